Context: an optimization exercise on an open-source flow, tuned for small area and a short achievable clock period. The choices shown serve that exercise and are no tape-out recipe.
At most, simulation tests tie the RTL to the original design; equivalence was not proved.
Order is by start time. A run may have started before the one above it ended, and the first run may already hold edits.
The series may have gaps, and a smaller design here may also do less where the tests do not look.
Only the layout flow was run in runs 3 and 4; the RTL was not checked for function there.
No activity file was given, so power comes from the tool's default toggle rates.

==> design/flow/design.v <==
module solix16_alu_top (
    input             clk,
    input      [15:0] a,
    input      [15:0] b,
    input      [2:0]  alu_op,
    output reg [15:0] result,
    output reg        zero,
    output reg        negative,
    output reg        carry,
    output reg        overflow
);
reg [15:0] a_q;
reg [15:0] b_q;
reg [2:0]  op_q;
wire [15:0] alu_result;
wire        alu_zero;
wire        alu_negative;
wire        alu_carry;
wire        alu_overflow;
alu u_alu (
    .a        (a_q),
    .b        (b_q),
    .alu_op   (op_q),
    .result   (alu_result),
    .zero     (alu_zero),
    .negative (alu_negative),
    .carry    (alu_carry),
    .overflow (alu_overflow)
);
always @(posedge clk) begin
    a_q      <= a;
    b_q      <= b;
    op_q     <= alu_op;
    result   <= alu_result;
    zero     <= alu_zero;
    negative <= alu_negative;
    carry    <= alu_carry;
    overflow <= alu_overflow;
end
endmodule

module alu(
    input [15:0] a,         
    input [15:0] b,         
    input [2:0] alu_op,     
    output reg [15:0] result,   
    output reg zero,        
    output reg negative,    
    output reg carry,       
    output reg overflow     
);
wire [16:0] add_result;   
wire [16:0] sub_result;   
wire [15:0] b_invert;     
assign add_result = {1'b0, a} + {1'b0, b};
assign b_invert = ~b;
assign sub_result = {1'b0, a} + {1'b0, b_invert} + 17'b1;
always @(*) begin
    carry = 0;
    overflow = 0;
    case(alu_op)
        3'b000: begin  
            result = add_result[15:0];
            carry = add_result[16];   
            overflow = (a[15] & b[15] & ~result[15]) | (~a[15] & ~b[15] & result[15]);
        end
        3'b001: begin  
            result = sub_result[15:0];
            carry = sub_result[16];
            overflow = (a[15] & ~b[15] & ~result[15]) | (~a[15] & b[15] & result[15]);
        end
        3'b010: begin  
            result = a & b;
        end
        3'b011: begin  
            result = a | b;
        end
        3'b100: begin  
            result = a ^ b;
        end
        3'b101: begin  
            result = ~a;   
        end
        3'b110: begin  
            result = a << 1;
            carry = a[15];   
        end
        3'b111: begin  
            result = a >> 1;
            carry = a[0];    
        end
        default: begin
            result = 16'h0000;
        end
    endcase
    zero = (result == 16'h0000);
    negative = result[15];
end
endmodule
==> design/flow/run.sh <==
#!/bin/bash
# synth_recipe.tcl (not shown) runs the flow's synth.tcl, then flattens the netlist and writes it again
# the make line also repeats each setting of config.mk as NAME=value (left out here)
make -C /OpenROAD-flow-scripts/flow DESIGN_CONFIG=/design/flow/config.mk WORK_HOME=/design/flow/orfs CLKGATE_MAP_FILE= SYNTH_SCRIPT=/design/flow/synth_recipe.tcl finish
==> design/flow/config.mk <==
export PLATFORM = sky130hd
export DESIGN_NAME = solix16_alu_top
export DESIGN_NICKNAME = solix16_alu_top
export VERILOG_FILES = /design/flow/design.v
export SDC_FILE = /design/flow/constraint.sdc
export NUM_CORES = 4
export LEC_CHECK = 0
export CAP_MARGIN = 20
export CORE_MARGIN = 2
export CORE_UTILIZATION = 40
export SLEW_MARGIN = 20
==> design/flow/constraint.sdc <==
create_clock -name core_clock -period 3.5 [get_ports {clk}]
set_input_delay 0.7000 -clock core_clock [delete_from_list [all_inputs] [get_ports {clk}]]
set_output_delay 0.7000 -clock core_clock [all_outputs]
set_load 0.01 [all_outputs]
==> load_flow_metrics.sql, run 1 <==
INSERT INTO impl_metrics (metric_group, metric, value, unit) VALUES
('run', 'max_cap_violations', '0', ''),
('route', 'antenna_violating_nets_post_route', '0', ''),
('outcome', 'outcome', 'finished clean', ''),
('finish', 'final_cell_area', '5199', 'um^2'),
('floorplanning', 'dieHeight', '108.2', 'um'),
('yosys', 'synth.mux.area_fraction', '4.724', '%'),
('setup_path', 'critical_path.n_buffers_inverters', '1', ''),
('yosys', 'share_of_the_synthesized_area_in_the_top_cell_type', '24.88', '%'),
('setup_path', 'critical_path_arrival', '3.60', 'ns'),
('pwr', 'ir_worst_vdd', '0.0001717', 'V'),
('setup_path', 'critical-path-top-delay-family', 'compound AO/OA/AOI/OAI gates', ''),
('floorplanning', 'design.portCount', '56', ''),
('setup_path', 'critPathMaxFanout', '10', ''),
('finish', 'layout-area-overhead-vs-synth', '19.67', '%'),
('setup_path', 'timing.setup.critical_path_class', 'reg2reg', ''),
('setup_path', 'critical_path.startpoint_type', 'register', ''),
('floorplanning', 'dieWidth', '108.2', 'um'),
('placement', 'detailed_place_hpwl', '9976', 'um'),
('yosys', 'synth_enable_flop_cells', '0', ''),
('sta', 'fin_worst_hold_slack', '0.7380', 'ns'),
('sta', 'setup_viol', '0', ''),
('floorplanning', 'floorplan.initialDensity', '40.61', '%'),
('clocking', 'cts_inserted_buffers', '5', ''),
('sta', 'min_period', '3.351', 'ns'),
('floorplanning', 'row_count', '38', ''),
('sta', 'worst_clock_skew', '0.005284', 'ns'),
('clocking', 'tritoncts', 'built', ''),
('yosys', 'synth_cell_type_count', '70', ''),
('clocking', 'cts.reportedPaths.clkPinSlew', '0.10', 'ns'),
('global_route', 'groute.usage.overall', '22.88', '%'),
('yosys', 'synth.top_cells.by_area', 'sky130_fd_sc_hd__dfxtp_1 25%, sky130_fd_sc_hd__ha_1 15%, sky130_fd_sc_hd__inv_1 4.7%', ''),
('yosys', 'post_synthesis_compound_gate_area_fraction', '28.34', '%'),
('yosys', 'synth_ff_type', 'sky130_fd_sc_hd__dfxtp_1', ''),
('pwr', 'total_leakage_power', '2.218', 'nW'),
('yosys', 'synth-seq-area-share', '24.88', '%'),
('route', 'postRouteWirelength', '13060', 'um'),
('placement', 'place_congestion', '0.9408', ''),
('placement', 'detailed_place.area', '5087', 'um^2'),
('clocking', 'clockRootBuffer', 'sky130_fd_sc_hd__clkbuf_8', ''),
('yosys', 'yosys.area.top_type', 'sky130_fd_sc_hd__dfxtp_1', ''),
('placement', 'place.port_buffers', '55', ''),
('clocking', 'cts.path.max_buffers', '2', ''),
('yosys', 'synth-warning-count', '2', ''),
('route', 'drt-pass1-iter-count', '6', ''),
('yosys', 'synth_top_family_by_area', 'compound AO/OA/AOI/OAI gates', ''),
('sta', 'max_freq', '298.4', 'MHz'),
('yosys', 'postSynthRegisterBits', '54', ''),
('global_route', 'first_global_vias', '3868', ''),
('pwr', 'p_per_area', '341.7', 'nW/um^2'),
('sta', 'count_of_final_max_slew_check_failures', '0', ''),
('setup_path', 'number_of_cells_on_the_critical_path', '10', ''),
('floorplanning', 'dieArea', '11710', 'um^2'),
('clocking', 'ctsHtreeMaxLevel', '2', ''),
('route', 'routed_wire_length_per_instance', '18.04', 'um'),
('setup_path', 'worst-r2r-setup-slack', '0.15', 'ns'),
('yosys', 'synthesis.nets', '623', ''),
('setup_path', 'cp-endpoint', 'zero', ''),
('setup_path', 'reg2reg_to', 'zero', ''),
('yosys', 'post_synth.cell_area_avg', '8.166', 'um^2'),
('global_route', 'grt_pass1_wl', '20580', 'um'),
('finish', 'drive_above_1_share', '9.247', '%'),
('hold_path', 'min-delay-path-class', 'reg2reg', ''),
('sta', 'slew_headroom', '62.26', '%'),
('route', 'remaining_drc_errors', '0', ''),
('floorplanning', 'coreArea', '10700', 'um^2'),
('yosys', 'syn-instance-count', '532', ''),
('yosys', 'synthXorXnorAreaFrac', '0.8065', '%'),
('setup_path', 'worstPathCellList', 'inv_1 > ha_1 > and2_4 > a221o_1 > o2111a_2 > o41ai_4 > nor2_2 > o31a_1 > or4b_1 > nor4_2', ''),
('global_route', 'grt_max_degree', '40', ''),
('route', 'via_count', '4201', ''),
('setup_path', 'cp-end-kind', 'register', '');
[per-layer routing]
metal  routed length, um  GRT usage (%)
met1                6039          32.43
met2                5557          34.86
met3                1189          4.882
met4                 276          6.685
met5                   0              0
[kinds of logic (layout without fill, tap and decap cells)]
logic type	Yosys count	count (layout)
fa+ha+maj	55	55
simple gates	144	144
buf+inv	85	137
mux	14	14
xor+xnor	4	4
compound gates	176	176
flops	54	54
[worst min path at each step]
| stage | startpoint | to | slack, ns | depth (start not counted) |
|---|---|---|---|---|
| after floorplan | b_q[0] | result[0] | 0.62 | 3 |
| after CTS | op_q[1] | carry | 0.71 | 2 |
| after global placement | op_q[1] | carry | 0.68 | 2 |
| final | op_q[1] | carry | 0.74 | 2 |
| after detailed placement | op_q[1] | carry | 0.69 | 2 |
| after global routing | op_q[1] | carry | 0.77 | 2 |
[metrics by stage]
step	TNS [ns]	setup slack, ns	std cells	utilization [%]	power (mW)
floorplan	0	0.3283	532	-	1.141
global placement	0	0.2834	716	47.56	1.400
detailed placement	0	0.2156	716	47.56	1.406
CTS	0	0.1781	724	48.43	1.772
global route	-0.006412	-0.006412	724	48.60	1.881
finish	0	0.1492	724	48.60	1.776
[tightest hold or removal path, delay by kind of cell (launching register included)]
family,cells,cell delay (ns)
compound gates,2,0.29
flops,1,0.39
[placed cells by master (no fill, tap or decap), types with 4 or more instances in the layout]
master and count:
sky130_fd_sc_hd__a21oi_1 34, sky130_fd_sc_hd__nor2b_1 12, sky130_fd_sc_hd__a21o_1 8, sky130_fd_sc_hd__or3_1 4
sky130_fd_sc_hd__dfxtp_1 54, sky130_fd_sc_hd__clkdlybuf4s50_1 55, sky130_fd_sc_hd__a211oi_1 13, sky130_fd_sc_hd__nor4_1 4
sky130_fd_sc_hd__mux4_2 5, sky130_fd_sc_hd__a31oi_1 6, sky130_fd_sc_hd__o221ai_1 7, sky130_fd_sc_hd__buf_4 20
sky130_fd_sc_hd__nor2_1 34, sky130_fd_sc_hd__ha_1 53, sky130_fd_sc_hd__inv_1 54, sky130_fd_sc_hd__nand2_1 29
sky130_fd_sc_hd__clkbuf_8 5, sky130_fd_sc_hd__a221o_1 6, sky130_fd_sc_hd__a22oi_1 7, sky130_fd_sc_hd__a22o_1 5
sky130_fd_sc_hd__nor3_1 13, sky130_fd_sc_hd__and2_1 5, sky130_fd_sc_hd__o211ai_1 6, sky130_fd_sc_hd__o22ai_1 7
sky130_fd_sc_hd__o21ai_0 35, sky130_fd_sc_hd__or2_2 6, sky130_fd_sc_hd__mux2i_1 7, sky130_fd_sc_hd__nand2b_1 10
sky130_fd_sc_hd__nand3_1 9
[sequential cells by signal (all words and copies together) (netlist names)]
name	flops
a_q	16
b_q	16
carry	1
op_q	3
overflow	1
result	16
zero	1
[cell usage after synthesis, types with 6 or more instances]
library cell,instances
sky130_fd_sc_hd__o221ai_1,7
sky130_fd_sc_hd__clkbuf_1,23
sky130_fd_sc_hd__a211oi_1,14
sky130_fd_sc_hd__nand2_1,29
sky130_fd_sc_hd__nor2_1,34
sky130_fd_sc_hd__nand2b_1,10
sky130_fd_sc_hd__dfxtp_1,54
sky130_fd_sc_hd__o21ai_0,35
sky130_fd_sc_hd__o22ai_1,7
sky130_fd_sc_hd__nor3_1,13
sky130_fd_sc_hd__mux2i_1,7
sky130_fd_sc_hd__a31oi_1,6
sky130_fd_sc_hd__ha_1,53
sky130_fd_sc_hd__a22oi_1,7
sky130_fd_sc_hd__a21oi_1,34
sky130_fd_sc_hd__o211ai_1,6
sky130_fd_sc_hd__a221o_1,6
sky130_fd_sc_hd__nor2b_1,12
sky130_fd_sc_hd__nand3_1,9
sky130_fd_sc_hd__inv_1,54
sky130_fd_sc_hd__a21o_1,8
sky130_fd_sc_hd__or2_2,6
[layout make-up]
class / count / area (um^2)
multi-input cells: 393 / 2945
clock inverters: 3 / 25.02
flip-flops and latches: 54 / 1081
clock buffers: 5 / 68.82
repair buffers: 75 / 700.7
well taps: 140 / 175.2
inverters: 54 / 202.7
fillers: 1047 / 5499
[where the power goes]
group	total (mW)	internal [mW]	switching [mW]
clock network	0.365	0.145	0.220
registers	0.708	0.675	0.0333
logic	0.703	0.325	0.378
[timing repair]
item / in CTS / in global routing
endpoints found under the setup margin: 0 / 1
buffers inserted: 0 / 0
hold buffers: 0 / 0
resized for setup: 0 / 3
==> run 2: changes to the inputs <==
==> design/flow/design.v (replaced) <==
module solix16_alu_top (
    input             clk,
    input      [15:0] a,
    input      [15:0] b,
    input      [2:0]  alu_op,
    output reg [15:0] result,
    output reg        zero,
    output reg        negative,
    output reg        carry,
    output reg        overflow
);
reg [15:0] a_q;
reg [15:0] b_q;
reg [2:0]  op_q;
wire [15:0] alu_result;
wire        alu_zero;
wire        alu_negative;
wire        alu_carry;
wire        alu_overflow;
alu u_alu (
    .a        (a_q),
    .b        (b_q),
    .alu_op   (op_q),
    .result   (alu_result),
    .zero     (alu_zero),
    .negative (alu_negative),
    .carry    (alu_carry),
    .overflow (alu_overflow)
);
always @(posedge clk) begin
    a_q      <= a;
    b_q      <= b;
    op_q     <= alu_op;
    result   <= alu_result;
    zero     <= alu_zero;
    negative <= alu_negative;
    carry    <= alu_carry;
    overflow <= alu_overflow;
end
endmodule

module alu(
    input [15:0] a,         
    input [15:0] b,         
    input [2:0] alu_op,     
    output reg [15:0] result,   
    output reg zero,        
    output reg negative,    
    output reg carry,       
    output reg overflow     
);
wire        cin = alu_op[0];
wire [15:0] bb  = b ^ {16{cin}};
wire [15:0] g0  = a & bb;
wire [15:0] p0  = a ^ bb;
wire [15:0] g1, p1, g2, p2, g3, p3, g4;
wire        gin0 = g0[0] | (p0[0] & cin);
genvar i;
generate
    for (i = 0; i < 16; i = i + 1) begin : l1
        if (i == 0) begin
            assign g1[i] = gin0;
            assign p1[i] = 1'b0;
        end else if (i == 1) begin
            assign g1[i] = g0[i] | (p0[i] & gin0);
            assign p1[i] = 1'b0;
        end else begin
            assign g1[i] = g0[i] | (p0[i] & g0[i-1]);
            assign p1[i] = p0[i] & p0[i-1];
        end
    end
    for (i = 0; i < 16; i = i + 1) begin : l2
        if (i < 2) begin
            assign g2[i] = g1[i];
            assign p2[i] = 1'b0;
        end else begin
            assign g2[i] = g1[i] | (p1[i] & g1[i-2]);
            assign p2[i] = p1[i] & p1[i-2];
        end
    end
    for (i = 0; i < 16; i = i + 1) begin : l3
        if (i < 4) begin
            assign g3[i] = g2[i];
            assign p3[i] = 1'b0;
        end else begin
            assign g3[i] = g2[i] | (p2[i] & g2[i-4]);
            assign p3[i] = p2[i] & p2[i-4];
        end
    end
    for (i = 0; i < 16; i = i + 1) begin : l4
        if (i < 8) begin
            assign g4[i] = g3[i];
        end else begin
            assign g4[i] = g3[i] | (p3[i] & g3[i-8]);
        end
    end
endgenerate
wire [16:0] c   = {g4, cin};
wire [15:0] sum = p0 ^ c[15:0];
wire [15:0] kbelow = {a[14:0] | bb[14:0], cin};
wire        zero_arith = ~|(p0 ^ kbelow);
wire        arith = ~alu_op[2] & ~alu_op[1];
always @(*) begin
    carry = 1'b0;
    overflow = 1'b0;
    case (alu_op)
        3'b000, 3'b001: begin
            result = sum;
            carry = c[16];
            overflow = (a[15] ~^ bb[15]) & (bb[15] ^ c[15]);
        end
        3'b010: result = a & b;
        3'b011: result = a | b;
        3'b100: result = a ^ b;
        3'b101: result = ~a;
        3'b110: begin
            result = {a[14:0], 1'b0};
            carry = a[15];
        end
        default: begin
            result = {1'b0, a[15:1]};
            carry = a[0];
        end
    endcase
    zero = arith ? zero_arith : (result == 16'h0000);
    negative = result[15];
end
endmodule
==> run 2 against run 1 <==
Compared with the run above:
- critical path type unchanged
- register-to-register slack better by 0.03 ns
- setup slack gained 0.032 ns
- wire length is 16% lower
==> load_flow_metrics.sql, run 2 <==
INSERT INTO impl_metrics (metric_group, metric, value, unit) VALUES
('pwr', 'ir_worst_vdd', '0.0001666', 'V'),
('setup_path', 'rr_worst_depth', '12', ''),
('global_route', 'grt_max_degree', '22', ''),
('sta', 'timing_worst_slew_pin_value', '0.6871', 'ns'),
('yosys', 'yosys.area.top_type', 'sky130_fd_sc_hd__dfxtp_1', ''),
('yosys', 'postSynthRegisterBits', '54', ''),
('placement', 'detailedPlace.worstSlack', '-0.01480', 'ns'),
('sta', 'final_critical_path_setup_slack', '0.1816', 'ns'),
('yosys', 'synthXorXnorAreaFrac', '9.679', '%'),
('setup_path', 'critical_path.startpoint_type', 'register', ''),
('sta', 'min_period', '3.318', 'ns'),
('yosys', 'post_synth.cell_area_avg', '8.693', 'um^2'),
('yosys', 'synth_cell_type_count', '57', ''),
('setup_path', 'timing.setup.critical_path_class', 'reg2reg', ''),
('setup_path', 'cpMaxStageDelayCell', 'sky130_fd_sc_hd__or4_1', ''),
('sta', 'final_hold_viol_count', '0', ''),
('yosys', 'synth_top_family_by_area', 'adder cells', ''),
('setup_path', 'worst-r2r-setup-slack', '0.18', 'ns'),
('placement', 'place_congestion', '0.9217', ''),
('clocking', 'cts_inserted_buffers', '5', ''),
('setup_path', 'cp-end-kind', 'register', ''),
('placement', 'instance_count_after_placement_with_tap_cells_included', '647', ''),
('floorplanning', 'coreArea', '9729', 'um^2'),
('finish', 'drive_above_1_share', '10.67', '%'),
('yosys', 'synth_ff_type', 'sky130_fd_sc_hd__dfxtp_1', ''),
('finish', 'nets', '624', ''),
('route', 'drt-pass1-iter-count', '4', ''),
('setup_path', 'critical-path-top-cell-by-count', 'sky130_fd_sc_hd__or4_1', ''),
('yosys', 'synth.top_cells.by_area', 'sky130_fd_sc_hd__dfxtp_1 27%, sky130_fd_sc_hd__ha_1 20%, sky130_fd_sc_hd__xor2_1 7.3%', ''),
('sta', 'slew_headroom', '54.10', '%'),
('finish', 'reg.largest.list', 'a_q (16), b_q (16), result (16)', ''),
('finish', 'fillers', '945', ''),
('route', 'routed_wire_length_per_instance', '16.78', 'um'),
('hold_path', 'min-delay-path-class', 'reg2reg', ''),
('sta', 'count_of_final_max_slew_check_failures', '0', ''),
('sta', 'grt_setup_unrepaired', 'false', ''),
('clocking', 'clockRootBuffer', 'sky130_fd_sc_hd__clkbuf_8', ''),
('sta', 'max_freq', '301.4', 'MHz'),
('setup_path', 'worst-endpoint-required', '3.71', 'ns'),
('placement', 'detailed_place_hpwl', '8594', 'um'),
('clocking', 'cts.path.max_buffers', '2', ''),
('route', 'post_drt_via_cell_ratio', '5.214', ''),
('yosys', 'synthAdderAreaFrac', '20.30', '%'),
('yosys', 'synth_commonest_cells', '63 x sky130_fd_sc_hd__ha_1, 54 x sky130_fd_sc_hd__dfxtp_1, 53 x sky130_fd_sc_hd__inv_1', ''),
('route', 'postRouteWirelength', '11040', 'um'),
('finish', 'final_cell_area', '4985', 'um^2'),
('floorplanning', 'dieWidth', '103.8', 'um'),
('hold_path', 'hold_path_depth', '2', ''),
('finish', 'layout.core_utilization', '51.23', '%'),
('setup_path', 'critPathMaxStageDelay', '0.52', 'ns'),
('floorplanning', 'design.portCount', '56', ''),
('pwr', 'p_per_area', '365.9', 'nW/um^2'),
('yosys', 'synth_simple_gate_area_share', '10.53', '%'),
('run', 'max_cap_violations', '0', ''),
('setup_path', 'reg2reg_to', 'zero', ''),
('yosys', 'syn-instance-count', '458', ''),
('yosys', 'synth_enable_flop_cells', '0', ''),
('placement', 'detailed_place.area', '4810', 'um^2'),
('floorplanning', 'floorplan.initialDensity', '40.92', '%'),
('placement', 'place.port_buffers', '55', ''),
('finish', 'layout.cells.non_filler', '658', ''),
('sta', 'finalSetupTns', '0', 'ns'),
('global_route', 'first_global_vias', '3506', ''),
('setup_path', 'worstPathCellList', 'buf_4 > xor2_1 > inv_1 > ha_4 > inv_2 > nand3_1 > o21ai_0 > a221oi_2 > or3b_1 > or4_1 > or4_1 > o41ai_2', ''),
('sta', 'setup_viol', '0', ''),
('floorplanning', 'dieArea', '10770', 'um^2'),
('clocking', 'clock_sinks', '54', ''),
('setup_path', 'critical_path.reg2reg.startpoint', 'op_q[0]', ''),
('route', 'drt-initial-drc-count', '186', ''),
('clocking', 'clk_latency', '0.31', 'ns'),
('yosys', 'synthMostInstantiatedCell', 'sky130_fd_sc_hd__ha_1', ''),
('pwr', 'fin_total_pwr', '1.824', 'mW'),
('pwr', 'total_leakage_power', '2.356', 'nW'),
('yosys', 'share_of_the_synthesized_area_in_the_top_cell_type', '27.15', '%'),
('clocking', 'cts.reportedPaths.clkPinSlew', '0.09', 'ns'),
('floorplanning', 'dieHeight', '103.8', 'um'),
('hold_path', 'worst_hold_launch', 'a_q[10]', ''),
('sta', 'worst_clock_skew', '0.008476', 'ns'),
('route', 'antenna_violating_nets_post_route', '0', ''),
('setup_path', 'critPathMaxFanout', '4', ''),
('outcome', 'outcome', 'finished clean', ''),
('yosys', 'post_synthesis_compound_gate_area_fraction', '19.17', '%'),
('global_route', 'groute.usage.overall', '20.84', '%'),
('route', 'via_count', '3431', ''),
('yosys', 'syn-cell-area', '3981', 'um^2'),
('floorplanning', 'row_count', '36', ''),
('global_route', 'grt.overflow.total', '0', ''),
('global_route', 'grt_pass1_wl', '17900', 'um'),
('clocking', 'ctsHtreeMaxLevel', '2', ''),
('yosys', 'synth-warning-count', '2', ''),
('yosys', 'synthesis.nets', '558', ''),
('yosys', 'synth-seq-area-share', '27.15', '%'),
('yosys', 'share_of_synthesized_flip_flops_with_an_asynchronous_set_or_reset', '0', '%'),
('global_route', 'initial_antenna_violation_count', '0', ''),
('yosys', 'synth.mux.area_fraction', '5.091', '%'),
('finish', 'layout-area-overhead-vs-synth', '25.20', '%'),
('sta', 'fin_worst_hold_slack', '0.5864', 'ns'),
('clocking', 'tritoncts', 'built', ''),
('hold_path', 'worstHoldEndpoint', 'result[9]', ''),
('finish', 'layout_commonest_cell', 'sky130_fd_sc_hd__ha_1', ''),
('finish', 'final_cell_mix', '60 x sky130_fd_sc_hd__ha_1, 55 x sky130_fd_sc_hd__clkdlybuf4s50_1, 53 x sky130_fd_sc_hd__dfxtp_1, 51 x sky130_fd_sc_hd__inv_1, 36 x sky130_fd_sc_hd__a21oi_1', ''),
('setup_path', 'critical_path_arrival', '3.53', 'ns'),
('sta', 'finalCritPeriodShare', '94.81', '%'),
('finish', 'antennaDiodeCount', '0', ''),
('route', 'remaining_drc_errors', '0', '');
-- run 2: changes by cell type in the layout (fill, tap and decap cells not counted), moves of 5 or more --
cell | before | now
sky130_fd_sc_hd__nand2_1 | 29 | 21
sky130_fd_sc_hd__xor2_1 | 1 | 30
sky130_fd_sc_hd__o221ai_1 | 7 | 1
sky130_fd_sc_hd__nand2b_1 | 10 | 1
sky130_fd_sc_hd__nor2_1 | 34 | 27
sky130_fd_sc_hd__nor2b_1 | 12 | 5
sky130_fd_sc_hd__xnor2_1 | 3 | 11
sky130_fd_sc_hd__ha_1 | 53 | 60
sky130_fd_sc_hd__o21ai_0 | 35 | 20
sky130_fd_sc_hd__a221o_1 | 6 | 1
sky130_fd_sc_hd__nor3_1 | 13 | 3
sky130_fd_sc_hd__or2_2 | 6 | 0
sky130_fd_sc_hd__a211oi_1 | 13 | 0
sky130_fd_sc_hd__mux2i_1 | 7 | 12
-- run 2: area by class of cell --
| cell class | instances | area [um^2] | share of cell area [%] |
|---|---|---|---|
| repair buffers | 80 | 763.2 | 15.31 |
| clock buffers | 7 | 76.32 | 1.531 |
| well taps | 133 | 166.4 | 3.338 |
| multi-input cells | 328 | 2658 | 53.31 |
| inverters | 55 | 206.4 | 4.142 |
| flip-flops and latches | 54 | 1085 | 21.76 |
| clock inverters | 1 | 30.03 | 0.6024 |
-- run 2: power breakdown --
part / internal (mW) / leakage, nW / total, mW / switching (mW)
Sequential: 0.668 / 0.455 / 0.708 / 0.0405
Clock: 0.214 / 0.0524 / 0.418 / 0.203
Combinational: 0.340 / 1.85 / 0.698 / 0.358
Total: 1.22 / 2.36 / 1.82 / 0.601
-- run 2: repair_timing --
item | in CTS | in global routing
hold buffers | 0 | 0
setup endpoints to repair | 1 | 1
gates cloned | 0 | 0
setup buffers | 3 | 0
resized for setup | 0 | 6
pin swaps | 0 | 0
-- run 2: critical path, delay by kind of cell (launching register included) --
kind                       cells  cell delay, ns
buffers and inverters          3            0.30
DFF                            1            0.40
xor gates and xnor gates       1            0.21
AOI/OAI and AO/OA              3            0.59
and+or+nand+nor                4            1.42
adders and majority gates      1            0.30
-- run 2: kinds of logic after synthesis --
| group | Yosys count |
|---|---|
| simple gates | 86 |
| fa+ha+maj | 64 |
| buf+inv | 76 |
| xor+xnor | 44 |
| mux | 17 |
| flops | 54 |
| compound gates | 117 |
-- run 2: layer usage --
metal	global-route usage, %	part of all wire (%)	vias to the layer above
met1	28.49	46	1595
met3	3.210	6.6	8
met2	34.82	47	124
li1	-	-	1704
met4	4.537	0.90	0
met5	0	0	-
-- run 2: worst max path at each step --
stage | startpoint | end | slack [ns] | cells past startpoint
floorplan | op_q[0] | zero | -0.006 | 16
global placement | op_q[0] | zero | -0.04 | 13
detailed placement | op_q[0] | zero | -0.01 | 13
CTS | op_q[0] | zero | 0.14 | 13
global route | op_q[0] | zero | 0.005 | 13
finish | op_q[0] | zero | 0.18 | 12
==> run 3: changes to the inputs <==
==> design/flow/design.v (replaced) <==
module solix16_alu_top (
    input             clk,
    input      [15:0] a,
    input      [15:0] b,
    input      [2:0]  alu_op,
    output reg [15:0] result,
    output reg        zero,
    output reg        negative,
    output reg        carry,
    output reg        overflow
);
reg [15:0] a_q;
reg [15:0] b_q;
reg [2:0]  op_q;
wire [15:0] alu_result;
wire        alu_zero;
wire        alu_negative;
wire        alu_carry;
wire        alu_overflow;
alu u_alu (
    .a        (a_q),
    .b        (b_q),
    .alu_op   (op_q),
    .result   (alu_result),
    .zero     (alu_zero),
    .negative (alu_negative),
    .carry    (alu_carry),
    .overflow (alu_overflow)
);
always @(posedge clk) begin
    a_q      <= a;
    b_q      <= b;
    op_q     <= alu_op;
    result   <= alu_result;
    zero     <= alu_zero;
    negative <= alu_negative;
    carry    <= alu_carry;
    overflow <= alu_overflow;
end
endmodule

module alu(
    input [15:0] a,         
    input [15:0] b,         
    input [2:0] alu_op,     
    output [15:0] result,   
    output zero,            
    output negative,        
    output carry,           
    output overflow         
);
wire [2:0] op = alu_op;
wire sub;       
wire arith;     
wire sl, sr;    
wire [3:0] T;   
wire [15:0] res;
wire carry_o, overflow_o, zero_o, zero_arith, zero_logic;
alu_dec udec (.op(op), .sub(sub), .arith(arith), .sl(sl), .sr(sr), .t(T));
wire bb0;
wire pn0;
wire gn0;
wire t0;
wire bb1;
wire pn1;
wire gn1;
wire t1;
wire k0;
wire bb2;
wire pn2;
wire gn2;
wire t2;
wire k1;
wire bb3;
wire pn3;
wire gn3;
wire t3;
wire k2;
wire bb4;
wire pn4;
wire gn4;
wire t4;
wire k3;
wire bb5;
wire pn5;
wire gn5;
wire t5;
wire k4;
wire bb6;
wire pn6;
wire gn6;
wire t6;
wire k5;
wire bb7;
wire pn7;
wire gn7;
wire t7;
wire k6;
wire bb8;
wire pn8;
wire gn8;
wire t8;
wire k7;
wire bb9;
wire pn9;
wire gn9;
wire t9;
wire k8;
wire bb10;
wire pn10;
wire gn10;
wire t10;
wire k9;
wire bb11;
wire pn11;
wire gn11;
wire t11;
wire k10;
wire bb12;
wire pn12;
wire gn12;
wire t12;
wire k11;
wire bb13;
wire pn13;
wire gn13;
wire t13;
wire k12;
wire bb14;
wire pn14;
wire gn14;
wire t14;
wire k13;
wire bb15;
wire pn15;
wire gn15;
wire t15;
wire k14;
wire g1_1;
wire g1_2;
wire p1_2;
wire g1_3;
wire p1_3;
wire g1_4;
wire p1_4;
wire g1_5;
wire p1_5;
wire g1_6;
wire p1_6;
wire g1_7;
wire p1_7;
wire g1_8;
wire p1_8;
wire g1_9;
wire p1_9;
wire g1_10;
wire p1_10;
wire g1_11;
wire p1_11;
wire g1_12;
wire p1_12;
wire g1_13;
wire p1_13;
wire g1_14;
wire p1_14;
wire g1_15;
wire p1_15;
wire g2_2n;
wire gn0_p;
wire g2_3n;
wire g2_4n;
wire p2_4n;
wire g2_5n;
wire p2_5n;
wire g2_6n;
wire p2_6n;
wire g2_7n;
wire p2_7n;
wire g2_8n;
wire p2_8n;
wire g2_9n;
wire p2_9n;
wire g2_10n;
wire p2_10n;
wire g2_11n;
wire p2_11n;
wire g2_12n;
wire p2_12n;
wire g2_13n;
wire p2_13n;
wire g2_14n;
wire p2_14n;
wire g2_15n;
wire p2_15n;
wire g3_4;
wire g3_5;
wire g1_1_n;
wire g3_6;
wire g3_7;
wire g3_8;
wire p3_8;
wire g3_9;
wire p3_9;
wire g3_10;
wire p3_10;
wire g3_11;
wire p3_11;
wire g3_12;
wire p3_12;
wire g3_13;
wire p3_13;
wire g3_14;
wire p3_14;
wire g3_15;
wire p3_15;
wire g4_8n;
wire g4_9n;
wire g4_10n;
wire g2_2n_p;
wire g4_11n;
wire g2_3n_p;
wire g4_12n;
wire g4_13n;
wire g4_14n;
wire g4_15n;
wire x0;
wire x1;
wire x2;
wire x3;
wire x4;
wire x5;
wire x6;
wire x7;
wire x8;
wire x9;
wire x10;
wire x11;
wire x12;
wire x13;
wire x14;
wire x15;
    alu_xor2 u1 (.a(b[0]), .b(sub), .y(bb0));
    alu_xnor2 u2 (.a(a[0]), .b(bb0), .y(pn0));
    alu_g0n u3 (.a0(a[0]), .b0(b[0]), .sub(sub), .arith(arith), .y(gn0));
    alu_xnor2 u4 (.a(pn0), .b(sub), .y(t0));
    alu_xor2 u5 (.a(b[1]), .b(sub), .y(bb1));
    alu_xnor2 u6 (.a(a[1]), .b(bb1), .y(pn1));
    alu_nand3 u7 (.a(a[1]), .b(bb1), .c(arith), .y(gn1));
    alu_or2 u8 (.a(a[0]), .b(bb0), .y(k0));
    alu_xnor2 u9 (.a(pn1), .b(k0), .y(t1));
    alu_xor2 u10 (.a(b[2]), .b(sub), .y(bb2));
    alu_xnor2 u11 (.a(a[2]), .b(bb2), .y(pn2));
    alu_nand3 u12 (.a(a[2]), .b(bb2), .c(arith), .y(gn2));
    alu_or2 u13 (.a(a[1]), .b(bb1), .y(k1));
    alu_xnor2 u14 (.a(pn2), .b(k1), .y(t2));
    alu_xor2 u15 (.a(b[3]), .b(sub), .y(bb3));
    alu_xnor2 u16 (.a(a[3]), .b(bb3), .y(pn3));
    alu_nand3 u17 (.a(a[3]), .b(bb3), .c(arith), .y(gn3));
    alu_or2 u18 (.a(a[2]), .b(bb2), .y(k2));
    alu_xnor2 u19 (.a(pn3), .b(k2), .y(t3));
    alu_xor2 u20 (.a(b[4]), .b(sub), .y(bb4));
    alu_xnor2 u21 (.a(a[4]), .b(bb4), .y(pn4));
    alu_nand3 u22 (.a(a[4]), .b(bb4), .c(arith), .y(gn4));
    alu_or2 u23 (.a(a[3]), .b(bb3), .y(k3));
    alu_xnor2 u24 (.a(pn4), .b(k3), .y(t4));
    alu_xor2 u25 (.a(b[5]), .b(sub), .y(bb5));
    alu_xnor2 u26 (.a(a[5]), .b(bb5), .y(pn5));
    alu_nand3 u27 (.a(a[5]), .b(bb5), .c(arith), .y(gn5));
    alu_or2 u28 (.a(a[4]), .b(bb4), .y(k4));
    alu_xnor2 u29 (.a(pn5), .b(k4), .y(t5));
    alu_xor2 u30 (.a(b[6]), .b(sub), .y(bb6));
    alu_xnor2 u31 (.a(a[6]), .b(bb6), .y(pn6));
    alu_nand3 u32 (.a(a[6]), .b(bb6), .c(arith), .y(gn6));
    alu_or2 u33 (.a(a[5]), .b(bb5), .y(k5));
    alu_xnor2 u34 (.a(pn6), .b(k5), .y(t6));
    alu_xor2 u35 (.a(b[7]), .b(sub), .y(bb7));
    alu_xnor2 u36 (.a(a[7]), .b(bb7), .y(pn7));
    alu_nand3 u37 (.a(a[7]), .b(bb7), .c(arith), .y(gn7));
    alu_or2 u38 (.a(a[6]), .b(bb6), .y(k6));
    alu_xnor2 u39 (.a(pn7), .b(k6), .y(t7));
    alu_xor2 u40 (.a(b[8]), .b(sub), .y(bb8));
    alu_xnor2 u41 (.a(a[8]), .b(bb8), .y(pn8));
    alu_nand3 u42 (.a(a[8]), .b(bb8), .c(arith), .y(gn8));
    alu_or2 u43 (.a(a[7]), .b(bb7), .y(k7));
    alu_xnor2 u44 (.a(pn8), .b(k7), .y(t8));
    alu_xor2 u45 (.a(b[9]), .b(sub), .y(bb9));
    alu_xnor2 u46 (.a(a[9]), .b(bb9), .y(pn9));
    alu_nand3 u47 (.a(a[9]), .b(bb9), .c(arith), .y(gn9));
    alu_or2 u48 (.a(a[8]), .b(bb8), .y(k8));
    alu_xnor2 u49 (.a(pn9), .b(k8), .y(t9));
    alu_xor2 u50 (.a(b[10]), .b(sub), .y(bb10));
    alu_xnor2 u51 (.a(a[10]), .b(bb10), .y(pn10));
    alu_nand3 u52 (.a(a[10]), .b(bb10), .c(arith), .y(gn10));
    alu_or2 u53 (.a(a[9]), .b(bb9), .y(k9));
    alu_xnor2 u54 (.a(pn10), .b(k9), .y(t10));
    alu_xor2 u55 (.a(b[11]), .b(sub), .y(bb11));
    alu_xnor2 u56 (.a(a[11]), .b(bb11), .y(pn11));
    alu_nand3 u57 (.a(a[11]), .b(bb11), .c(arith), .y(gn11));
    alu_or2 u58 (.a(a[10]), .b(bb10), .y(k10));
    alu_xnor2 u59 (.a(pn11), .b(k10), .y(t11));
    alu_xor2 u60 (.a(b[12]), .b(sub), .y(bb12));
    alu_xnor2 u61 (.a(a[12]), .b(bb12), .y(pn12));
    alu_nand3 u62 (.a(a[12]), .b(bb12), .c(arith), .y(gn12));
    alu_or2 u63 (.a(a[11]), .b(bb11), .y(k11));
    alu_xnor2 u64 (.a(pn12), .b(k11), .y(t12));
    alu_xor2 u65 (.a(b[13]), .b(sub), .y(bb13));
    alu_xnor2 u66 (.a(a[13]), .b(bb13), .y(pn13));
    alu_nand3 u67 (.a(a[13]), .b(bb13), .c(arith), .y(gn13));
    alu_or2 u68 (.a(a[12]), .b(bb12), .y(k12));
    alu_xnor2 u69 (.a(pn13), .b(k12), .y(t13));
    alu_xor2 u70 (.a(b[14]), .b(sub), .y(bb14));
    alu_xnor2 u71 (.a(a[14]), .b(bb14), .y(pn14));
    alu_nand3 u72 (.a(a[14]), .b(bb14), .c(arith), .y(gn14));
    alu_or2 u73 (.a(a[13]), .b(bb13), .y(k13));
    alu_xnor2 u74 (.a(pn14), .b(k13), .y(t14));
    alu_xor2 u75 (.a(b[15]), .b(sub), .y(bb15));
    alu_xnor2 u76 (.a(a[15]), .b(bb15), .y(pn15));
    alu_nand3 u77 (.a(a[15]), .b(bb15), .c(arith), .y(gn15));
    alu_or2 u78 (.a(a[14]), .b(bb14), .y(k14));
    alu_xnor2 u79 (.a(pn15), .b(k14), .y(t15));
    alu_oai21 u80 (.a1(pn1), .a2(gn0), .b1(gn1), .y(g1_1));
    alu_oai21 u81 (.a1(pn2), .a2(gn1), .b1(gn2), .y(g1_2));
    alu_nor2 u82 (.a(pn2), .b(pn1), .y(p1_2));
    alu_oai21 u83 (.a1(pn3), .a2(gn2), .b1(gn3), .y(g1_3));
    alu_nor2 u84 (.a(pn3), .b(pn2), .y(p1_3));
    alu_oai21 u85 (.a1(pn4), .a2(gn3), .b1(gn4), .y(g1_4));
    alu_nor2 u86 (.a(pn4), .b(pn3), .y(p1_4));
    alu_oai21 u87 (.a1(pn5), .a2(gn4), .b1(gn5), .y(g1_5));
    alu_nor2 u88 (.a(pn5), .b(pn4), .y(p1_5));
    alu_oai21 u89 (.a1(pn6), .a2(gn5), .b1(gn6), .y(g1_6));
    alu_nor2 u90 (.a(pn6), .b(pn5), .y(p1_6));
    alu_oai21 u91 (.a1(pn7), .a2(gn6), .b1(gn7), .y(g1_7));
    alu_nor2 u92 (.a(pn7), .b(pn6), .y(p1_7));
    alu_oai21 u93 (.a1(pn8), .a2(gn7), .b1(gn8), .y(g1_8));
    alu_nor2 u94 (.a(pn8), .b(pn7), .y(p1_8));
    alu_oai21 u95 (.a1(pn9), .a2(gn8), .b1(gn9), .y(g1_9));
    alu_nor2 u96 (.a(pn9), .b(pn8), .y(p1_9));
    alu_oai21 u97 (.a1(pn10), .a2(gn9), .b1(gn10), .y(g1_10));
    alu_nor2 u98 (.a(pn10), .b(pn9), .y(p1_10));
    alu_oai21 u99 (.a1(pn11), .a2(gn10), .b1(gn11), .y(g1_11));
    alu_nor2 u100 (.a(pn11), .b(pn10), .y(p1_11));
    alu_oai21 u101 (.a1(pn12), .a2(gn11), .b1(gn12), .y(g1_12));
    alu_nor2 u102 (.a(pn12), .b(pn11), .y(p1_12));
    alu_oai21 u103 (.a1(pn13), .a2(gn12), .b1(gn13), .y(g1_13));
    alu_nor2 u104 (.a(pn13), .b(pn12), .y(p1_13));
    alu_oai21 u105 (.a1(pn14), .a2(gn13), .b1(gn14), .y(g1_14));
    alu_nor2 u106 (.a(pn14), .b(pn13), .y(p1_14));
    alu_oai21 u107 (.a1(pn15), .a2(gn14), .b1(gn15), .y(g1_15));
    alu_nor2 u108 (.a(pn15), .b(pn14), .y(p1_15));
    alu_inv u109 (.a(gn0), .y(gn0_p));
    alu_aoi21 u110 (.a1(p1_2), .a2(gn0_p), .b1(g1_2), .y(g2_2n));
    alu_aoi21 u111 (.a1(p1_3), .a2(g1_1), .b1(g1_3), .y(g2_3n));
    alu_aoi21 u112 (.a1(p1_4), .a2(g1_2), .b1(g1_4), .y(g2_4n));
    alu_nand2 u113 (.a(p1_4), .b(p1_2), .y(p2_4n));
    alu_aoi21 u114 (.a1(p1_5), .a2(g1_3), .b1(g1_5), .y(g2_5n));
    alu_nand2 u115 (.a(p1_5), .b(p1_3), .y(p2_5n));
    alu_aoi21 u116 (.a1(p1_6), .a2(g1_4), .b1(g1_6), .y(g2_6n));
    alu_nand2 u117 (.a(p1_6), .b(p1_4), .y(p2_6n));
    alu_aoi21 u118 (.a1(p1_7), .a2(g1_5), .b1(g1_7), .y(g2_7n));
    alu_nand2 u119 (.a(p1_7), .b(p1_5), .y(p2_7n));
    alu_aoi21 u120 (.a1(p1_8), .a2(g1_6), .b1(g1_8), .y(g2_8n));
    alu_nand2 u121 (.a(p1_8), .b(p1_6), .y(p2_8n));
    alu_aoi21 u122 (.a1(p1_9), .a2(g1_7), .b1(g1_9), .y(g2_9n));
    alu_nand2 u123 (.a(p1_9), .b(p1_7), .y(p2_9n));
    alu_aoi21 u124 (.a1(p1_10), .a2(g1_8), .b1(g1_10), .y(g2_10n));
    alu_nand2 u125 (.a(p1_10), .b(p1_8), .y(p2_10n));
    alu_aoi21 u126 (.a1(p1_11), .a2(g1_9), .b1(g1_11), .y(g2_11n));
    alu_nand2 u127 (.a(p1_11), .b(p1_9), .y(p2_11n));
    alu_aoi21 u128 (.a1(p1_12), .a2(g1_10), .b1(g1_12), .y(g2_12n));
    alu_nand2 u129 (.a(p1_12), .b(p1_10), .y(p2_12n));
    alu_aoi21 u130 (.a1(p1_13), .a2(g1_11), .b1(g1_13), .y(g2_13n));
    alu_nand2 u131 (.a(p1_13), .b(p1_11), .y(p2_13n));
    alu_aoi21 u132 (.a1(p1_14), .a2(g1_12), .b1(g1_14), .y(g2_14n));
    alu_nand2 u133 (.a(p1_14), .b(p1_12), .y(p2_14n));
    alu_aoi21 u134 (.a1(p1_15), .a2(g1_13), .b1(g1_15), .y(g2_15n));
    alu_nand2 u135 (.a(p1_15), .b(p1_13), .y(p2_15n));
    alu_oai21 u136 (.a1(p2_4n), .a2(gn0), .b1(g2_4n), .y(g3_4));
    alu_inv u137 (.a(g1_1), .y(g1_1_n));
    alu_oai21 u138 (.a1(p2_5n), .a2(g1_1_n), .b1(g2_5n), .y(g3_5));
    alu_oai21 u139 (.a1(p2_6n), .a2(g2_2n), .b1(g2_6n), .y(g3_6));
    alu_oai21 u140 (.a1(p2_7n), .a2(g2_3n), .b1(g2_7n), .y(g3_7));
    alu_oai21 u141 (.a1(p2_8n), .a2(g2_4n), .b1(g2_8n), .y(g3_8));
    alu_nor2 u142 (.a(p2_8n), .b(p2_4n), .y(p3_8));
    alu_oai21 u143 (.a1(p2_9n), .a2(g2_5n), .b1(g2_9n), .y(g3_9));
    alu_nor2 u144 (.a(p2_9n), .b(p2_5n), .y(p3_9));
    alu_oai21 u145 (.a1(p2_10n), .a2(g2_6n), .b1(g2_10n), .y(g3_10));
    alu_nor2 u146 (.a(p2_10n), .b(p2_6n), .y(p3_10));
    alu_oai21 u147 (.a1(p2_11n), .a2(g2_7n), .b1(g2_11n), .y(g3_11));
    alu_nor2 u148 (.a(p2_11n), .b(p2_7n), .y(p3_11));
    alu_oai21 u149 (.a1(p2_12n), .a2(g2_8n), .b1(g2_12n), .y(g3_12));
    alu_nor2 u150 (.a(p2_12n), .b(p2_8n), .y(p3_12));
    alu_oai21 u151 (.a1(p2_13n), .a2(g2_9n), .b1(g2_13n), .y(g3_13));
    alu_nor2 u152 (.a(p2_13n), .b(p2_9n), .y(p3_13));
    alu_oai21 u153 (.a1(p2_14n), .a2(g2_10n), .b1(g2_14n), .y(g3_14));
    alu_nor2 u154 (.a(p2_14n), .b(p2_10n), .y(p3_14));
    alu_oai21 u155 (.a1(p2_15n), .a2(g2_11n), .b1(g2_15n), .y(g3_15));
    alu_nor2 u156 (.a(p2_15n), .b(p2_11n), .y(p3_15));
    alu_aoi21 u157 (.a1(p3_8), .a2(gn0_p), .b1(g3_8), .y(g4_8n));
    alu_aoi21 u158 (.a1(p3_9), .a2(g1_1), .b1(g3_9), .y(g4_9n));
    alu_inv u159 (.a(g2_2n), .y(g2_2n_p));
    alu_aoi21 u160 (.a1(p3_10), .a2(g2_2n_p), .b1(g3_10), .y(g4_10n));
    alu_inv u161 (.a(g2_3n), .y(g2_3n_p));
    alu_aoi21 u162 (.a1(p3_11), .a2(g2_3n_p), .b1(g3_11), .y(g4_11n));
    alu_aoi21 u163 (.a1(p3_12), .a2(g3_4), .b1(g3_12), .y(g4_12n));
    alu_aoi21 u164 (.a1(p3_13), .a2(g3_5), .b1(g3_13), .y(g4_13n));
    alu_aoi21 u165 (.a1(p3_14), .a2(g3_6), .b1(g3_14), .y(g4_14n));
    alu_aoi21 u166 (.a1(p3_15), .a2(g3_7), .b1(g3_15), .y(g4_15n));
    alu_lbit_lo u167 (.t(T), .a(a[0]), .b(b[0]), .sr(sr), .ap(a[1]), .y(x0));
    alu_xor2 u168 (.a(x0), .b(sub), .y(res[0]));
    alu_lbit u169 (.t(T), .a(a[1]), .b(b[1]), .sl(sl), .am(a[0]), .sr(sr), .ap(a[2]), .y(x1));
    alu_xor2 u170 (.a(x1), .b(gn0_p), .y(res[1]));
    alu_lbit u171 (.t(T), .a(a[2]), .b(b[2]), .sl(sl), .am(a[1]), .sr(sr), .ap(a[3]), .y(x2));
    alu_xor2 u172 (.a(x2), .b(g1_1), .y(res[2]));
    alu_lbit u173 (.t(T), .a(a[3]), .b(b[3]), .sl(sl), .am(a[2]), .sr(sr), .ap(a[4]), .y(x3));
    alu_xor2 u174 (.a(x3), .b(g2_2n_p), .y(res[3]));
    alu_lbit u175 (.t(T), .a(a[4]), .b(b[4]), .sl(sl), .am(a[3]), .sr(sr), .ap(a[5]), .y(x4));
    alu_xor2 u176 (.a(x4), .b(g2_3n_p), .y(res[4]));
    alu_lbit u177 (.t(T), .a(a[5]), .b(b[5]), .sl(sl), .am(a[4]), .sr(sr), .ap(a[6]), .y(x5));
    alu_xor2 u178 (.a(x5), .b(g3_4), .y(res[5]));
    alu_lbit u179 (.t(T), .a(a[6]), .b(b[6]), .sl(sl), .am(a[5]), .sr(sr), .ap(a[7]), .y(x6));
    alu_xor2 u180 (.a(x6), .b(g3_5), .y(res[6]));
    alu_lbit u181 (.t(T), .a(a[7]), .b(b[7]), .sl(sl), .am(a[6]), .sr(sr), .ap(a[8]), .y(x7));
    alu_xor2 u182 (.a(x7), .b(g3_6), .y(res[7]));
    alu_lbit u183 (.t(T), .a(a[8]), .b(b[8]), .sl(sl), .am(a[7]), .sr(sr), .ap(a[9]), .y(x8));
    alu_xor2 u184 (.a(x8), .b(g3_7), .y(res[8]));
    alu_lbit u185 (.t(T), .a(a[9]), .b(b[9]), .sl(sl), .am(a[8]), .sr(sr), .ap(a[10]), .y(x9));
    alu_xnor2 u186 (.a(x9), .b(g4_8n), .y(res[9]));
    alu_lbit u187 (.t(T), .a(a[10]), .b(b[10]), .sl(sl), .am(a[9]), .sr(sr), .ap(a[11]), .y(x10));
    alu_xnor2 u188 (.a(x10), .b(g4_9n), .y(res[10]));
    alu_lbit u189 (.t(T), .a(a[11]), .b(b[11]), .sl(sl), .am(a[10]), .sr(sr), .ap(a[12]), .y(x11));
    alu_xnor2 u190 (.a(x11), .b(g4_10n), .y(res[11]));
    alu_lbit u191 (.t(T), .a(a[12]), .b(b[12]), .sl(sl), .am(a[11]), .sr(sr), .ap(a[13]), .y(x12));
    alu_xnor2 u192 (.a(x12), .b(g4_11n), .y(res[12]));
    alu_lbit u193 (.t(T), .a(a[13]), .b(b[13]), .sl(sl), .am(a[12]), .sr(sr), .ap(a[14]), .y(x13));
    alu_xnor2 u194 (.a(x13), .b(g4_12n), .y(res[13]));
    alu_lbit u195 (.t(T), .a(a[14]), .b(b[14]), .sl(sl), .am(a[13]), .sr(sr), .ap(a[15]), .y(x14));
    alu_xnor2 u196 (.a(x14), .b(g4_13n), .y(res[14]));
    alu_lbit_hi u197 (.t(T), .a(a[15]), .b(b[15]), .sl(sl), .am(a[14]), .y(x15));
    alu_xnor2 u198 (.a(x15), .b(g4_14n), .y(res[15]));
    alu_cflag u199 (.sl(sl), .sr(sr), .a15(a[15]), .a0(a[0]), .cs(g4_15n), .y(carry_o));
    alu_vflag u200 (.arith(arith), .a15(a[15]), .bb15(bb15), .cs(g4_14n), .y(overflow_o));
    alu_zero16 u201 (.t({t15, t14, t13, t12, t11, t10, t9, t8, t7, t6, t5, t4, t3, t2, t1, t0}), .y(zero_arith));
    alu_zero16 u202 (.t({x15, x14, x13, x12, x11, x10, x9, x8, x7, x6, x5, x4, x3, x2, x1, x0}), .y(zero_logic));
    alu_mux2 u203 (.s(arith), .d0(zero_logic), .d1(zero_arith), .y(zero_o));
assign result = res;
assign negative = res[15];
assign carry = carry_o;
assign overflow = overflow_o;
assign zero = zero_o;
endmodule
module alu_buf(input a, output y); assign y = a; endmodule
module alu_inv(input a, output y); assign y = ~a; endmodule
module alu_xor2(input a, b, output y); assign y = a ^ b; endmodule
module alu_xnor2(input a, b, output y); assign y = ~(a ^ b); endmodule
module alu_nand2(input a, b, output y); assign y = ~(a & b); endmodule
module alu_nor2(input a, b, output y); assign y = ~(a | b); endmodule
module alu_or2(input a, b, output y); assign y = a | b; endmodule
module alu_aoi21(input a1, a2, b1, output y); assign y = ~((a1 & a2) | b1); endmodule
module alu_oai21(input a1, a2, b1, output y); assign y = ~((a1 | a2) & b1); endmodule
module alu_mux2(input s, d0, d1, output y); assign y = s ? d1 : d0; endmodule
module alu_g0n(input a0, b0, sub, arith, output y);
    assign y = ~(arith & (sub ? (a0 | ~b0) : (a0 & b0)));
endmodule
module alu_nand3(input a, b, c, output y); assign y = ~(a & b & c); endmodule
module alu_dec(input [2:0] op, output sub, arith, sl, sr, output reg [3:0] t);
    assign arith = (op[2:1] == 2'b00);
    assign sub = (op == 3'b001);
    assign sl = (op == 3'b110);
    assign sr = (op == 3'b111);
    always @(*) case (op)               
        3'b000: t = 4'b0110;
        3'b001: t = 4'b1001;
        3'b010: t = 4'b1000;
        3'b011: t = 4'b1110;
        3'b100: t = 4'b0110;
        3'b101: t = 4'b0011;
        default: t = 4'b0000;
    endcase
endmodule
module alu_mux4(input [3:0] t, input a, b, output y); assign y = t[{a, b}]; endmodule
module alu_lbit(input [3:0] t, input a, b, sl, am, sr, ap, output y);
    wire f;
    alu_mux4 um (.t(t), .a(a), .b(b), .y(f));
    assign y = f | (sl & am) | (sr & ap);
endmodule
module alu_lbit_lo(input [3:0] t, input a, b, sr, ap, output y);
    wire f;
    alu_mux4 um (.t(t), .a(a), .b(b), .y(f));
    assign y = f | (sr & ap);
endmodule
module alu_lbit_hi(input [3:0] t, input a, b, sl, am, output y);
    wire f;
    alu_mux4 um (.t(t), .a(a), .b(b), .y(f));
    assign y = f | (sl & am);
endmodule
module alu_cflag(input sl, sr, a15, a0, cs, output y);
    wire c16 = ~cs;
    assign y = c16 | (sl & a15) | (sr & a0);
endmodule
module alu_vflag(input arith, a15, bb15, cs, output y);
    wire c15 = ~cs;
    assign y = arith & (c15 ? (~a15 & ~bb15) : (a15 & bb15));
endmodule
module alu_zero16(input [15:0] t, output y); assign y = ~|t; endmodule
--- a/design/flow/config.mk
+++ b/design/flow/config.mk
@@ -9,3 +9,4 @@
 export CORE_MARGIN = 2
 export CORE_UTILIZATION = 40
 export SLEW_MARGIN = 20
+export SYNTH_HIERARCHICAL = 1
==> run 3 against run 2 <==
Compared with the run above:
- total power is 15% lower
- synthesized cell count decreased by 35%
- sequential power increased by 3.2%
- global-route usage fell by 3.0 points
- die area down 23%
- first-iteration DRC count shrank 48%
- sequential share of layout area is 7.1 points higher
- register-to-register slack improved by 0.40 ns
- flip-flop and latch count up 1
- maximum frequency grew 14%
- critical path depth down 1
- clock power fell by 24%
- critical endpoint is now overflow
==> load_flow_metrics.sql, run 3 <==
INSERT INTO impl_metrics (metric_group, metric, value, unit) VALUES
('outcome', 'outcome', 'finished clean', ''),
('hold_path', 'min-delay-path-class', 'reg2reg', ''),
('route', 'remaining_drc_errors', '0', ''),
('yosys', 'synth-warning-count', '8', ''),
('finish', 'antennaDiodeCount', '0', ''),
('setup_path', 'cpMaxStageDelayCell', 'sky130_fd_sc_hd__and2b_1', ''),
('yosys', 'synth-seq-area-share', '36.39', '%'),
('yosys', 'share_of_synthesized_flip_flops_with_an_asynchronous_set_or_reset', '0', '%'),
('route', 'drt-initial-drc-count', '96', ''),
('pwr', 'total_leakage_power', '1.409', 'nW'),
('setup_path', 'critical_path.n_buffers_inverters', '1', ''),
('yosys', 'post_synth.cell_area_avg', '10.12', 'um^2'),
('route', 'drt-pass1-iter-count', '4', ''),
('sta', 'min_period', '2.920', 'ns'),
('global_route', 'grt_pass1_wl', '11770', 'um'),
('clocking', 'cts.hold.buffers_added', '0', ''),
('setup_path', 'critical-path-top-delay-family', 'simple AND/OR/NAND/NOR gates', ''),
('sta', 'worst_clock_skew', '0.006925', 'ns'),
('sta', 'final_critical_path_setup_slack', '0.5796', 'ns'),
('yosys', 'synth.top_cells.by_area', 'sky130_fd_sc_hd__dfxtp_1 36%, sky130_fd_sc_hd__mux4_2 12%, sky130_fd_sc_hd__xnor2_1 12%', ''),
('finish', 'nets', '402', ''),
('floorplanning', 'row_count', '31', ''),
('pwr', 'p_per_area', '409.0', 'nW/um^2'),
('route', 'post_drt_via_cell_ratio', '5.181', ''),
('finish', 'drive_above_1_share', '14.25', '%'),
('pwr', 'ir_worst_vdd', '0.0001424', 'V'),
('route', 'antenna_violating_nets_post_route', '0', ''),
('yosys', 'synth_commonest_cells', '55 x sky130_fd_sc_hd__dfxtp_1, 40 x sky130_fd_sc_hd__xnor2_1, 27 x sky130_fd_sc_hd__o21ai_1', ''),
('clocking', 'cts.path.max_buffers', '2', ''),
('finish', 'reg.largest.list', 'a_q (16), b_q (16), result (16)', ''),
('sta', 'count_of_final_max_slew_check_failures', '0', ''),
('yosys', 'postSynthRegisterBits', '55', ''),
('sta', 'final_hold_viol_count', '0', ''),
('floorplanning', 'dieWidth', '90.97', 'um'),
('sta', 'timing_worst_slew_pin_value', '0.6875', 'ns'),
('finish', 'final_cell_area', '3812', 'um^2'),
('yosys', 'synth_simple_gate_area_share', '14.39', '%'),
('setup_path', 'worstPathCellList', 'nor2b_4 > and2b_1 > buf_4 > xor2_1 > xnor2_1 > nor2_1 > nand2_1 > o21ai_1 > a21oi_2 > or3_1 > a21boi_1', ''),
('global_route', 'grt_max_degree', '19', ''),
('yosys', 'synthesis.nets', '335', ''),
('setup_path', 'timing.setup.critical_path_class', 'reg2reg', ''),
('clocking', 'clk_latency', '0.31', 'ns'),
('sta', 'fin_worst_hold_slack', '0.5963', 'ns'),
('yosys', 'share_of_the_synthesized_area_in_the_top_cell_type', '36.39', '%'),
('finish', 'layout-area-overhead-vs-synth', '26.01', '%'),
('clocking', 'post_cts_resized', '0', ''),
('global_route', 'initial_antenna_violation_count', '0', ''),
('sta', 'setup_viol', '0', ''),
('route', 'postRouteWirelength', '7084', 'um'),
('setup_path', 'critical_path_arrival', '3.17', 'ns'),
('clocking', 'postCtsSetupBuffers', '0', ''),
('finish', 'layout.core_utilization', '52.28', '%'),
('yosys', 'synth_enable_flop_cells', '0', ''),
('clocking', 'cts_inserted_buffers', '5', ''),
('yosys', 'synth_ff_type', 'sky130_fd_sc_hd__dfxtp_1', ''),
('placement', 'place_congestion', '0.8972', ''),
('global_route', 'grt.overflow.total', '0', ''),
('clocking', 'tritoncts', 'built', ''),
('placement', 'detailed_place.area', '3740', 'um^2'),
('yosys', 'synth_cell_type_count', '26', ''),
('sta', 'slew_headroom', '54.16', '%'),
('clocking', 'cts.reportedPaths.clkPinSlew', '0.09', 'ns'),
('clocking', 'clock_sinks', '55', ''),
('yosys', 'synth_top_family_by_area', 'XOR/XNOR gates', ''),
('yosys', 'yosys.area.top_type', 'sky130_fd_sc_hd__dfxtp_1', ''),
('setup_path', 'cp-end-kind', 'register', ''),
('route', 'routed_wire_length_per_instance', '15.27', 'um'),
('global_route', 'first_global_vias', '2303', ''),
('run', 'max_cap_violations', '0', ''),
('yosys', 'syn-instance-count', '299', ''),
('sta', 'grt_setup_unrepaired', 'false', ''),
('placement', 'place.port_buffers', '55', ''),
('finish', 'final_cell_mix', '55 x sky130_fd_sc_hd__dfxtp_1, 55 x sky130_fd_sc_hd__clkdlybuf4s50_1, 40 x sky130_fd_sc_hd__xnor2_1, 27 x sky130_fd_sc_hd__o21ai_1, 26 x sky130_fd_sc_hd__nor2_1', ''),
('floorplanning', 'dieArea', '8276', 'um^2'),
('sta', 'max_freq', '342.4', 'MHz'),
('clocking', 'clockRootBuffer', 'sky130_fd_sc_hd__clkbuf_8', ''),
('yosys', 'synth.mux.area_fraction', '12.78', '%'),
('setup_path', 'critPathMaxFanout', '13', ''),
('clocking', 'ctsHtreeMaxLevel', '2', ''),
('global_route', 'groute.usage.overall', '17.80', '%'),
('sta', 'finalCritPeriodShare', '83.44', '%'),
('setup_path', 'critPathMaxStageDelay', '0.57', 'ns'),
('placement', 'detailed_place_hpwl', '5684', 'um'),
('setup_path', 'worst-endpoint-required', '3.75', 'ns'),
('sta', 'finalSetupTns', '0', 'ns'),
('setup_path', 'critical_path.startpoint_type', 'register', ''),
('yosys', 'synthXorXnorAreaFrac', '18.82', '%'),
('placement', 'detailedPlace.worstSlack', '0.5886', 'ns'),
('yosys', 'syn-cell-area', '3025', 'um^2'),
('route', 'via_count', '2404', ''),
('yosys', 'synthAdderAreaFrac', '0', '%'),
('floorplanning', 'floorplan.initialDensity', '41.49', '%'),
('yosys', 'synthMostInstantiatedCell', 'sky130_fd_sc_hd__dfxtp_1', ''),
('floorplanning', 'coreArea', '7292', 'um^2'),
('floorplanning', 'dieHeight', '90.97', 'um'),
('yosys', 'post_synthesis_compound_gate_area_fraction', '16.71', '%'),
('floorplanning', 'design.portCount', '56', '');
==> run 3: final cells by class <==
class | instances | area, um^2
clock buffer | 6 | 72.57
multi-input combinational | 238 | 1897
inverter | 4 | 15.01
sequential | 55 | 1101
tap | 99 | 123.9
timing repair buffer | 62 | 603.1
fill | 722 | 3480
==> run 3: report_power, final <==
part	switching, mW	total, mW	internal [mW]
sequential	0.0394	0.731	0.692
combinational	0.245	0.511	0.266
clock	0.183	0.317	0.134
==> run 3: metrics by stage <==
step	instances	power [mW]
after floorplan	299	1.056
after global placement	458	1.255
after detailed placement	458	1.257
after CTS	464	1.575
after global routing	464	1.662
final	464	1.559
==> run 3: logic make-up (layout without fill, tap and decap cells) <==
| kind of cell | after synthesis | after routing |
|---|---|---|
| AND/OR/NAND/NOR | 87 | 87 |
| flip-flops | 55 | 55 |
| buffers and inverters | 6 | 72 |
| multiplexers | 18 | 18 |
| XOR/XNOR | 65 | 65 |
| AO/OA/AOI/OAI | 68 | 68 |
==> run 3: final timing paths <==
kind	end	depth (start not counted)	slack, ns	startpoint
min	overflow	2	0.60	a_q[15]
max reg2reg	overflow	11	0.58	op_q[0]
max	overflow	11	0.58	op_q[0]
min reg2reg	overflow	2	0.60	a_q[15]
==> run 3: routing by layer <==
layer / vias to the layer above / GRT usage, % / part of all wire [%]
met3: 9 / 3.071 / 3.9
met2: 58 / 27.47 / 46
li1: 1215 / - / -
met5: - / 0 / 0
met4: 0 / 4.798 / 1.3
met1: 1122 / 25.70 / 49
==> run 3: modules after synthesis, one instance, submodules excluded, a selection <==
module	cells inside	area, um^2	times used	flops+latches
alu_nand3	1	5.005	15	0
alu	1	7.507	1	0
alu_lbit	1	10.01	14	0
alu_cflag	2	11.26	1	0
alu_g0n	2	15.01	1	0
alu_xor2	1	8.758	25	0
alu_inv	1	3.754	4	0
alu_oai21	1	5.005	27	0
alu_aoi21	1	8.758	22	0
alu_dec	12	73.82	1	0
alu_mux4	1	22.52	16	0
alu_lbit_hi	1	7.507	1	0
solix16_alu_top	55	1101	1	55
==> run 3: worst reg2reg max path, stage by stage (launching register included) <==
cell and delay, ns:
sky130_fd_sc_hd__dfxtp_1 0.38, sky130_fd_sc_hd__nor2b_4 0.19, sky130_fd_sc_hd__and2b_1 0.57, sky130_fd_sc_hd__buf_4 0.27, sky130_fd_sc_hd__xor2_1 0.25, sky130_fd_sc_hd__xnor2_1 0.19, sky130_fd_sc_hd__nor2_1 0.23, sky130_fd_sc_hd__nand2_1 0.11
sky130_fd_sc_hd__o21ai_1 0.16, sky130_fd_sc_hd__a21oi_2 0.07, sky130_fd_sc_hd__or3_1 0.32, sky130_fd_sc_hd__a21boi_1 0.14
==> run 4: changes to the inputs <==
--- a/design/flow/config.mk
+++ b/design/flow/config.mk
@@ -8,5 +8,6 @@
 export CAP_MARGIN = 20
 export CORE_MARGIN = 2
 export CORE_UTILIZATION = 40
+export SETUP_SLACK_MARGIN = 1.8
 export SLEW_MARGIN = 20
 export SYNTH_HIERARCHICAL = 1
==> run 4 against run 3 <==
Compared with the run above:
- via count up 7.1%
- sequential power up 1%
- clock-buffer cell count unchanged
- first-iteration DRC count up 65%
- non-clock buffer count up 21
- combinational power up 17%
- critical path depth unchanged
- maximum frequency up 22%
- utilization up 9.4 points
- critical path type unchanged
- critical endpoint unchanged
==> load_flow_metrics.sql, run 4 <==
INSERT INTO impl_metrics (metric_group, metric, value, unit) VALUES
('yosys', 'synth.top_cells.by_area', 'sky130_fd_sc_hd__dfxtp_1 36%, sky130_fd_sc_hd__mux4_2 12%, sky130_fd_sc_hd__xnor2_1 12%', ''),
('setup_path', 'critical_path.reg2reg.startpoint', 'op_q[0]', ''),
('yosys', 'synth-seq-area-share', '36.39', '%'),
('placement', 'place.port_buffers', '55', ''),
('yosys', 'share_of_the_synthesized_area_in_the_top_cell_type', '36.39', '%'),
('setup_path', 'critical-path-top-delay-family', 'simple AND/OR/NAND/NOR gates', ''),
('sta', 'timing_worst_slew_pin_value', '0.7330', 'ns'),
('yosys', 'synth_commonest_cells', '55 x sky130_fd_sc_hd__dfxtp_1, 40 x sky130_fd_sc_hd__xnor2_1, 27 x sky130_fd_sc_hd__o21ai_1', ''),
('run', 'max_cap_violations', '0', ''),
('finish', 'final_cell_area', '4494', 'um^2'),
('hold_path', 'worst_hold_launch', 'a_q[15]', ''),
('sta', 'setup_viol', '0', ''),
('setup_path', 'reg2reg_to', 'overflow', ''),
('route', 'via_count', '2574', ''),
('yosys', 'yosys.area.top_type', 'sky130_fd_sc_hd__dfxtp_1', ''),
('finish', 'antennaDiodeCount', '0', ''),
('setup_path', 'rr_worst_depth', '11', ''),
('global_route', 'initial_antenna_violation_count', '0', ''),
('placement', 'place_congestion', '0.9179', ''),
('route', 'routed_wire_length_per_instance', '16.53', 'um'),
('yosys', 'synth_ff_type', 'sky130_fd_sc_hd__dfxtp_1', ''),
('floorplanning', 'floorplan.initialDensity', '41.49', '%'),
('sta', 'finalCritPeriodShare', '68.54', '%'),
('clocking', 'clk_latency', '0.30', 'ns'),
('sta', 'slew_headroom', '51.13', '%'),
('setup_path', 'critical_path.n_buffers_inverters', '1', ''),
('sta', 'final_hold_viol_count', '0', ''),
('yosys', 'synthesis.nets', '335', ''),
('setup_path', 'critPathMaxStageDelay', '0.35', 'ns'),
('global_route', 'gr-usage-met2', '32.96', '%'),
('clocking', 'tritoncts', 'built', ''),
('setup_path', 'worstPathCellList', 'nor2b_4 > and2b_4 > buf_12 > xor2_4 > nand3_2 > o21ai_2 > a21oi_2 > o21ai_2 > a21oi_2 > or3_1 > a21boi_1', ''),
('floorplanning', 'dieArea', '8276', 'um^2'),
('route', 'drt-initial-drc-count', '158', ''),
('yosys', 'synth_cell_type_count', '26', ''),
('setup_path', 'worst-r2r-setup-slack', '1.10', 'ns'),
('route', 'post_drt_via_cell_ratio', '5.296', ''),
('global_route', 'global_route.usage.met1', '27.63', '%'),
('outcome', 'outcome', 'finished clean', ''),
('global_route', 'groute.usage.overall', '19.96', '%'),
('finish', 'layout_commonest_cell', 'sky130_fd_sc_hd__dfxtp_1', ''),
('clocking', 'ctsHtreeMaxLevel', '2', ''),
('placement', 'detailed_place_hpwl', '5638', 'um'),
('clocking', 'clock_sinks', '55', ''),
('floorplanning', 'row_count', '31', ''),
('clocking', 'clockRootBuffer', 'sky130_fd_sc_hd__clkbuf_8', ''),
('setup_path', 'critical_path.startpoint_type', 'register', ''),
('yosys', 'post_synth.cell_area_avg', '10.12', 'um^2'),
('setup_path', 'critPathMaxFanout', '5', ''),
('sta', 'max_freq', '416.8', 'MHz'),
('yosys', 'syn-instance-count', '299', ''),
('setup_path', 'cpMaxStageDelayCell', 'sky130_fd_sc_hd__dfxtp_2', ''),
('sta', 'finalSetupTns', '0', 'ns'),
('route', 'postRouteWirelength', '8035', 'um'),
('sta', 'min_period', '2.399', 'ns'),
('finish', 'final_cell_mix', '52 x sky130_fd_sc_hd__dfxtp_1, 35 x sky130_fd_sc_hd__clkdlybuf4s50_1, 24 x sky130_fd_sc_hd__buf_4, 23 x sky130_fd_sc_hd__xnor2_1, 21 x sky130_fd_sc_hd__a21oi_2', ''),
('pwr', 'total_leakage_power', '1.717', 'nW'),
('yosys', 'share_of_synthesized_flip_flops_with_an_asynchronous_set_or_reset', '0', '%'),
('setup_path', 'critical_path_arrival', '2.64', 'ns'),
('sta', 'count_of_final_max_slew_check_failures', '0', ''),
('yosys', 'synth-warning-count', '8', ''),
('placement', 'detailedPlace.worstSlack', '0.8493', 'ns'),
('finish', 'layout-area-overhead-vs-synth', '48.55', '%'),
('clocking', 'cts_inserted_buffers', '5', ''),
('pwr', 'ir_worst_vdd', '0.0001947', 'V'),
('floorplanning', 'coreArea', '7292', 'um^2'),
('sta', 'final_critical_path_setup_slack', '1.101', 'ns'),
('sta', 'grt_setup_unrepaired', 'true', ''),
('global_route', 'first_global_vias', '2566', ''),
('hold_path', 'hold_path_depth', '2', ''),
('yosys', 'syn-cell-area', '3025', 'um^2'),
('yosys', 'synth_enable_flop_cells', '0', ''),
('finish', 'drive_above_1_share', '36.95', '%'),
('setup_path', 'cp-end-kind', 'register', ''),
('hold_path', 'worstHoldEndpoint', 'overflow', ''),
('yosys', 'postSynthRegisterBits', '55', ''),
('clocking', 'cts.reportedPaths.clkPinSlew', '0.09', 'ns'),
('global_route', 'met3_usage', '3.320', '%'),
('route', 'drt-pass1-iter-count', '4', ''),
('sta', 'worst_clock_skew', '0.005772', 'ns'),
('finish', 'reg.largest.list', 'a_q (16), b_q (16), result (16)', ''),
('global_route', 'grt_pass1_wl', '13190', 'um'),
('floorplanning', 'design.portCount', '56', ''),
('hold_path', 'min-delay-path-class', 'reg2reg', ''),
('yosys', 'synthMostInstantiatedCell', 'sky130_fd_sc_hd__dfxtp_1', ''),
('global_route', 'grt_max_degree', '19', ''),
('finish', 'fillers', '652', ''),
('finish', 'layout.core_utilization', '61.63', '%'),
('placement', 'detailed_place.area', '3726', 'um^2'),
('global_route', 'grt.overflow.total', '0', ''),
('floorplanning', 'dieHeight', '90.97', 'um'),
('finish', 'nets', '424', ''),
('pwr', 'fin_total_pwr', '1.654', 'mW'),
('pwr', 'p_per_area', '368.0', 'nW/um^2'),
('route', 'antenna_violating_nets_post_route', '0', ''),
('global_route', 'busiest_layer', 'met2', ''),
('setup_path', 'timing.setup.critical_path_class', 'reg2reg', ''),
('floorplanning', 'dieWidth', '90.97', 'um'),
('route', 'remaining_drc_errors', '0', ''),
('clocking', 'cts.path.max_buffers', '2', ''),
('setup_path', 'worst-endpoint-required', '3.74', 'ns');
-- run 4: worst max path at each step --
stage                  from  endpoint  cells after the start
finish              op_q[0]  overflow                     11
CTS                 op_q[0]  overflow                     11
global route        op_q[0]  overflow                     11
global placement    op_q[0]  overflow                     10
floorplan           op_q[0]  overflow                     10
detailed placement  op_q[0]  overflow                     10
-- run 4: timing repair --
action                     in CTS  in global routing
pin swaps                      19                  7
gates cloned                    1                  0
hold buffers                    0                  0
setup endpoints to repair      40                 20
gates resized for setup        86                 23
buffers inserted               18                  6
-- run 4: per-layer routing --
layer,wire length [um],share of wire [%],vias to the layer above
met5,0,0,-
met1,3648,45,1245
met2,3962,49,71
li1,-,-,1251
met3,346,4.3,7
met4,78,0.97,0
-- run 4: worst register-to-register path: cells and delay by family (launching register included) --
family | cells | cell delay [ns]
buffers and inverters | 1 | 0.17
XOR/XNOR | 1 | 0.20
flip-flops | 1 | 0.35
AO/OA/AOI/OAI | 5 | 0.69
AND/OR/NAND/NOR | 4 | 0.93
-- run 4: area by class of cell --
| cell class | instances | area, um^2 | share of cell area [%] |
|---|---|---|---|
| multi-input combinational | 239 | 2407 | 53.56 |
| sequential | 55 | 1107 | 24.64 |
| timing repair buffer | 83 | 768.2 | 17.09 |
| tap | 99 | 123.9 | 2.756 |
| clock buffer | 6 | 72.57 | 1.615 |
| inverter | 4 | 15.01 | 0.3341 |
-- run 4: where the power goes --
part / internal (mW) / leakage, nW / total [mW] / switching (mW)
sequential: 0.692 / 0.464 / 0.740 / 0.0479
combinational: 0.305 / 1.22 / 0.600 / 0.296
clock: 0.134 / 0.0371 / 0.314 / 0.180
total: 1.13 / 1.72 / 1.65 / 0.524
-- run 4: cells by family (layout without fill, tap and decap cells) --
| family | Yosys count | in the layout | synth area share [%] |
|---|---|---|---|
| XOR/XNOR | 65 | 65 | 18.82 |
| flip-flops | 55 | 55 | 36.39 |
| AND/OR/NAND/NOR | 87 | 88 | 14.39 |
| buffers and inverters | 6 | 93 | 0.9096 |
| multiplexers | 18 | 18 | 12.78 |
| AO/OA/AOI/OAI | 68 | 68 | 16.71 |
-- run 4: per-stage QoR --
stage	hold WS (ns)	std cells
final	0.6295	486
after global routing	0.6879	486
after CTS	0.6162	480
after detailed placement	0.5730	455
after global placement	0.5811	455
after floorplan	0.5320	299
-- run 4: per-module statistics from Yosys, one instance, submodules excluded, excerpt --
| module | cells | flip-flops and latches |
|---|---|---|
| alu_vflag | 3 | 0 |
| alu_nor2 | 1 | 0 |
| alu_mux2 | 1 | 0 |
| alu_zero16 | 5 | 0 |
| alu_lbit_hi | 1 | 0 |
| solix16_alu_top | 55 | 55 |
| alu_lbit_lo | 1 | 0 |
| alu_or2 | 1 | 0 |
==> run 5: changes to the inputs <==
--- a/design/flow/design.v
+++ b/design/flow/design.v
@@ -55,8 +55,9 @@
 wire sl, sr;    
 wire [3:0] T;   
 wire [15:0] res;
-wire carry_o, overflow_o, zero_o, zero_arith, zero_logic;
-alu_dec udec (.op(op), .sub(sub), .arith(arith), .sl(sl), .sr(sr), .t(T));
+wire carry_o, overflow_o, zero_o, zero_arith, zero_logic, vn, vp;
+alu_buf ubs (.a(op[0]), .y(sub));
+alu_dec udec (.op(op), .arith(arith), .sl(sl), .sr(sr), .t(T));
 wire bb0;
 wire pn0;
 wire gn0;
@@ -246,77 +247,77 @@
     alu_xor2 u5 (.a(b[1]), .b(sub), .y(bb1));
     alu_xnor2 u6 (.a(a[1]), .b(bb1), .y(pn1));
     alu_nand3 u7 (.a(a[1]), .b(bb1), .c(arith), .y(gn1));
-    alu_or2 u8 (.a(a[0]), .b(bb0), .y(k0));
+    alu_nand2 u8 (.a(gn0), .b(pn0), .y(k0));
     alu_xnor2 u9 (.a(pn1), .b(k0), .y(t1));
     alu_xor2 u10 (.a(b[2]), .b(sub), .y(bb2));
     alu_xnor2 u11 (.a(a[2]), .b(bb2), .y(pn2));
     alu_nand3 u12 (.a(a[2]), .b(bb2), .c(arith), .y(gn2));
-    alu_or2 u13 (.a(a[1]), .b(bb1), .y(k1));
+    alu_nand2 u13 (.a(gn1), .b(pn1), .y(k1));
     alu_xnor2 u14 (.a(pn2), .b(k1), .y(t2));
     alu_xor2 u15 (.a(b[3]), .b(sub), .y(bb3));
     alu_xnor2 u16 (.a(a[3]), .b(bb3), .y(pn3));
     alu_nand3 u17 (.a(a[3]), .b(bb3), .c(arith), .y(gn3));
-    alu_or2 u18 (.a(a[2]), .b(bb2), .y(k2));
+    alu_nand2 u18 (.a(gn2), .b(pn2), .y(k2));
     alu_xnor2 u19 (.a(pn3), .b(k2), .y(t3));
     alu_xor2 u20 (.a(b[4]), .b(sub), .y(bb4));
     alu_xnor2 u21 (.a(a[4]), .b(bb4), .y(pn4));
     alu_nand3 u22 (.a(a[4]), .b(bb4), .c(arith), .y(gn4));
-    alu_or2 u23 (.a(a[3]), .b(bb3), .y(k3));
+    alu_nand2 u23 (.a(gn3), .b(pn3), .y(k3));
     alu_xnor2 u24 (.a(pn4), .b(k3), .y(t4));
     alu_xor2 u25 (.a(b[5]), .b(sub), .y(bb5));
     alu_xnor2 u26 (.a(a[5]), .b(bb5), .y(pn5));
     alu_nand3 u27 (.a(a[5]), .b(bb5), .c(arith), .y(gn5));
-    alu_or2 u28 (.a(a[4]), .b(bb4), .y(k4));
+    alu_nand2 u28 (.a(gn4), .b(pn4), .y(k4));
     alu_xnor2 u29 (.a(pn5), .b(k4), .y(t5));
     alu_xor2 u30 (.a(b[6]), .b(sub), .y(bb6));
     alu_xnor2 u31 (.a(a[6]), .b(bb6), .y(pn6));
     alu_nand3 u32 (.a(a[6]), .b(bb6), .c(arith), .y(gn6));
-    alu_or2 u33 (.a(a[5]), .b(bb5), .y(k5));
+    alu_nand2 u33 (.a(gn5), .b(pn5), .y(k5));
     alu_xnor2 u34 (.a(pn6), .b(k5), .y(t6));
     alu_xor2 u35 (.a(b[7]), .b(sub), .y(bb7));
     alu_xnor2 u36 (.a(a[7]), .b(bb7), .y(pn7));
     alu_nand3 u37 (.a(a[7]), .b(bb7), .c(arith), .y(gn7));
-    alu_or2 u38 (.a(a[6]), .b(bb6), .y(k6));
+    alu_nand2 u38 (.a(gn6), .b(pn6), .y(k6));
     alu_xnor2 u39 (.a(pn7), .b(k6), .y(t7));
     alu_xor2 u40 (.a(b[8]), .b(sub), .y(bb8));
     alu_xnor2 u41 (.a(a[8]), .b(bb8), .y(pn8));
     alu_nand3 u42 (.a(a[8]), .b(bb8), .c(arith), .y(gn8));
-    alu_or2 u43 (.a(a[7]), .b(bb7), .y(k7));
+    alu_nand2 u43 (.a(gn7), .b(pn7), .y(k7));
     alu_xnor2 u44 (.a(pn8), .b(k7), .y(t8));
     alu_xor2 u45 (.a(b[9]), .b(sub), .y(bb9));
     alu_xnor2 u46 (.a(a[9]), .b(bb9), .y(pn9));
     alu_nand3 u47 (.a(a[9]), .b(bb9), .c(arith), .y(gn9));
-    alu_or2 u48 (.a(a[8]), .b(bb8), .y(k8));
+    alu_nand2 u48 (.a(gn8), .b(pn8), .y(k8));
     alu_xnor2 u49 (.a(pn9), .b(k8), .y(t9));
     alu_xor2 u50 (.a(b[10]), .b(sub), .y(bb10));
     alu_xnor2 u51 (.a(a[10]), .b(bb10), .y(pn10));
     alu_nand3 u52 (.a(a[10]), .b(bb10), .c(arith), .y(gn10));
-    alu_or2 u53 (.a(a[9]), .b(bb9), .y(k9));
+    alu_nand2 u53 (.a(gn9), .b(pn9), .y(k9));
     alu_xnor2 u54 (.a(pn10), .b(k9), .y(t10));
     alu_xor2 u55 (.a(b[11]), .b(sub), .y(bb11));
     alu_xnor2 u56 (.a(a[11]), .b(bb11), .y(pn11));
     alu_nand3 u57 (.a(a[11]), .b(bb11), .c(arith), .y(gn11));
-    alu_or2 u58 (.a(a[10]), .b(bb10), .y(k10));
+    alu_nand2 u58 (.a(gn10), .b(pn10), .y(k10));
     alu_xnor2 u59 (.a(pn11), .b(k10), .y(t11));
     alu_xor2 u60 (.a(b[12]), .b(sub), .y(bb12));
     alu_xnor2 u61 (.a(a[12]), .b(bb12), .y(pn12));
     alu_nand3 u62 (.a(a[12]), .b(bb12), .c(arith), .y(gn12));
-    alu_or2 u63 (.a(a[11]), .b(bb11), .y(k11));
+    alu_nand2 u63 (.a(gn11), .b(pn11), .y(k11));
     alu_xnor2 u64 (.a(pn12), .b(k11), .y(t12));
     alu_xor2 u65 (.a(b[13]), .b(sub), .y(bb13));
     alu_xnor2 u66 (.a(a[13]), .b(bb13), .y(pn13));
     alu_nand3 u67 (.a(a[13]), .b(bb13), .c(arith), .y(gn13));
-    alu_or2 u68 (.a(a[12]), .b(bb12), .y(k12));
+    alu_nand2 u68 (.a(gn12), .b(pn12), .y(k12));
     alu_xnor2 u69 (.a(pn13), .b(k12), .y(t13));
     alu_xor2 u70 (.a(b[14]), .b(sub), .y(bb14));
     alu_xnor2 u71 (.a(a[14]), .b(bb14), .y(pn14));
     alu_nand3 u72 (.a(a[14]), .b(bb14), .c(arith), .y(gn14));
-    alu_or2 u73 (.a(a[13]), .b(bb13), .y(k13));
+    alu_nand2 u73 (.a(gn13), .b(pn13), .y(k13));
     alu_xnor2 u74 (.a(pn14), .b(k13), .y(t14));
     alu_xor2 u75 (.a(b[15]), .b(sub), .y(bb15));
     alu_xnor2 u76 (.a(a[15]), .b(bb15), .y(pn15));
     alu_nand3 u77 (.a(a[15]), .b(bb15), .c(arith), .y(gn15));
-    alu_or2 u78 (.a(a[14]), .b(bb14), .y(k14));
+    alu_nand2 u78 (.a(gn14), .b(pn14), .y(k14));
     alu_xnor2 u79 (.a(pn15), .b(k14), .y(t15));
     alu_oai21 u80 (.a1(pn1), .a2(gn0), .b1(gn1), .y(g1_1));
     alu_oai21 u81 (.a1(pn2), .a2(gn1), .b1(gn2), .y(g1_2));
@@ -406,7 +407,7 @@
     alu_aoi21 u165 (.a1(p3_14), .a2(g3_6), .b1(g3_14), .y(g4_14n));
     alu_aoi21 u166 (.a1(p3_15), .a2(g3_7), .b1(g3_15), .y(g4_15n));
     alu_lbit_lo u167 (.t(T), .a(a[0]), .b(b[0]), .sr(sr), .ap(a[1]), .y(x0));
-    alu_xor2 u168 (.a(x0), .b(sub), .y(res[0]));
+    alu_g0c u168 (.x(x0), .sub(sub), .arith(arith), .y(res[0]));
     alu_lbit u169 (.t(T), .a(a[1]), .b(b[1]), .sl(sl), .am(a[0]), .sr(sr), .ap(a[2]), .y(x1));
     alu_xor2 u170 (.a(x1), .b(gn0_p), .y(res[1]));
     alu_lbit u171 (.t(T), .a(a[2]), .b(b[2]), .sl(sl), .am(a[1]), .sr(sr), .ap(a[3]), .y(x2));
@@ -438,10 +439,11 @@
     alu_lbit_hi u197 (.t(T), .a(a[15]), .b(b[15]), .sl(sl), .am(a[14]), .y(x15));
     alu_xnor2 u198 (.a(x15), .b(g4_14n), .y(res[15]));
     alu_cflag u199 (.sl(sl), .sr(sr), .a15(a[15]), .a0(a[0]), .cs(g4_15n), .y(carry_o));
-    alu_vflag u200 (.arith(arith), .a15(a[15]), .bb15(bb15), .cs(g4_14n), .y(overflow_o));
-    alu_zero16 u201 (.t({t15, t14, t13, t12, t11, t10, t9, t8, t7, t6, t5, t4, t3, t2, t1, t0}), .y(zero_arith));
-    alu_zero16 u202 (.t({x15, x14, x13, x12, x11, x10, x9, x8, x7, x6, x5, x4, x3, x2, x1, x0}), .y(zero_logic));
-    alu_mux2 u203 (.s(arith), .d0(zero_logic), .d1(zero_arith), .y(zero_o));
+    alu_vpre u200 (.arith(arith), .a15(a[15]), .bb15(bb15), .vn(vn), .vp(vp));
+    alu_mux2 u201 (.s(g4_14n), .d0(vn), .d1(vp), .y(overflow_o));
+    alu_zero16 u202 (.t({t15, t14, t13, t12, t11, t10, t9, t8, t7, t6, t5, t4, t3, t2, t1, t0}), .y(zero_arith));
+    alu_zero16 u203 (.t({x15, x14, x13, x12, x11, x10, x9, x8, x7, x6, x5, x4, x3, x2, x1, x0}), .y(zero_logic));
+    alu_mux2 u204 (.s(arith), .d0(zero_logic), .d1(zero_arith), .y(zero_o));
 assign result = res;
 assign negative = res[15];
 assign carry = carry_o;
@@ -454,17 +456,16 @@
 module alu_xnor2(input a, b, output y); assign y = ~(a ^ b); endmodule
 module alu_nand2(input a, b, output y); assign y = ~(a & b); endmodule
 module alu_nor2(input a, b, output y); assign y = ~(a | b); endmodule
-module alu_or2(input a, b, output y); assign y = a | b; endmodule
 module alu_aoi21(input a1, a2, b1, output y); assign y = ~((a1 & a2) | b1); endmodule
 module alu_oai21(input a1, a2, b1, output y); assign y = ~((a1 | a2) & b1); endmodule
 module alu_mux2(input s, d0, d1, output y); assign y = s ? d1 : d0; endmodule
 module alu_g0n(input a0, b0, sub, arith, output y);
     assign y = ~(arith & (sub ? (a0 | ~b0) : (a0 & b0)));
 endmodule
+module alu_g0c(input x, sub, arith, output y); assign y = x ^ (sub & arith); endmodule
 module alu_nand3(input a, b, c, output y); assign y = ~(a & b & c); endmodule
-module alu_dec(input [2:0] op, output sub, arith, sl, sr, output reg [3:0] t);
+module alu_dec(input [2:0] op, output arith, sl, sr, output reg [3:0] t);
     assign arith = (op[2:1] == 2'b00);
-    assign sub = (op == 3'b001);
     assign sl = (op == 3'b110);
     assign sr = (op == 3'b111);
     always @(*) case (op)               
@@ -497,8 +498,8 @@
     wire c16 = ~cs;
     assign y = c16 | (sl & a15) | (sr & a0);
 endmodule
-module alu_vflag(input arith, a15, bb15, cs, output y);
-    wire c15 = ~cs;
-    assign y = arith & (c15 ? (~a15 & ~bb15) : (a15 & bb15));
+module alu_vpre(input arith, a15, bb15, output vn, vp);
+    assign vn = arith & ~a15 & ~bb15;
+    assign vp = arith & a15 & bb15;
 endmodule
 module alu_zero16(input [15:0] t, output y); assign y = ~|t; endmodule
--- a/design/flow/config.mk
+++ b/design/flow/config.mk
@@ -8,6 +8,6 @@
 export CAP_MARGIN = 20
 export CORE_MARGIN = 2
 export CORE_UTILIZATION = 40
-export SETUP_SLACK_MARGIN = 1.8
+export SETUP_SLACK_MARGIN = 1.5
 export SLEW_MARGIN = 20
 export SYNTH_HIERARCHICAL = 1
==> run 5 against run 4 <==
Compared with the run above:
- critical path depth down 4
- sequential share of layout area down 1.5 points
- maximum frequency up 3.7%
- clock-buffer cell count up 2
- final cell count up 1.4%
- clock power up 22%
- global-route usage up 0.22 points
- area after synthesis down 0.66%
- register-to-register slack better by 0.08 ns
- setup slack better by 0.085 ns
- combinational power up about 30%
==> load_flow_metrics.sql, run 5 <==
INSERT INTO impl_metrics (metric_group, metric, value, unit) VALUES
('outcome', 'outcome', 'finished clean', ''),
('floorplanning', 'row_count', '31', ''),
('route', 'drt-initial-drc-count', '204', ''),
('yosys', 'post_synth.cell_area_avg', '10.05', 'um^2'),
('yosys', 'postSynthRegisterBits', '55', ''),
('placement', 'detailedPlace.worstSlack', '0.7612', 'ns'),
('placement', 'place_congestion', '0.8994', ''),
('global_route', 'first_global_vias', '2546', ''),
('setup_path', 'critical_path_arrival', '2.58', 'ns'),
('clocking', 'tritoncts', 'built', ''),
('clocking', 'cts.reportedPaths.clkPinSlew', '0.09', 'ns'),
('yosys', 'share_of_synthesized_flip_flops_with_an_asynchronous_set_or_reset', '0', '%'),
('route', 'remaining_drc_errors', '0', ''),
('floorplanning', 'dieWidth', '90.68', 'um'),
('floorplanning', 'coreArea', '7253', 'um^2'),
('setup_path', 'worst-r2r-setup-slack', '1.19', 'ns'),
('finish', 'seqCellArea', '1110', 'um^2'),
('pwr', 'netSwitchingFraction', '32.90', '%'),
('yosys', 'synthXorXnorAreaFrac', '18.94', '%'),
('route', 'drt-pass1-iter-count', '5', ''),
('clocking', 'clk_latency', '0.31', 'ns'),
('sta', 'worst_clock_skew', '0.007169', 'ns'),
('yosys', 'synth_ff_type', 'sky130_fd_sc_hd__dfxtp_1', ''),
('pwr', 'clock_power_share', '20.0', '%'),
('route', 'routed_wire_length_per_instance', '18.10', 'um'),
('finish', 'final_cell_area', '4796', 'um^2'),
('global_route', 'groute.usage.overall', '20.18', '%'),
('floorplanning', 'dieArea', '8223', 'um^2'),
('route', 'via_count', '2777', ''),
('run', 'max_cap_violations', '0', ''),
('pwr', 'power_report.internal_total', '1.282', 'mW'),
('setup_path', 'rr_worst_depth', '7', ''),
('sta', 'finalCritPeriodShare', '66.12', '%'),
('sta', 'final_hold_viol_count', '0', ''),
('setup_path', 'worst-endpoint-required', '3.76', 'ns'),
('yosys', 'synth.top_cells.by_area', 'sky130_fd_sc_hd__dfxtp_1 37%, sky130_fd_sc_hd__mux4_2 12%, sky130_fd_sc_hd__xnor2_1 12%', ''),
('yosys', 'synth_simple_gate_area_share', '13.49', '%'),
('placement', 'detailed_place.area', '3755', 'um^2'),
('route', 'postRouteWirelength', '8925', 'um'),
('floorplanning', 'floorplan.initialDensity', '41.44', '%'),
('yosys', 'post_synthesis_compound_gate_area_fraction', '16.57', '%'),
('pwr', 'power.share.combinational', '40.8', '%'),
('yosys', 'synth_top_family_by_area', 'XOR/XNOR gates', ''),
('setup_path', 'critPathMaxStageDelay', '0.49', 'ns'),
('sta', 'slew_headroom', '55.53', '%'),
('yosys', 'synth-seq-area-share', '36.64', '%'),
('yosys', 'yosys.area.top_type', 'sky130_fd_sc_hd__dfxtp_1', ''),
('pwr', 'total_switching_power', '0.6284', 'mW'),
('clocking', 'cts_inserted_buffers', '5', ''),
('finish', 'layout_commonest_cell', 'sky130_fd_sc_hd__clkdlybuf4s50_1', ''),
('sta', 'setup_viol', '0', ''),
('setup_path', 'critical_path.reg2reg.startpoint', 'op_q[0]', ''),
('clocking', 'clockRootBuffer', 'sky130_fd_sc_hd__clkbuf_8', ''),
('global_route', 'grt_max_degree', '17', ''),
('yosys', 'synth.mux.area_fraction', '13.36', '%'),
('finish', 'multi_input_comb_area', '2566', 'um^2'),
('hold_path', 'worstHoldEndpoint', 'result[0]', ''),
('setup_path', 'critPathMaxFanout', '16', ''),
('sta', 'count_of_final_max_slew_check_failures', '0', ''),
('global_route', 'grt.overflow.total', '0', ''),
('yosys', 'synthesis.nets', '335', ''),
('yosys', 'syn-cell-area', '3005', 'um^2'),
('sta', 'fin_worst_hold_slack', '0.7742', 'ns'),
('hold_path', 'hold_path_depth', '3', ''),
('hold_path', 'min-delay-path-class', 'reg2reg', ''),
('yosys', 'synth_commonest_cells', '55 x sky130_fd_sc_hd__dfxtp_1, 41 x sky130_fd_sc_hd__xnor2_1, 31 x sky130_fd_sc_hd__nand2_1', ''),
('clocking', 'cts.hold.buffers_added', '0', ''),
('yosys', 'synthMostInstantiatedCell', 'sky130_fd_sc_hd__dfxtp_1', ''),
('finish', 'drive_above_1_share', '43.40', '%'),
('route', 'antenna_violating_nets_post_route', '0', ''),
('yosys', 'synth_cell_type_count', '23', ''),
('setup_path', 'reg2reg_to', 'zero', ''),
('setup_path', 'critical_path.startpoint_type', 'register', ''),
('finish', 'fillers', '535', ''),
('placement', 'place.port_buffers', '55', ''),
('finish', 'final_cell_mix', '55 x sky130_fd_sc_hd__clkdlybuf4s50_1, 52 x sky130_fd_sc_hd__dfxtp_1, 25 x sky130_fd_sc_hd__nand2_1, 23 x sky130_fd_sc_hd__xnor2_1, 23 x sky130_fd_sc_hd__buf_4', ''),
('pwr', 'total_leakage_power', '1.788', 'nW'),
('setup_path', 'cpMaxStageDelayCell', 'sky130_fd_sc_hd__mux4_2', ''),
('sta', 'grt_setup_unrepaired', 'true', ''),
('setup_path', 'timing.setup.critical_path_class', 'reg2reg', ''),
('finish', 'layout-area-overhead-vs-synth', '59.58', '%'),
('yosys', 'synthAdderAreaFrac', '0', '%'),
('yosys', 'synth-warning-count', '8', ''),
('clocking', 'cts.path.max_buffers', '2', ''),
('sta', 'max_freq', '432.1', 'MHz'),
('yosys', 'syn-instance-count', '299', ''),
('global_route', 'grt_pass1_wl', '12980', 'um'),
('sta', 'final_critical_path_setup_slack', '1.186', 'ns'),
('global_route', 'initial_antenna_violation_count', '0', ''),
('sta', 'finalSetupTns', '0', 'ns'),
('pwr', 'p_per_area', '398.3', 'nW/um^2'),
('pwr', 'ir_worst_vdd', '0.0002133', 'V'),
('setup_path', 'cp-end-kind', 'register', ''),
('placement', 'detailed_place_hpwl', '5873', 'um'),
('clocking', 'clock_sinks', '55', ''),
('sta', 'min_period', '2.314', 'ns'),
('floorplanning', 'dieHeight', '90.68', 'um'),
('hold_path', 'worst_hold_launch', 'op_q[0]', ''),
('yosys', 'synth_enable_flop_cells', '0', ''),
('pwr', 'p_seq_share', '39.1', '%'),
('yosys', 'share_of_the_synthesized_area_in_the_top_cell_type', '36.64', '%'),
('floorplanning', 'design.portCount', '56', ''),
('route', 'post_drt_via_cell_ratio', '5.633', ''),
('clocking', 'ctsHtreeMaxLevel', '2', ''),
('sta', 'timing_worst_slew_pin_value', '0.6663', 'ns'),
('finish', 'reg.largest.list', 'a_q (16), b_q (16), result (16)', ''),
('finish', 'nets', '429', ''),
('finish', 'antennaDiodeCount', '0', ''),
('setup_path', 'worstPathCellList', 'nor2b_4 > a21o_4 > mux4_2 > a221o_1 > nor4_2 > and4_1 > mux2_4', '');
[run 5: cell types whose count changed in the layout (fill, tap and decap cells not counted), sizes merged, moves of 2 or more]
cell and delta:
or2 -15, dlygate4sd2 -20, buf +6, clkdlybuf4s50 +20, clkbuf +2, nand2 +16
[run 5: routing by layer]
| layer | GRT usage [%] | share of wire, % | vias up |
|---|---|---|---|
| met5 | 0 | 0 | - |
| met4 | 8.205 | 2.9 | 0 |
| met3 | 3.172 | 7.5 | 20 |
| met2 | 33.21 | 49 | 135 |
| met1 | 26.50 | 40 | 1350 |
| li1 | - | - | 1272 |
[run 5: logic make-up after synthesis]
family / count (synthesis)
DFF: 55
AOI/OAI and AO/OA: 67
muxes: 19
xor gates and xnor gates: 65
and+or+nand+nor: 87
buffers and inverters: 6
[run 5: timing repair]
| action | CTS | global route |
|---|---|---|
| resized for setup | 63 | 50 |
| buffers inserted | 22 | 9 |
| setup endpoints to repair | 20 | 15 |
| pin swaps | 25 | 29 |
| cloned | 1 | 0 |
[run 5: worst max path at each step]
stage / start / slack (ns) / cells past startpoint / endpoint
global placement: op_q[0] / 0.83 / 7 / zero
CTS: op_q[1] / 1.24 / 7 / zero
floorplan: op_q[0] / 1.44 / 7 / zero
detailed placement: op_q[0] / 0.76 / 7 / zero
finish: op_q[0] / 1.19 / 7 / zero
global route: op_q[0] / 1.10 / 8 / zero
[run 5: final cells by class]
cell class	count	share of cell area, %
clock buffer	8	2.087
inverter	4	0.3131
multi-input combinational	238	53.51
sequential	55	23.14
tap	99	2.583
timing repair buffer	89	18.37
[run 5: per-stage QoR]
stage                     std cells  utilization, %  power (mW)
after floorplan                 299               -       1.111
after CTS                       484           61.39       1.821
after detailed placement        453           51.77       1.320
after global routing            493           66.12       2.004
after global placement          453           51.77       1.321
final                           493           66.12       1.910
[run 5: critical path, delay by kind of cell (launching register included)]
kind	cells	cell delay [ns]
flip-flops	1	0.37
multiplexers	2	0.62
AO/OA/AOI/OAI	2	0.59
AND/OR/NAND/NOR	3	0.68
[run 5: power by group through the flow]
stage	clock (mW)	combinational (mW)	sequential, mW
finish	0.382	0.780	0.748
global route	0.426	0.820	0.757
global placement	0	0.565	0.755
floorplan	0	0.342	0.769
detailed placement	0	0.563	0.757
CTS	0.392	0.684	0.745
[run 5: modules after synthesis, one instance, submodules excluded, a selection]
module | flops+latches | area, um^2
alu_g0c | 0 | 12.51
alu_g0n | 0 | 15.01
alu_mux4 | 0 | 22.52
alu_xnor2 | 0 | 8.758
alu_oai21 | 0 | 5.005
alu_nand2 | 0 | 3.754
alu_lbit_lo | 0 | 7.507
alu_inv | 0 | 3.754
alu_cflag | 0 | 11.26
alu_aoi21 | 0 | 8.758
alu_zero16 | 0 | 33.78
alu_xor2 | 0 | 8.758
alu_dec | 0 | 65.06
alu_lbit_hi | 0 | 7.507
alu_mux2 | 0 | 15.01
==> run 6: changes to the inputs <==
--- a/design/flow/config.mk
+++ b/design/flow/config.mk
@@ -8,6 +8,5 @@
 export CAP_MARGIN = 20
 export CORE_MARGIN = 2
 export CORE_UTILIZATION = 40
-export SETUP_SLACK_MARGIN = 1.5
 export SLEW_MARGIN = 20
 export SYNTH_HIERARCHICAL = 1
==> run 6 against run 5 <==
Compared with the run above:
- combinational power is 28% lower
- clock skew rose by 0.0063 ns
- total power fell by 7.0%
- synthesized cell count unchanged
- critical endpoint is now overflow
- largest cell class unchanged
==> load_flow_metrics.sql, run 6 <==
INSERT INTO impl_metrics (metric_group, metric, value, unit) VALUES
('sta', 'count_of_final_max_slew_check_failures', '0', ''),
('pwr', 'power.share.combinational', '31.7', '%'),
('route', 'post_drt_via_cell_ratio', '5.309', ''),
('setup_path', 'timing.setup.critical_path_class', 'reg2reg', ''),
('setup_path', 'critical_path.startpoint_type', 'register', ''),
('yosys', 'synth_commonest_cells', '55 x sky130_fd_sc_hd__dfxtp_1, 41 x sky130_fd_sc_hd__xnor2_1, 31 x sky130_fd_sc_hd__nand2_1', ''),
('yosys', 'postSynthRegisterBits', '55', ''),
('setup_path', 'cp-end-kind', 'register', ''),
('yosys', 'post_synth.cell_area_avg', '10.05', 'um^2'),
('clocking', 'clockRootBuffer', 'sky130_fd_sc_hd__clkbuf_8', ''),
('finish', 'layout-area-overhead-vs-synth', '27.35', '%'),
('sta', 'finalSetupTns', '0', 'ns'),
('yosys', 'share_of_the_synthesized_area_in_the_top_cell_type', '36.64', '%'),
('global_route', 'grt.overflow.total', '0', ''),
('sta', 'final_critical_path_setup_slack', '0.9773', 'ns'),
('finish', 'multi_input_comb_area', '1874', 'um^2'),
('global_route', 'grt_max_degree', '21', ''),
('run', 'max_cap_violations', '0', ''),
('sta', 'grt_setup_unrepaired', 'false', ''),
('floorplanning', 'dieHeight', '90.68', 'um'),
('setup_path', 'worstPathCellList', 'buf_4 > xor2_1 > xnor2_1 > nor2_1 > a21oi_2 > o21ai_1 > a21oi_2 > mux2_4', ''),
('pwr', 'total_switching_power', '0.5129', 'mW'),
('pwr', 'netSwitchingFraction', '28.87', '%'),
('pwr', 'power_report.internal_total', '1.264', 'mW'),
('setup_path', 'cpMaxStageDelayCell', 'sky130_fd_sc_hd__xnor2_1', ''),
('setup_path', 'critical_path_arrival', '2.72', 'ns'),
('floorplanning', 'row_count', '31', ''),
('sta', 'worst_clock_skew', '0.01342', 'ns'),
('pwr', 'ir_worst_vdd', '0.0001613', 'V'),
('setup_path', 'critPathMaxFanout', '20', ''),
('floorplanning', 'floorplan.initialDensity', '41.44', '%'),
('floorplanning', 'dieWidth', '90.68', 'um'),
('finish', 'final_cell_mix', '55 x sky130_fd_sc_hd__dfxtp_1, 55 x sky130_fd_sc_hd__clkdlybuf4s50_1, 41 x sky130_fd_sc_hd__xnor2_1, 31 x sky130_fd_sc_hd__nand2_1, 27 x sky130_fd_sc_hd__o21ai_1', ''),
('sta', 'min_period', '2.523', 'ns'),
('clocking', 'cts.reportedPaths.clkPinSlew', '0.10', 'ns'),
('clocking', 'postCtsSetupBuffers', '0', ''),
('placement', 'detailedPlace.worstSlack', '0.9854', 'ns'),
('setup_path', 'critPathMaxStageDelay', '0.52', 'ns'),
('yosys', 'syn-cell-area', '3005', 'um^2'),
('yosys', 'synth.top_cells.by_area', 'sky130_fd_sc_hd__dfxtp_1 37%, sky130_fd_sc_hd__mux4_2 12%, sky130_fd_sc_hd__xnor2_1 12%', ''),
('yosys', 'share_of_synthesized_flip_flops_with_an_asynchronous_set_or_reset', '0', '%'),
('floorplanning', 'design.portCount', '56', ''),
('pwr', 'p_seq_share', '41.3', '%'),
('clocking', 'cts.path.max_buffers', '2', ''),
('setup_path', 'critPathLaunch', 'op_q[0]', ''),
('finish', 'antennaDiodeCount', '0', ''),
('clocking', 'ctsHtreeMaxLevel', '2', ''),
('sta', 'max_freq', '396.4', 'MHz'),
('sta', 'finalCritPeriodShare', '72.08', '%'),
('clocking', 'clk_latency', '0.31', 'ns'),
('setup_path', 'critical_path.n_buffers_inverters', '1', ''),
('finish', 'layout.core_utilization', '52.77', '%'),
('floorplanning', 'dieArea', '8223', 'um^2'),
('setup_path', 'critical-path-top-delay-family', 'XOR/XNOR gates', ''),
('sta', 'slew_headroom', '44.70', '%'),
('route', 'drt-pass1-iter-count', '4', ''),
('finish', 'seqCellArea', '1101', 'um^2'),
('global_route', 'groute.usage.overall', '18.30', '%'),
('placement', 'place_congestion', '0.9514', ''),
('global_route', 'grt_pass1_wl', '11940', 'um'),
('sta', 'timing_worst_slew_pin_value', '0.8265', 'ns'),
('pwr', 'p_per_area', '464.1', 'nW/um^2'),
('placement', 'detailed_place_hpwl', '5922', 'um'),
('finish', 'reg.largest.list', 'a_q (16), b_q (16), result (16)', ''),
('yosys', 'yosys.area.top_type', 'sky130_fd_sc_hd__dfxtp_1', ''),
('yosys', 'synth_ff_type', 'sky130_fd_sc_hd__dfxtp_1', ''),
('hold_path', 'worst_hold_launch', 'a_q[0]', ''),
('setup_path', 'critical_path.reg2reg.startpoint', 'op_q[0]', ''),
('clocking', 'clock_sinks', '55', ''),
('clocking', 'cts.hold.buffers_added', '0', ''),
('route', 'via_count', '2458', ''),
('clocking', 'cts_inserted_buffers', '5', ''),
('setup_path', 'critical-path-top-cell-by-count', 'sky130_fd_sc_hd__a21oi_2', ''),
('yosys', 'synth_cell_type_count', '23', ''),
('finish', 'nets', '399', ''),
('finish', 'fillers', '672', ''),
('route', 'postRouteWirelength', '7260', 'um'),
('outcome', 'outcome', 'finished clean', ''),
('yosys', 'synth-seq-area-share', '36.64', '%'),
('route', 'drt-initial-drc-count', '155', ''),
('pwr', 'clock_power_share', '27.0', '%'),
('pwr', 'total_leakage_power', '1.428', 'nW'),
('clocking', 'post_cts_resized', '0', ''),
('yosys', 'synth_enable_flop_cells', '0', ''),
('setup_path', 'worst-endpoint-required', '3.70', 'ns'),
('route', 'antenna_violating_nets_post_route', '0', ''),
('hold_path', 'min-delay-path-class', 'reg2reg', ''),
('global_route', 'initial_antenna_violation_count', '0', ''),
('yosys', 'synth-warning-count', '8', ''),
('floorplanning', 'coreArea', '7253', 'um^2'),
('finish', 'drive_above_1_share', '15.11', '%'),
('placement', 'place.port_buffers', '55', ''),
('yosys', 'synthesis.nets', '335', ''),
('yosys', 'syn-instance-count', '299', ''),
('sta', 'setup_viol', '0', ''),
('route', 'remaining_drc_errors', '0', ''),
('sta', 'final_hold_viol_count', '0', ''),
('yosys', 'synthMostInstantiatedCell', 'sky130_fd_sc_hd__dfxtp_1', ''),
('clocking', 'tritoncts', 'built', ''),
('global_route', 'first_global_vias', '2317', ''),
('route', 'routed_wire_length_per_instance', '15.68', 'um');
-- run 6: cell counts after synthesis --
No cell type changed its count.
-- run 6: cells by family (layout without fill, tap and decap cells) --
group / count (synthesis) / after routing / synth area share [%]
xor gates and xnor gates: 65 / 65 / 18.94
DFF: 55 / 55 / 36.64
muxes: 19 / 19 / 13.36
AOI/OAI and AO/OA: 67 / 67 / 16.57
and+or+nand+nor: 87 / 87 / 13.49
buffers and inverters: 6 / 71 / 0.9989
-- run 6: cell type report --
cell class	instances	share of cell area, %
tap	99	3.236
clock inverter	2	1.569
sequential	55	28.77
multi-input combinational	238	48.97
clock buffer	6	1.896
timing repair buffer	59	15.17
inverter	4	0.3923
-- run 6: worst paths after layout --
| path | slack, ns | to | cells after the start |
|---|---|---|---|
| setup / recovery | 0.98 | overflow | 8 |
| hold / removal | 0.77 | carry | 2 |
| setup reg to reg | 0.98 | overflow | 8 |
| hold reg to reg | 0.77 | carry | 2 |
-- run 6: per-module statistics from Yosys (local to each module, per instance), a selection --
| module | cells inside | flops+latches | cell area [um^2] |
|---|---|---|---|
| alu_aoi21 | 1 | 0 | 8.758 |
| alu_nand2 | 1 | 0 | 3.754 |
| alu_lbit_hi | 1 | 0 | 7.507 |
| alu_dec | 10 | 0 | 65.06 |
| alu_xnor2 | 1 | 0 | 8.758 |
| alu_g0n | 2 | 0 | 15.01 |
| alu_inv | 1 | 0 | 3.754 |
| alu_nor2 | 1 | 0 | 3.754 |
| solix16_alu_top | 55 | 55 | 1101 |
| alu_g0c | 2 | 0 | 12.51 |
-- run 6: worst min-delay path, cell delays in order (launching register included) --
cell	delay [ns]
sky130_fd_sc_hd__dfxtp_1	0.51
sky130_fd_sc_hd__a22oi_1	0.15
sky130_fd_sc_hd__nand2_1	0.08
-- run 6: through the flow --
step / power [mW] / hold WS, ns / std cells / instance area (um^2)
after detailed placement: 1.311 / 0.7284 / 455 / 3695
final: 1.776 / 0.7728 / 463 / 3827
after global routing: 1.875 / 0.8108 / 463 / 3827
after floorplan: 1.098 / 0.5375 / 299 / 3005
after CTS: 1.795 / 0.7686 / 463 / 3827
after global placement: 1.308 / 0.7427 / 455 / 3695
-- run 6: power groups by stage --
stage | Combinational, mW | Clock (mW) | Sequential, mW
floorplan | 0.331 | 0 | 0.767
global placement | 0.559 | 0 | 0.749
detailed placement | 0.561 | 0 | 0.750
CTS | 0.563 | 0.497 | 0.735
global route | 0.608 | 0.523 | 0.745
finish | 0.563 | 0.479 | 0.734
-- run 6: metal layers --
layer	GRT usage (%)	vias up	part of all wire (%)	routed length, um
met5	0	-	0	0
met4	4.872	0	1.5	107
met3	3.589	9	6.4	466
met2	29.35	90	46	3308
met1	25.18	1142	47	3377
li1	-	1217	-	-
==> run 7: changes to the inputs <==
==> design/flow/flow/run.sh (new file) <==
#!/bin/bash
# The standard ORFS flow (standard.sh), with the port buffers that
# buffer_ports inserts made the smallest plain buffer instead of a delay cell.
set -euo pipefail
bash standard.sh "BUFFER_PORTS_ARGS=-buffer_cell sky130_fd_sc_hd__buf_1" ${MY_EXTRA:-} > orfs_flow.log 2>&1
==> design/flow/standard.sh (new file) <==
#!/bin/bash
# synth_recipe.tcl (not shown) runs the flow's synth.tcl, then flattens the netlist and writes it again
# the make line also repeats each setting of config.mk as NAME=value (left out here)
make -C /OpenROAD-flow-scripts/flow DESIGN_CONFIG=/design/flow/config.mk WORK_HOME=/design/flow/orfs CLKGATE_MAP_FILE= SYNTH_SCRIPT=/design/flow/synth_recipe.tcl "${@:-finish}"
removed: design/flow/run.sh
==> run 7 against run 6 <==
Compared with the run above:
- critical path depth unchanged
- combinational power decreased by 14%
- final cell count decreased by 0.22%
- total power decreased by 7.7%
- area after synthesis unchanged
- setup slack got worse by 0.00094 ns
- synthesized cell count unchanged
- non-clock buffer count decreased by 1
- clock-buffer cell count unchanged
- via count increased by 0.37%
- still clean
- first-iteration DRC count decreased by 5.2%
- clock skew decreased by 0.0060 ns
==> load_flow_metrics.sql, run 7 <==
INSERT INTO impl_metrics (metric_group, metric, value, unit) VALUES
('outcome', 'outcome', 'finished clean', ''),
('global_route', 'grt_pass1_wl', '11760', 'um'),
('setup_path', 'critical_path.startpoint_type', 'register', ''),
('setup_path', 'critPathLaunch', 'op_q[0]', ''),
('setup_path', 'cpMaxStageDelayCell', 'sky130_fd_sc_hd__xnor2_1', ''),
('finish', 'reg.largest.list', 'a_q (16), b_q (16), result (16)', ''),
('sta', 'timing_worst_slew_pin_value', '0.8769', 'ns'),
('yosys', 'synth-warning-count', '8', ''),
('setup_path', 'critPathMaxStageDelay', '0.53', 'ns'),
('floorplanning', 'dieArea', '8223', 'um^2'),
('route', 'drt-initial-drc-count', '147', ''),
('yosys', 'synth_ff_type', 'sky130_fd_sc_hd__dfxtp_1', ''),
('run', 'max_cap_violations', '0', ''),
('yosys', 'postSynthRegisterBits', '55', ''),
('hold_path', 'worst_hold_launch', 'a[1]', ''),
('clocking', 'clock_sinks', '55', ''),
('yosys', 'syn-instance-count', '299', ''),
('pwr', 'total_leakage_power', '1.276', 'nW'),
('finish', 'layout-area-overhead-vs-synth', '15.40', '%'),
('finish', 'nets', '398', ''),
('route', 'remaining_drc_errors', '0', ''),
('setup_path', 'critical_path_arrival', '2.72', 'ns'),
('sta', 'finalCritPeriodShare', '72.10', '%'),
('route', 'postRouteWirelength', '7346', 'um'),
('sta', 'worst_clock_skew', '0.007377', 'ns'),
('route', 'routed-wl-met3', '427', 'um'),
('setup_path', 'timing.setup.critical_path_class', 'reg2reg', ''),
('yosys', 'synthMostInstantiatedCell', 'sky130_fd_sc_hd__dfxtp_1', ''),
('setup_path', 'critPathMaxFanout', '22', ''),
('sta', 'finalSetupTns', '0', 'ns'),
('floorplanning', 'coreArea', '7253', 'um^2'),
('clocking', 'clk_latency', '0.30', 'ns'),
('hold_path', 'min-delay-path-class', 'in2reg', ''),
('sta', 'final_critical_path_setup_slack', '0.9764', 'ns'),
('pwr', 'ir_worst_vdd', '0.0001643', 'V'),
('yosys', 'synth_commonest_cells', '55 x sky130_fd_sc_hd__dfxtp_1, 41 x sky130_fd_sc_hd__xnor2_1, 31 x sky130_fd_sc_hd__nand2_1', ''),
('sta', 'grt_setup_unrepaired', 'false', ''),
('clocking', 'cts.reportedPaths.clkPinSlew', '0.10', 'ns'),
('sta', 'fin_worst_hold_slack', '0.4808', 'ns'),
('sta', 'final_hold_viol_count', '0', ''),
('clocking', 'post_cts_resized', '0', ''),
('floorplanning', 'dieHeight', '90.68', 'um'),
('yosys', 'synthesis.nets', '335', ''),
('sta', 'min_period', '2.524', 'ns'),
('placement', 'place_congestion', '0.9641', ''),
('floorplanning', 'floorplan.initialDensity', '41.44', '%'),
('clocking', 'tritoncts', 'built', ''),
('yosys', 'syn-cell-area', '3005', 'um^2'),
('setup_path', 'critical_path.reg2reg.startpoint', 'op_q[0]', ''),
('yosys', 'share_of_the_synthesized_area_in_the_top_cell_type', '36.64', '%'),
('yosys', 'synth_enable_flop_cells', '0', ''),
('clocking', 'cts.hold.buffers_added', '0', ''),
('floorplanning', 'row_count', '31', ''),
('yosys', 'synth-seq-area-share', '36.64', '%'),
('setup_path', 'critical-path-top-cell-by-count', 'sky130_fd_sc_hd__a21oi_2', ''),
('route', 'post_drt_via_cell_ratio', '5.340', ''),
('sta', 'max_freq', '396.3', 'MHz'),
('route', 'highest-signal-layer', 'met4', ''),
('sta', 'slew_headroom', '41.32', '%'),
('finish', 'antennaDiodeCount', '0', ''),
('yosys', 'yosys.area.top_type', 'sky130_fd_sc_hd__dfxtp_1', ''),
('route', 'm1WireLength', '3381', 'um'),
('clocking', 'cts.path.max_buffers', '2', ''),
('finish', 'drive_above_1_share', '15.43', '%'),
('sta', 'count_of_final_max_slew_check_failures', '0', ''),
('global_route', 'initial_antenna_violation_count', '0', ''),
('setup_path', 'worstPathCellList', 'buf_4 > xor2_1 > xnor2_1 > nor2_1 > a21oi_2 > o21ai_1 > a21oi_2 > mux2_4', ''),
('placement', 'detailed_place_hpwl', '5778', 'um'),
('clocking', 'clockRootBuffer', 'sky130_fd_sc_hd__clkbuf_8', ''),
('floorplanning', 'dieWidth', '90.68', 'um'),
('route', 'via_count', '2467', ''),
('global_route', 'groute.usage.overall', '18.05', '%'),
('sta', 'setup_viol', '0', ''),
('pwr', 'p_per_area', '472.8', 'nW/um^2'),
('finish', 'final_cell_mix', '55 x sky130_fd_sc_hd__dfxtp_1, 55 x sky130_fd_sc_hd__buf_1, 40 x sky130_fd_sc_hd__xnor2_1, 31 x sky130_fd_sc_hd__nand2_1, 27 x sky130_fd_sc_hd__o21ai_1', ''),
('floorplanning', 'design.portCount', '56', ''),
('route', 'antenna_violating_nets_post_route', '0', ''),
('global_route', 'grt_max_degree', '23', ''),
('setup_path', 'worst-endpoint-required', '3.69', 'ns'),
('placement', 'detailedPlace.worstSlack', '0.9316', 'ns'),
('yosys', 'share_of_synthesized_flip_flops_with_an_asynchronous_set_or_reset', '0', '%'),
('placement', 'place.port_buffers', '55', ''),
('route', 'drt-pass1-iter-count', '5', ''),
('global_route', 'grt.overflow.total', '0', ''),
('yosys', 'synth.top_cells.by_area', 'sky130_fd_sc_hd__dfxtp_1 37%, sky130_fd_sc_hd__mux4_2 12%, sky130_fd_sc_hd__xnor2_1 12%', ''),
('setup_path', 'cp-end-kind', 'register', ''),
('yosys', 'synth_cell_type_count', '23', ''),
('clocking', 'postCtsSetupBuffers', '0', ''),
('route', 'met2_wirelength', '3400', 'um'),
('clocking', 'cts_inserted_buffers', '5', ''),
('route', 'routed_wire_length_per_instance', '15.90', 'um'),
('yosys', 'post_synth.cell_area_avg', '10.05', 'um^2'),
('clocking', 'ctsHtreeMaxLevel', '2', ''),
('global_route', 'first_global_vias', '2310', '');
==> run 7: worst max-delay path: cells and delay by family, from the launching register on <==
| kind | cells | cell delay (ns) |
|---|---|---|
| AOI/OAI and AO/OA | 3 | 0.55 |
| xor gates and xnor gates | 2 | 0.68 |
| buffers and inverters | 1 | 0.33 |
| DFF | 1 | 0.36 |
| muxes | 1 | 0.31 |
| and+or+nand+nor | 1 | 0.18 |
==> run 7: stage by stage <==
step	total power [mW]	area [um^2]	util, %	cells
floorplan	1.098	3005	-	299
global placement	1.227	3343	46.09	454
detailed placement	1.227	3343	46.09	454
CTS	1.663	3461	47.71	462
global route	1.734	3468	47.82	462
finish	1.640	3468	47.82	462
==> run 7: area by class of cell <==
cell class	count	area [um^2]
clock inverters	2	35.03
repair buffers	58	229.0
clock buffers	6	82.58
multi-input cells	238	1882
well taps	99	123.9
fillers	726	3785
flip-flops and latches	55	1101
inverters	4	15.01
==> run 7: cells by family (layout without fill, tap and decap cells) <==
| kind of cell | Yosys count | after routing | share of synthesized area, % |
|---|---|---|---|
| compound gates | 67 | 67 | 16.57 |
| xor+xnor | 65 | 65 | 18.94 |
| buf+inv | 6 | 70 | 0.9989 |
| flops | 55 | 55 | 36.64 |
| mux | 19 | 19 | 13.36 |
| simple gates | 87 | 87 | 13.49 |
==> run 7: final timing paths <==
path	end	slack, ns	depth (start not counted)
worst max-delay path	overflow	0.98	8
worst min register to register	carry	0.74	2
worst max register to register	overflow	0.98	8
worst min-delay path	a_q[1]	0.48	1
==> run 7: Yosys stat by module (local to each module, per instance), excerpt <==
module,flip-flops and latches,area [um^2],cells inside
alu,0,7.507,1
alu_aoi21,0,8.758,1
alu_buf,0,7.507,1
alu_cflag,0,11.26,2
alu_dec,0,65.06,10
alu_g0n,0,15.01,2
alu_lbit_hi,0,7.507,1
alu_nor2,0,3.754,1
alu_xor2,0,8.758,1
alu_zero16,0,33.78,5
==> run 7: routing by layer <==
layer | up-vias | GRT usage (%)
met5 | - | 0
met4 | 0 | 6.026
met3 | 12 | 3.339
met2 | 97 | 28.05
met1 | 1141 | 25.22
li1 | 1217 | -
==> run 7: where the power goes <==
part	internal, mW	switching [mW]	total, mW
sequential	0.694	0.0393	0.733
clock	0.232	0.192	0.424
combinational	0.202	0.281	0.483
total	1.13	0.513	1.64
==> run 8: changes to the inputs <==
--- a/design/flow/config.mk
+++ b/design/flow/config.mk
@@ -8,5 +8,6 @@
 export CAP_MARGIN = 20
 export CORE_MARGIN = 2
 export CORE_UTILIZATION = 40
+export SETUP_SLACK_MARGIN = 1.0
 export SLEW_MARGIN = 20
 export SYNTH_HIERARCHICAL = 1
==> run 8 against run 7 <==
Compared with the run above:
- critical endpoint is now zero
- total power rose by 1.2%
- non-clock buffer count did not move
- die area did not move
==> load_flow_metrics.sql, run 8 <==
INSERT INTO impl_metrics (metric_group, metric, value, unit) VALUES
('setup_path', 'rr_worst_depth', '7', ''),
('yosys', 'synth.top_cells.by_area', 'sky130_fd_sc_hd__dfxtp_1 37%, sky130_fd_sc_hd__mux4_2 12%, sky130_fd_sc_hd__xnor2_1 12%', ''),
('yosys', 'post_synth.cell_area_avg', '10.05', 'um^2'),
('clocking', 'cts_inserted_buffers', '5', ''),
('yosys', 'synth_enable_flop_cells', '0', ''),
('yosys', 'share_of_synthesized_flip_flops_with_an_asynchronous_set_or_reset', '0', '%'),
('finish', 'antennaDiodeCount', '0', ''),
('floorplanning', 'floorplan.initialDensity', '41.44', '%'),
('yosys', 'synth-warning-count', '8', ''),
('yosys', 'synth_commonest_cells', '55 x sky130_fd_sc_hd__dfxtp_1, 41 x sky130_fd_sc_hd__xnor2_1, 31 x sky130_fd_sc_hd__nand2_1', ''),
('run', 'max_cap_violations', '0', ''),
('setup_path', 'critical-path-top-delay-family', 'compound AO/OA/AOI/OAI gates', ''),
('sta', 'max_freq', '426.9', 'MHz'),
('yosys', 'yosys.area.top_type', 'sky130_fd_sc_hd__dfxtp_1', ''),
('setup_path', 'worst-endpoint-required', '3.76', 'ns'),
('pwr', 'clock_power_share', '25.8', '%'),
('setup_path', 'critical_path.startpoint_type', 'register', ''),
('hold_path', 'hold_path_depth', '1', ''),
('yosys', 'synthMostInstantiatedCell', 'sky130_fd_sc_hd__dfxtp_1', ''),
('floorplanning', 'dieWidth', '90.68', 'um'),
('finish', 'fillers', '719', ''),
('route', 'remaining_drc_errors', '0', ''),
('sta', 'count_of_final_max_slew_check_failures', '0', ''),
('placement', 'detailedPlace.worstSlack', '0.9316', 'ns'),
('route', 'via_count', '2476', ''),
('yosys', 'synthesis.nets', '335', ''),
('finish', 'drive_above_1_share', '18.73', '%'),
('setup_path', 'cpMaxStageDelayCell', 'sky130_fd_sc_hd__mux4_2', ''),
('floorplanning', 'dieHeight', '90.68', 'um'),
('setup_path', 'timing.setup.critical_path_class', 'reg2reg', ''),
('sta', 'worst_clock_skew', '0.007686', 'ns'),
('finish', 'layout-area-overhead-vs-synth', '17.99', '%'),
('floorplanning', 'row_count', '31', ''),
('yosys', 'synth_ff_type', 'sky130_fd_sc_hd__dfxtp_1', ''),
('yosys', 'syn-cell-area', '3005', 'um^2'),
('finish', 'layout.cells.non_filler', '462', ''),
('finish', 'nets', '398', ''),
('route', 'routed_wire_length_per_instance', '16.08', 'um'),
('route', 'drt-initial-drc-count', '170', ''),
('sta', 'grt_setup_unrepaired', 'false', ''),
('setup_path', 'reg2reg_to', 'zero', ''),
('setup_path', 'critical_path.reg2reg.startpoint', 'op_q[2]', ''),
('sta', 'finalSetupTns', '0', 'ns'),
('placement', 'instance_count_after_placement_with_tap_cells_included', '454', ''),
('floorplanning', 'dieArea', '8223', 'um^2'),
('sta', 'final_critical_path_setup_slack', '1.157', 'ns'),
('hold_path', 'worstHoldEndpoint', 'a_q[1]', ''),
('pwr', 'total_switching_power', '0.5227', 'mW'),
('placement', 'place_congestion', '0.9641', ''),
('setup_path', 'critPathMaxFanout', '16', ''),
('global_route', 'groute.usage.overall', '18.12', '%'),
('route', 'drt-pass1-iter-count', '5', ''),
('setup_path', 'worstPathCellList', 'nor2b_4 > a21o_2 > mux4_2 > a221o_1 > nor4_1 > and4_1 > mux2_4', ''),
('global_route', 'grt_pass1_wl', '11790', 'um'),
('setup_path', 'critical_path_arrival', '2.60', 'ns'),
('finish', 'final_cell_area', '3546', 'um^2'),
('clocking', 'clock_sinks', '55', ''),
('finish', 'reg.largest.list', 'a_q (16), b_q (16), result (16)', ''),
('sta', 'min_period', '2.343', 'ns'),
('setup_path', 'worst-r2r-setup-slack', '1.16', 'ns'),
('clocking', 'cts.path.max_buffers', '2', ''),
('pwr', 'power.share.combinational', '30.0', '%'),
('yosys', 'syn-instance-count', '299', ''),
('pwr', 'ir_worst_vdd', '0.0001654', 'V'),
('route', 'antenna_violating_nets_post_route', '0', ''),
('placement', 'place.port_buffers', '55', ''),
('pwr', 'total_leakage_power', '1.322', 'nW'),
('placement', 'detailed_place_hpwl', '5778', 'um'),
('yosys', 'synth_cell_type_count', '23', ''),
('sta', 'final_hold_viol_count', '0', ''),
('clocking', 'postCtsSetupBuffers', '0', ''),
('setup_path', 'critical_path.n_buffers_inverters', '0', ''),
('route', 'postRouteWirelength', '7427', 'um'),
('clocking', 'ctsHtreeMaxLevel', '2', ''),
('global_route', 'grt_max_degree', '23', ''),
('sta', 'timing_worst_slew_pin_value', '0.6302', 'ns'),
('yosys', 'share_of_the_synthesized_area_in_the_top_cell_type', '36.64', '%'),
('floorplanning', 'design.portCount', '56', ''),
('clocking', 'cts.reportedPaths.clkPinSlew', '0.10', 'ns'),
('global_route', 'grt.overflow.total', '0', ''),
('sta', 'slew_headroom', '57.78', '%'),
('pwr', 'p_seq_share', '44.3', '%'),
('placement', 'detailed_place.area', '3343', 'um^2'),
('clocking', 'tritoncts', 'built', ''),
('setup_path', 'critPathMaxStageDelay', '0.49', 'ns'),
('clocking', 'cts.hold.buffers_added', '0', ''),
('global_route', 'initial_antenna_violation_count', '0', ''),
('yosys', 'synth-seq-area-share', '36.64', '%'),
('floorplanning', 'coreArea', '7253', 'um^2'),
('clocking', 'clockRootBuffer', 'sky130_fd_sc_hd__clkbuf_8', ''),
('hold_path', 'min-delay-path-class', 'in2reg', ''),
('outcome', 'outcome', 'finished clean', ''),
('pwr', 'power_report.internal_total', '1.137', 'mW'),
('pwr', 'p_per_area', '468.1', 'nW/um^2'),
('finish', 'layout_commonest_cell', 'sky130_fd_sc_hd__buf_1', ''),
('setup_path', 'cp-end-kind', 'register', ''),
('finish', 'layout.core_utilization', '48.89', '%'),
('hold_path', 'worst_hold_launch', 'a[1]', ''),
('global_route', 'first_global_vias', '2312', ''),
('route', 'post_drt_via_cell_ratio', '5.359', ''),
('yosys', 'postSynthRegisterBits', '55', ''),
('sta', 'finalCritPeriodShare', '66.93', '%'),
('finish', 'final_cell_mix', '55 x sky130_fd_sc_hd__buf_1, 54 x sky130_fd_sc_hd__dfxtp_1, 32 x sky130_fd_sc_hd__xnor2_1, 31 x sky130_fd_sc_hd__nand2_1, 27 x sky130_fd_sc_hd__o21ai_1', ''),
('pwr', 'netSwitchingFraction', '31.48', '%'),
('clocking', 'clk_latency', '0.31', 'ns'),
('sta', 'setup_viol', '0', '');
run 8: per-module statistics from Yosys, one instance, submodules excluded, a selection:
module           area, um^2  times used
solix16_alu_top        1101           1
alu_oai21             5.005          27
alu_g0n               15.01           1
alu_buf               7.507           1
alu_lbit_lo           7.507           1
alu_xor2              8.758          24
alu_lbit_hi           7.507           1
alu_dec               65.06           1
alu_xnor2             8.758          39
alu_zero16            33.78           2
alu_aoi21             8.758          22
alu_vpre              18.77           1
alu_mux4              22.52          16
alu_inv               3.754           4
alu_lbit              10.01          14
alu_nand2             3.754          27
run 8: kinds of logic (layout without fill, tap and decap cells):
kind of cell    after synthesis  count (layout)  synth area share [%]
flops                        55              55                 36.64
xor+xnor                     65              65                 18.94
mux                          19              19                 13.36
simple gates                 87              87                 13.49
compound gates               67              67                 16.57
buf+inv                       6              70                0.9989
run 8: how the worst max path moves through the flow:
stage,to,cells past startpoint,startpoint
after detailed placement,zero,7,op_q[2]
after global placement,zero,7,op_q[2]
after CTS,overflow,8,op_q[0]
after global routing,zero,7,op_q[2]
after floorplan,overflow,7,op_q[2]
final,zero,7,op_q[2]
run 8: timing repair:
item,CTS,global route
resized for setup,2,13
endpoints found under the hold margin,0,0
endpoints found under the setup margin,2,4
run 8: per-layer routing:
layer	global-route usage, %	part of all wire [%]
met1	25.27	46
met2	28.23	46
met5	0	0
met3	3.339	5.5
met4	6.026	2.1
run 8: area by class of cell:
cell class / instances / area [um^2] / share of cell area, %
Clock buffer: 6 / 82.58 / 2.329
Multi-Input combinational cell: 238 / 1954 / 55.12
Sequential cell: 55 / 1102 / 31.09
Timing Repair Buffer: 58 / 232.7 / 6.563
Tap cell: 99 / 123.9 / 3.493
Clock inverter: 2 / 35.03 / 0.9880
Inverter: 4 / 15.01 / 0.4234
run 8: power by group through the flow:
stage	logic (mW)	registers (mW)	clock network [mW]
floorplan	0.331	0.767	0
global placement	0.480	0.747	0
detailed placement	0.478	0.749	0
CTS	0.483	0.734	0.449
global route	0.538	0.744	0.468
finish	0.497	0.735	0.428
run 8: through the flow:
step	hold slack, ns	total power, mW
detailed placement	0.7099	1.227
finish	0.4740	1.660
floorplan	0.5375	1.098
global placement	0.7158	1.227
global route	0.4558	1.750
CTS	0.4684	1.665
==> run 9: changes to the inputs <==
==> design/flow/flow/run.sh (replaced) <==
#!/bin/bash
# The standard ORFS flow (standard.sh), with the port buffers that
# buffer_ports inserts made the smallest plain buffer instead of a delay cell,
# and clock tree synthesis without dummy load cells.
set -euo pipefail
bash standard.sh "BUFFER_PORTS_ARGS=-buffer_cell sky130_fd_sc_hd__buf_1" \
  "CTS_ARGS=-sink_clustering_enable -repair_clock_nets -dont_use_dummy_load" > orfs_flow.log 2>&1
--- a/design/flow/config.mk
+++ b/design/flow/config.mk
@@ -7,7 +7,8 @@
 export LEC_CHECK = 0
 export CAP_MARGIN = 20
 export CORE_MARGIN = 2
-export CORE_UTILIZATION = 40
+export CORE_UTILIZATION = 70
+export PLACE_DENSITY = 0.8
 export SETUP_SLACK_MARGIN = 1.0
 export SLEW_MARGIN = 20
 export SYNTH_HIERARCHICAL = 1
==> run 9 against run 8 <==
Compared with the run above:
- first-iteration DRC count grew 76%
- critical endpoint unchanged
- critical path depth is the same
- wire length grew 9.0%
- total power shrank 6.8%
- sequential share of layout area grew 1.2 points
- utilization grew 35 points
- maximum frequency shrank 3.0%
- largest power group unchanged
- setup slack lost 0.074 ns
- flip-flop and latch count is the same
- clock power shrank 29%
- sequential power is essentially flat
==> load_flow_metrics.sql, run 9 <==
INSERT INTO impl_metrics (metric_group, metric, value, unit) VALUES
('outcome', 'outcome', 'finished clean', ''),
('run', 'max_cap_violations', '0', ''),
('floorplanning', 'design.portCount', '56', ''),
('floorplanning', 'row_count', '23', ''),
('placement', 'detailedPlace.worstSlack', '0.6122', 'ns'),
('yosys', 'synth-warning-count', '8', ''),
('yosys', 'synth_cell_type_count', '23', ''),
('floorplanning', 'dieWidth', '69.53', 'um'),
('hold_path', 'hold_path_depth', '1', ''),
('floorplanning', 'dieArea', '4834', 'um^2'),
('yosys', 'post_synth.cell_area_avg', '10.05', 'um^2'),
('yosys', 'syn-cell-area', '3005', 'um^2'),
('yosys', 'postSynthRegisterBits', '55', ''),
('global_route', 'groute.usage.overall', '31.69', '%'),
('route', 'drt-pass1-iter-count', '6', ''),
('sta', 'final_critical_path_setup_slack', '1.084', 'ns'),
('hold_path', 'worst_hold_launch', 'b[6]', ''),
('sta', 'worst_clock_skew', '0.01126', 'ns'),
('finish', 'nets', '399', ''),
('global_route', 'grt_pass1_wl', '11990', 'um'),
('clocking', 'clock_sinks', '55', ''),
('route', 'drt-initial-drc-count', '299', ''),
('clocking', 'tritoncts', 'built', ''),
('setup_path', 'critical_path_arrival', '2.66', 'ns'),
('sta', 'finalSetupTns', '0', 'ns'),
('setup_path', 'cpMaxStageDelayCell', 'sky130_fd_sc_hd__dfxtp_1', ''),
('placement', 'place.port_buffers', '55', ''),
('yosys', 'synth_commonest_cells', '55 x sky130_fd_sc_hd__dfxtp_1, 41 x sky130_fd_sc_hd__xnor2_1, 31 x sky130_fd_sc_hd__nand2_1', ''),
('setup_path', 'critPathMaxStageDelay', '0.47', 'ns'),
('route', 'remaining_drc_errors', '0', ''),
('setup_path', 'rr_worst_depth', '7', ''),
('route', 'routed_wire_length_per_instance', '19.70', 'um'),
('yosys', 'synth_enable_flop_cells', '0', ''),
('yosys', 'share_of_synthesized_flip_flops_with_an_asynchronous_set_or_reset', '0', '%'),
('setup_path', 'worst-r2r-setup-slack', '1.08', 'ns'),
('setup_path', 'worstPathCellList', 'nor2b_4 > a21o_4 > mux4_2 > a221o_1 > nor4_2 > and4_1 > mux2_4', ''),
('finish', 'reg.largest.list', 'a_q (16), b_q (16), result (16)', ''),
('setup_path', 'critPathMaxFanout', '16', ''),
('global_route', 'grt.overflow.total', '0', ''),
('route', 'post_drt_via_cell_ratio', '6.557', ''),
('finish', 'layout.cells.non_filler', '411', ''),
('placement', 'place_congestion', '0.9720', ''),
('sta', 'fin_worst_hold_slack', '0.4827', 'ns'),
('clocking', 'clockRootBuffer', 'sky130_fd_sc_hd__clkbuf_8', ''),
('finish', 'layout-area-overhead-vs-synth', '13.86', '%'),
('sta', 'min_period', '2.416', 'ns'),
('setup_path', 'timing.setup.critical_path_class', 'reg2reg', ''),
('finish', 'layout_commonest_cell', 'sky130_fd_sc_hd__buf_1', ''),
('sta', 'max_freq', '413.8', 'MHz'),
('placement', 'instance_count_after_placement_with_tap_cells_included', '404', ''),
('hold_path', 'worstHoldEndpoint', 'b_q[6]', ''),
('yosys', 'share_of_the_synthesized_area_in_the_top_cell_type', '36.64', '%'),
('setup_path', 'reg2reg_to', 'zero', ''),
('sta', 'final_hold_viol_count', '0', ''),
('placement', 'detailed_place_hpwl', '5767', 'um'),
('yosys', 'synth-seq-area-share', '36.64', '%'),
('hold_path', 'min-delay-path-class', 'in2reg', ''),
('pwr', 'p_per_area', '452.3', 'nW/um^2'),
('finish', 'antennaDiodeCount', '0', ''),
('sta', 'count_of_final_max_slew_check_failures', '0', ''),
('floorplanning', 'coreArea', '4058', 'um^2'),
('finish', 'fillers', '249', ''),
('finish', 'multi_input_comb_area', '1933', 'um^2'),
('clocking', 'cts.hold.buffers_added', '0', ''),
('pwr', 'ir_worst_vdd', '0.0003695', 'V'),
('clocking', 'cts.path.max_buffers', '2', ''),
('yosys', 'yosys.area.top_type', 'sky130_fd_sc_hd__dfxtp_1', ''),
('setup_path', 'critical_path.startpoint_type', 'register', ''),
('global_route', 'grt_max_degree', '21', ''),
('sta', 'grt_setup_unrepaired', 'false', ''),
('setup_path', 'cp-end-kind', 'register', ''),
('route', 'postRouteWirelength', '8096', 'um'),
('pwr', 'total_leakage_power', '1.268', 'nW'),
('sta', 'setup_viol', '0', ''),
('setup_path', 'critical_path.reg2reg.startpoint', 'op_q[2]', ''),
('finish', 'seqCellArea', '1106', 'um^2'),
('floorplanning', 'dieHeight', '69.53', 'um'),
('setup_path', 'worst-endpoint-required', '3.74', 'ns'),
('route', 'via_count', '2695', ''),
('yosys', 'synth.top_cells.by_area', 'sky130_fd_sc_hd__dfxtp_1 37%, sky130_fd_sc_hd__mux4_2 12%, sky130_fd_sc_hd__xnor2_1 12%', ''),
('yosys', 'syn-instance-count', '299', ''),
('sta', 'slew_headroom', '54.37', '%'),
('clocking', 'cts_inserted_buffers', '5', ''),
('floorplanning', 'floorplan.initialDensity', '74.07', '%'),
('clocking', 'clk_latency', '0.30', 'ns'),
('sta', 'finalCritPeriodShare', '69.04', '%'),
('sta', 'timing_worst_slew_pin_value', '0.6837', 'ns'),
('clocking', 'cts.reportedPaths.clkPinSlew', '0.09', 'ns'),
('finish', 'drive_above_1_share', '17.45', '%'),
('global_route', 'first_global_vias', '2559', ''),
('clocking', 'ctsHtreeMaxLevel', '2', ''),
('yosys', 'synthesis.nets', '335', ''),
('global_route', 'initial_antenna_violation_count', '0', ''),
('finish', 'final_cell_mix', '55 x sky130_fd_sc_hd__buf_1, 53 x sky130_fd_sc_hd__dfxtp_1, 38 x sky130_fd_sc_hd__xnor2_1, 31 x sky130_fd_sc_hd__nand2_1, 27 x sky130_fd_sc_hd__o21ai_1', ''),
('route', 'antenna_violating_nets_post_route', '0', ''),
('yosys', 'synthMostInstantiatedCell', 'sky130_fd_sc_hd__dfxtp_1', ''),
('yosys', 'synth_ff_type', 'sky130_fd_sc_hd__dfxtp_1', '');
run 9: layout make-up:
| class | count | share of cell area (%) |
|---|---|---|
| Multi-Input combinational cell | 238 | 56.49 |
| Sequential cell | 55 | 32.32 |
| Timing Repair Buffer | 59 | 6.910 |
| Clock buffer | 5 | 2.011 |
| Tap cell | 50 | 1.828 |
| Inverter | 4 | 0.4388 |
run 9: worst max-delay path, delay by kind of cell (launching register included):
kind | cells | cell delay (ns)
AND/OR/NAND/NOR | 3 | 0.67
AO/OA/AOI/OAI | 2 | 0.62
multiplexers | 2 | 0.61
flip-flops | 1 | 0.47
run 9: power by group:
part / internal [mW] / total, mW / switching [mW]
sequential: 0.694 / 0.738 / 0.0441
clock: 0.129 / 0.305 / 0.175
combinational: 0.209 / 0.506 / 0.297
total: 1.03 / 1.55 / 0.516
run 9: timing repair:
action / CTS / global route
pin swaps: 0 / 0
resized for setup: 4 / 8
setup endpoints to repair: 5 / 2
buffers inserted: 0 / 2
run 9: worst max-delay path by stage:
stage,slack [ns],depth (start not counted),endpoint,startpoint
2_1_floorplan,1.25,7,overflow,op_q[2]
3_3_place_gp,0.74,7,zero,op_q[0]
3_5_place_dp,0.61,7,zero,op_q[0]
4_1_cts,1.03,7,zero,op_q[1]
5_1_grt,1.02,7,zero,op_q[2]
6_report,1.08,7,zero,op_q[2]
run 9: logic make-up (layout without fill, tap and decap cells):
kind of cell | after synthesis | in the layout | synth area share [%]
AOI/OAI and AO/OA | 67 | 67 | 16.57
buffers and inverters | 6 | 68 | 0.9989
xor gates and xnor gates | 65 | 65 | 18.94
and+or+nand+nor | 87 | 87 | 13.49
DFF | 55 | 55 | 36.64
muxes | 19 | 19 | 13.36
run 9: metrics by stage:
stage                     instance area (um^2)  power, mW  util (%)
after floorplan                           3005      1.098         -
after global placement                    3274      1.210     80.70
after detailed placement                  3274      1.222     80.70
after CTS                                 3356      1.523     82.70
after global routing                      3422      1.612     84.34
final                                     3422      1.548     84.34
run 9: per-module statistics from Yosys (local to each module, per instance), a selection:
module / cells / area, um^2 / flip-flops and latches / copies in the design
alu_vpre: 2 / 18.77 / 0 / 1
alu_dec: 10 / 65.06 / 0 / 1
alu_mux2: 1 / 15.01 / 0 / 2
alu_nand2: 1 / 3.754 / 0 / 27
alu_xor2: 1 / 8.758 / 0 / 24
alu_aoi21: 1 / 8.758 / 0 / 22
run 9: metal layers:
metal	track usage (%)	part of all wire [%]
met1	40.26	39
met2	52.14	46
met3	6.686	9.5
met4	13.94	5.2
met5	0	0

-- static timing again, ports no longer ideal --
Ports are ideal in the flow. The routed layouts listed here were re-timed in OpenROAD. Step 1 sets driving cells, clkbuf_16 on the clock port and buf_2 on the other inputs (assumed; they add their load-dependent delay and slew). Step 2 also shifts input and output timing later by t, the mid clock arrival at the registers, as if the neighbouring blocks saw the same clock. Three values: no drivers, after step 1, after step 2; two values: the first two.
run	t (ns)	slack for setup (ns)	clock arrival spread, ns	slew at the worst register clock pin (ns)
run 1	0.355	0.149 / 0.149 / 0.149	0.007 / 0.007	0.10 / 0.10
run 2	0.337	0.182 / 0.182 / 0.182	0.010 / 0.010	0.10 / 0.10
run 3	0.332	0.580 / 0.580 / 0.580	0.007 / 0.007	0.09 / 0.09
run 4	0.327	1.101 / 1.101 / 1.101	0.006 / 0.006	0.09 / 0.09
run 5	0.340	1.186 / 1.186 / 1.186	0.008 / 0.009	0.10 / 0.10
run 6	0.336	0.977 / 0.977 / 0.977	0.014 / 0.014	0.10 / 0.10
run 7	0.328	0.976 / 0.976 / 0.976	0.008 / 0.008	0.10 / 0.10
run 8	0.334	1.157 / 1.157 / 1.157	0.008 / 0.008	0.10 / 0.10
run 9	0.325	1.084 / 1.084 / 1.084	0.011 / 0.011	0.09 / 0.09
After both steps every run listed still meets setup and hold.
